This design comes from an exercise in tuning for small area on the open sky130 flow, not from production work.
The RTL was checked by simulation tests, not by an equivalence proof against the original design.
Order is by start time. A run may have started before the one above it ended, and the first run may already hold edits.
Not every run is shown, and edits may drop behaviour that the tests do not exercise.

## config.mk

```make
export PLATFORM = sky130hd
export DESIGN_NAME = digital_clock_lcd
export DESIGN_NICKNAME = digital_clock_lcd
export VERILOG_FILES = /design/flow/design.v
export SDC_FILE = /design/flow/constraint.sdc
export NUM_CORES = 4
export LEC_CHECK = 0
export CAP_MARGIN = 20
export CORE_MARGIN = 2
export CORE_UTILIZATION = 40
export SLEW_MARGIN = 20
```

## constraint.sdc

```tcl
create_clock -name core_clock -period 12.0 [get_ports {clk}]
set_input_delay 2.4000 -clock core_clock [delete_from_list [all_inputs] [get_ports {clk}]]
set_output_delay 2.4000 -clock core_clock [all_outputs]
set_load 0.01 [all_outputs]
```

## design.v

```verilog
module digital_clock_lcd #(
    parameter CNT1MS = 10   
)(
    input             clk,
    input             resetn,
    input             set_en,
    input      [11:0] set_year,
    input      [4:0]  set_month,
    input      [4:0]  set_day,
    input      [4:0]  set_hour,
    input      [5:0]  set_min,
    input      [5:0]  set_sec,
    output reg        lcd_e,
    output reg        lcd_rs,
    output            lcd_rw,
    output reg [7:0]  lcd_data
);
    localparam [7:0] CMD_FUNCTION_SET = 8'b0011_1000;
    localparam [7:0] CMD_DISPLAY_OFF  = 8'b0000_1000;
    localparam [7:0] CMD_CLEAR        = 8'b0000_0001;
    localparam [7:0] CMD_ENTRY_MODE   = 8'b0000_0110;
    localparam [7:0] CMD_DISPLAY_ON   = 8'b0000_1100;
    localparam [7:0] CMD_RETURN_HOME  = 8'b0000_0010;
    localparam [7:0] CMD_SET_LINE1    = 8'b1000_0000;
    localparam [7:0] CMD_SET_LINE2    = 8'b1100_0000;
    localparam [7:0] CG_SPACE  = 8'h20;
    localparam [7:0] CG_DIGIT0 = 8'h30;  
    localparam [7:0] CG_SLASH  = 8'h2F;
    localparam [7:0] CG_COLON  = 8'h3A;
    assign lcd_rw = 1'b0;
    reg [31:0] cnt_clk;
    reg        tick1ms;
    always @(posedge clk or negedge resetn) begin
        if (!resetn) begin
            cnt_clk <= 0; tick1ms <= 0;
        end else if (cnt_clk == CNT1MS-1) begin
            cnt_clk <= 0; tick1ms <= 1;
        end else begin
            cnt_clk <= cnt_clk + 1; tick1ms <= 0;
        end
    end
    reg [1:0] t4_cnt;
    reg       tick4ms;
    always @(posedge clk or negedge resetn) begin
        if (!resetn) begin
            t4_cnt  <= 0; tick4ms <= 0;
        end else if (tick1ms) begin
            if (t4_cnt == 3) begin t4_cnt <= 0; tick4ms <= 1; end
            else begin t4_cnt <= t4_cnt + 1; tick4ms <= 0; end
        end else tick4ms <= 0;
    end
    reg [7:0] cnt1s;
    reg       tick1s;
    always @(posedge clk or negedge resetn) begin
        if (!resetn) begin
            cnt1s <= 0; tick1s <= 0;
        end else if (tick4ms) begin
            if (cnt1s == 249) begin cnt1s <= 0; tick1s <= 1; end
            else begin cnt1s <= cnt1s + 1; tick1s <= 0; end
        end else tick1s <= 0;
    end
    reg [11:0] year;
    reg [4:0]  month;
    reg [7:0]  day;
    reg [4:0]  hour;
    reg [5:0]  min;
    reg [5:0]  sec;
    function [7:0] days_in_month;
        input [4:0] m;
        begin
            case (m)
                1,3,5,7,8,10,12: days_in_month = 31;
                4,6,9,11:        days_in_month = 30;
                2:               days_in_month = 28;
                default:         days_in_month = 31;
            endcase
        end
    endfunction
    always @(posedge clk or negedge resetn) begin
        if (!resetn) begin
            year  <= 12'd2024;
            month <= 5'd1;
            day   <= 8'd1;
            hour  <= 5'd0;
            min   <= 6'd0;
            sec   <= 6'd0;
        end else if (set_en) begin
            year  <= set_year;
            month <= set_month;
            day   <= {3'b000, set_day};
            hour  <= set_hour;
            min   <= set_min;
            sec   <= set_sec;
        end else if (tick1s) begin
            if (sec == 59) begin sec <= 0;
                if (min == 59) begin min <= 0;
                    if (hour == 23) begin hour <= 0;
                        if (day == days_in_month(month)) begin day <= 1;
                            if (month == 12) begin month <= 1; year <= year + 1; end
                            else month <= month + 1;
                        end else day <= day + 1;
                    end else hour <= hour + 1;
                end else min <= min + 1;
            end else sec <= sec + 1;
        end
    end
    localparam S_INIT   = 2'd0;
    localparam S_WRITE  = 2'd1;
    localparam S_RETURN = 2'd2;
    reg [1:0] state;
    reg [2:0] init_cnt;
    reg [4:0] pos;
    reg       line_sel;
    reg [1:0] e_cnt;   
    always @(posedge clk or negedge resetn) begin
        if (!resetn) begin
            state    <= S_INIT;
            init_cnt <= 0;
            pos      <= 0;
            line_sel <= 0;
            e_cnt    <= 0;
        end else begin
            if (tick1ms) begin
                if (e_cnt == 3) e_cnt <= 0;
                else             e_cnt <= e_cnt + 1;
            end
            if (tick4ms) begin
                case (state)
                    S_INIT:    if (init_cnt < 5) init_cnt <= init_cnt + 1;
                               else              state    <= S_WRITE;
                    S_WRITE:   if (pos < 16) pos <= pos + 1;
                               else begin pos <= 0; state <= S_RETURN; end
                    S_RETURN:  begin state <= S_WRITE;
                               line_sel <= ~line_sel; end
                    default:   state <= S_INIT;
                endcase
            end
        end
    end
    function [7:0] init_cmds;
        input [2:0] i;
        begin
            case (i)
                3'd0:    init_cmds = CMD_FUNCTION_SET;
                3'd1:    init_cmds = CMD_DISPLAY_OFF;
                3'd2:    init_cmds = CMD_CLEAR;
                3'd3:    init_cmds = CMD_ENTRY_MODE;
                3'd4:    init_cmds = CMD_DISPLAY_ON;
                3'd5:    init_cmds = CMD_RETURN_HOME;
                default: init_cmds = 8'h00;
            endcase
        end
    endfunction
    function [7:0] get_char;
        input        line;
        input [4:0]  idx;
        begin
            if (!line) begin
                case (idx)
                    0:  get_char = CG_DIGIT0 + (year / 1000);
                    1:  get_char = CG_DIGIT0 + ((year / 100)   % 10);
                    2:  get_char = CG_DIGIT0 + ((year / 10)    % 10);
                    3:  get_char = CG_DIGIT0 + (year           % 10);
                    4:  get_char = CG_SLASH;
                    5:  get_char = CG_DIGIT0 + (month / 10);
                    6:  get_char = CG_DIGIT0 + (month % 10);
                    7:  get_char = CG_SLASH;
                    8:  get_char = CG_DIGIT0 + (day   / 10);
                    9:  get_char = CG_DIGIT0 + (day   % 10);
                    default: get_char = CG_SPACE;
                endcase
            end else begin
                case (idx)
                    0:  get_char = CG_DIGIT0 + (hour  / 10);
                    1:  get_char = CG_DIGIT0 + (hour  % 10);
                    2:  get_char = CG_COLON;
                    3:  get_char = CG_DIGIT0 + (min   / 10);
                    4:  get_char = CG_DIGIT0 + (min   % 10);
                    5:  get_char = CG_COLON;
                    6:  get_char = CG_DIGIT0 + (sec   / 10);
                    7:  get_char = CG_DIGIT0 + (sec   % 10);
                    default: get_char = CG_SPACE;
                endcase
            end
        end
    endfunction
    always @(posedge clk or negedge resetn) begin
        if (!resetn) begin
            lcd_rs   <= 0;
            lcd_data <= 0;
            lcd_e    <= 0;
        end else begin
            if (tick4ms) begin
                case (state)
                    S_INIT: begin
                        lcd_rs   <= 0;
                        lcd_data <= init_cmds(init_cnt);
                    end
                    S_WRITE: begin
                        if (pos == 0) begin
                            lcd_rs   <= 0;
                            lcd_data <= (line_sel ? CMD_SET_LINE2 : CMD_SET_LINE1);
                        end else begin
                            lcd_rs   <= 1;
                            lcd_data <= get_char(line_sel, pos-1);
                        end
                    end
                    S_RETURN: begin
                        lcd_rs   <= 0;
                        lcd_data <= CMD_RETURN_HOME;
                    end
                endcase
            end
            lcd_e <= (e_cnt == 2'd1);
        end
    end
endmodule
```

## run.sh

```bash
#!/bin/bash
# synth_recipe.tcl (not shown) runs the flow's synth.tcl, then flattens the netlist and writes it again
# the make line also repeats each setting of config.mk as NAME=value (left out here)
make -C /OpenROAD-flow-scripts/flow DESIGN_CONFIG=/design/flow/config.mk WORK_HOME=/design/flow/orfs CLKGATE_MAP_FILE= SYNTH_SCRIPT=/design/flow/synth_recipe.tcl finish
```

==> results.yml, run 1 <==
synth:
  seq_area_frac_synth_pct: 20.21
  post_synth_inst_count: 1893
  synth_common_cells: "209 x sky130_fd_sc_hd__nor2_1, 182 x sky130_fd_sc_hd__nand2_1, 163 x sky130_fd_sc_hd__o21ai_0, 137 x sky130_fd_sc_hd__a21oi_1, 101 x sky130_fd_sc_hd__dfrtp_1"
  async_reset_ff_share_pct: 100.0
  synth_enable_flop_cells: 0
  synth.avg_cell_area_um2: 7.224
  syn_nets: 2004
  synth.largest_area_cell: "sky130_fd_sc_hd__dfrtp_1"
  yosysTopAreaCellShare_pct: 18.48
  post_synth_mux_area_share_pct: 2.608
  post_synth_main_area_contributors: "sky130_fd_sc_hd__dfrtp_1 18%, sky130_fd_sc_hd__ha_1 6.3%, sky130_fd_sc_hd__o21ai_0 6.0%"
  synth.yosys.warnings: 1
  total_of_flip_flops_plus_latches_after_synthesis: 110
  synth-xor-area-share_pct: 6.203
  mappedNetlistArea_mm2: 0.01368
  yosys_most_used_dff: "sky130_fd_sc_hd__dfrtp_1"
  combinational_family_with_the_most_area_after_synthesis: "compound AO/OA/AOI/OAI gates"
  synth_compound_gate_area_share_pct: 32.18
  yosys.cell_count.top_type: "sky130_fd_sc_hd__nor2_1"
  synth_fa_ha_area_share_pct: 7.356
  synth_simple_gate_area_share_pct: 25.75
  post_synth_cell_types: 113
critical_path:
  worst-r2r-setup-slack_ns: 2.83
  critical_path_class: "register to register"
  worst-endpoint-required_ns: 12.31
  worst-path-max-fanout: 31
  critical_path.reg2reg.startpoint: "year[9]"
  worst_path_largest_cell_delay_ns: 0.90
  startpoint_type: "register"
  worst_path_max_delay_cell: "sky130_fd_sc_hd__dfstp_2"
  critPathLaunch: "year[9]"
  critical_path.endpoint_type: "register"
  critical-path-top-cell-by-count: "sky130_fd_sc_hd__nor2_1"
  arrival_ns: 9.48
global_routing:
  grt_usage_pct: 22.56
  globalRouteOverflowTotal: 0
  antenna_found_initial: 0
  grt_first_pass_wirelength_um: 66640
  first_global_vias: 12610
  grt_max_degree: 57
route:
  drt-met1-wl_um: 19620
  dr_wl_met3_um: 1843
  first_iter_violations: 1081
  routed_wirelength_um: 40940
  remaining_drc_errors: 0
  drt-vias-per-instance: 6.116
  route.met2.wl_um: 18650
  dr_total_vias: 14040
  wl_per_cell_um: 17.84
  highest-signal-layer: "met4"
  drt.antenna.violating_nets: 0
  firstDrtPassIters: 7
run:
  drv.max_cap_violation_count: 0
timing:
  finalMaxSlewViolations: 0
  max-slew-margin-rel_pct: 32.38
  maxClockFrequency_ghz: 0.1091
  finalClockSkew_ns: 0.02139
  fin_crit_sh_pct: 76.40
  timing_hold_violations_final: 0
  setup_tns_ns: 0
  worst-slew-pin-transition_ns: 1.003
  timing.final.setup_violations: 0
  layout_min_cycle_time_ns: 9.169
  rsz0062_at_grt: "false"
cells_and_area:
  flow.area_growth_from_synthesis_pct: 6.651
  final_layout_size_suffix_gt1_share_pct: 5.577
  combined_area_of_the_multi_input_logic_cells_mm2: 0.01014
  antenna_cells: 0
  fin_util_pct: 43.39
  ff_latch_area_mm2: 0.002764
  nFillCells: 3433
  nets: 1953
floorplan:
  rows: 67
  design.die.area_mm2: 0.03568
  top_level_ports: 53
  dieWidth_um: 188.9
  die_h_um: 188.9
  floorplan.initialDensity_pct: 40.68
  coreArea_mm2: 0.03362
run_status:
  run_status: "finished clean"
clocking:
  post_cts_hold_fix_bufs: 0
  clock_latency_ns: 0.38
  cts.htree.levels: 3
  clock_buffer_count_from_cts: 9
  cts_tree: "built"
  cts_resized: 0
  worst_setup_hold_path_clk_slew_ns: 0.09
  post_cts.repair.setup_buffers: 0
  clock_tree.buffer_depth: 2
  cts_sinks: 110
  cts_root_buffer: "sky130_fd_sc_hd__clkbuf_16"
place:
  buffer_ports.inserted: 51
  finalWeightedCongestion: 0.9287
  detailed_place_hpwl_um: 30620
hold_path:
  holdCritPathClass: "register to register"
  worstHoldStart: "cnt_clk[31]"
==> cell type report <==
class                      instances  area share [%]
clock buffer                       9           1.544
clock inverter                     7          0.4461
inverter                          72           1.853
multi-input combinational       1591           69.55
sequential                       110           18.95
tap                              448           3.843
timing repair buffer              58           3.809
==> metal layers <==
layer	vias up	global-route usage, %
li1	6923	-
met1	6650	32.35
met2	412	35.98
met3	52	1.872
met4	0	6.881
met5	-	0
==> worst max-delay path, delay by kind of cell (launching register included) <==
kind            cells  cell delay [ns]
simple gates       11             4.04
compound gates     13             3.25
fa+ha+maj           2             0.59
buf+inv             1             0.11
xor+xnor            1             0.19
flops               1             0.90
==> stage by stage <==
stage               cells  worst slack, ns  instance area, um2  hold WS, ns
finish               2295            2.832               14590       0.4834
global route         2295            2.244               14590       0.5170
detailed placement   2279            3.056               14300       0.4806
CTS                  2295            2.996               14590       0.4958
global placement     2279            3.415               14300       0.4712
floorplan            1893            5.214               13680       0.4467
==> registers in the layout, summed over array words and instances, names as in the netlist, 2 cells and up <==
signal    cells
cnt_clk      32
year         12
cnt1s         8
day           8
lcd_data      8
min           6
sec           6
hour          5
month         5
pos           5
init_cnt      3
e_cnt         2
state         2
t4_cnt        2
==> cells by family after synthesis <==
group                      Yosys count
xor gates and xnor gates            96
adders and majority gates           83
DFF                                110
and+or+nand+nor                    731
other                                1
buffers and inverters              192
muxes                               34
AOI/OAI and AO/OA                  646
==> path summary, 6_finish.rpt <==
| path | endpoint | depth (start not counted) |
|---|---|---|
| max | lcd_data[5] | 28 |
| min | cnt_clk[31] | 1 |
| max reg2reg | lcd_data[5] | 28 |
| min reg2reg | cnt_clk[31] | 1 |
| max in group asynchronous | init_cnt[1] | 2 |
| min in group asynchronous | hour[3] | 1 |
==> cell usage in the layout, fill, tap and decap left out, types with 11 or more instances in the layout <==
master,n
sky130_fd_sc_hd__or3_1,11
sky130_fd_sc_hd__nand2_1,182
sky130_fd_sc_hd__xor2_1,17
sky130_fd_sc_hd__nor3_1,64
sky130_fd_sc_hd__a21o_1,17
sky130_fd_sc_hd__mux2i_1,21
sky130_fd_sc_hd__o21a_1,15
sky130_fd_sc_hd__and3_1,21
sky130_fd_sc_hd__a32oi_1,12
sky130_fd_sc_hd__nand2b_1,28
sky130_fd_sc_hd__o21ai_1,12
sky130_fd_sc_hd__a211oi_1,22
sky130_fd_sc_hd__dfrtp_1,101
sky130_fd_sc_hd__o21ai_0,163
sky130_fd_sc_hd__o211ai_1,21
sky130_fd_sc_hd__o31ai_1,12
sky130_fd_sc_hd__ha_1,69
sky130_fd_sc_hd__o22ai_1,22
sky130_fd_sc_hd__nor2_1,209
sky130_fd_sc_hd__a31oi_1,32
sky130_fd_sc_hd__a21oi_1,137
sky130_fd_sc_hd__and2_1,16
sky130_fd_sc_hd__xnor2_1,78
sky130_fd_sc_hd__or2_2,13
sky130_fd_sc_hd__maj3_1,12
sky130_fd_sc_hd__clkdlybuf4s50_1,49
sky130_fd_sc_hd__nand4_1,20
sky130_fd_sc_hd__a22oi_1,21
sky130_fd_sc_hd__nor4_1,26
sky130_fd_sc_hd__nor2b_1,22
sky130_fd_sc_hd__inv_1,66
sky130_fd_sc_hd__mux2_2,12
sky130_fd_sc_hd__nand3_1,80
sky130_fd_sc_hd__a221oi_1,12
Power of run 1 is not shown: the default activity estimate is doubtful for this run.
==> run 2, diff against run 1 <==
==> design.v (replaced) <==
module digital_clock_lcd (
    input             clk,
    input             resetn,
    input             set_en,
    input      [11:0] set_year,
    input      [4:0]  set_month,
    input      [4:0]  set_day,
    input      [4:0]  set_hour,
    input      [5:0]  set_min,
    input      [5:0]  set_sec,
    output            lcd_e,
    output            lcd_rs,
    output            lcd_rw,
    output     [7:0]  lcd_data
);
    assign lcd_rw = 1'b0;
    reg [3:0] cb;
    reg [1:0] ca;
    wire cb9  = cb[3] & cb[0];
    wire tick = cb9 & ca[1] & ca[0];
    wire t0   = ~cb[3] & ~cb[2] & ~cb[1] & ~cb[0] & ~ca[1] & ~ca[0];
    always @(posedge clk or negedge resetn) begin
        if (!resetn) begin
            cb <= 4'd8; ca <= 2'd3;
        end else begin
            cb <= cb9 ? 4'd0 : cb + 4'd1;
            if (cb9) ca <= ca + 2'd1;
        end
    end
    assign lcd_e = ~ca[1] & ca[0];
    reg [7:0] sc;
    wire sc249 = sc[7] & sc[6] & sc[5] & sc[4] & sc[3] & ~sc[2] & sc[0];
    wire adv   = t0 & sc249;
    always @(posedge clk or negedge resetn) begin
        if (!resetn) sc <= 8'hff;
        else if (t0) sc <= sc249 ? 8'd0 : sc + 8'd1;
    end
    reg [11:0] year;
    reg [3:0]  month;
    reg [4:0]  day;
    reg [4:0]  hour;
    reg [5:0]  min;
    reg [5:0]  sec;
    reg [4:0] dim;
    always @* begin
        case (month)
            4'd4, 4'd6, 4'd9, 4'd11: dim = 5'd30;
            4'd2:                    dim = 5'd28;
            default:                 dim = 5'd31;
        endcase
    end
    always @(posedge clk or negedge resetn) begin
        if (!resetn) begin
            year  <= 12'd2024;
            month <= 4'd1;
            day   <= 5'd1;
            hour  <= 5'd0;
            min   <= 6'd0;
            sec   <= 6'd0;
        end else if (set_en) begin
            year  <= set_year;
            month <= set_month[3:0];
            day   <= set_day;
            hour  <= set_hour;
            min   <= set_min;
            sec   <= set_sec;
        end else if (adv) begin
            if (sec == 6'd59) begin sec <= 6'd0;
                if (min == 6'd59) begin min <= 6'd0;
                    if (hour == 5'd23) begin hour <= 5'd0;
                        if (day == dim) begin day <= 5'd1;
                            if (month == 4'd12) begin month <= 4'd1; year <= year + 12'd1; end
                            else month <= month + 4'd1;
                        end else day <= day + 5'd1;
                    end else hour <= hour + 5'd1;
                end else min <= min + 6'd1;
            end else sec <= sec + 6'd1;
        end
    end
    reg       ln;
    reg [4:0] p;
    wire      pz = (p == 5'd0);
    wire       nln = pz ? ~ln : ln;
    wire [4:0] np  = pz ? 5'd15 : p + 5'd1;
    always @(posedge clk or negedge resetn) begin
        if (!resetn) begin
            ln <= 1'b0; p <= 5'd7;
        end else if (tick) begin
            ln <= nln; p <= np;
        end
    end
    function [3:0] add3;
        input [3:0] a;
        reg g;
        begin
            g = a[3] | (a[2] & (a[1] | a[0]));
            add3[3] = g;
            add3[2] = (a[3] & a[0]) | (a[2] & ~a[1] & ~a[0]);
            add3[1] = (a[3] & ~a[0]) | (~a[2] & a[1]) | (a[2] & a[1] & a[0]);
            add3[0] = a[0] ^ g;
        end
    endfunction
    function [15:0] bcd12;
        input [11:0] y;
        integer i;
        reg [27:0] s;
        begin
            s = {16'b0, y};
            for (i = 0; i < 12; i = i + 1) begin
                if (i >= 3) s[15:12] = add3(s[15:12]);
                if (i >= 6) s[19:16] = add3(s[19:16]);
                if (i >= 9) s[23:20] = add3(s[23:20]);
                s = s << 1;
            end
            bcd12 = s[27:12];
        end
    endfunction
    reg [11:0] cv;    
    reg [1:0]  cs;    
    always @* begin
        cv = 12'd0; cs = 2'd0;
        if (!nln) begin
            case (np[3:0])
                4'd0: begin cv = year; cs = 2'd3; end
                4'd1: begin cv = year; cs = 2'd2; end
                4'd2: begin cv = year; cs = 2'd1; end
                4'd3: begin cv = year; cs = 2'd0; end
                4'd5: begin cv = month; cs = 2'd1; end
                4'd6: begin cv = month; cs = 2'd0; end
                4'd8: begin cv = day; cs = 2'd1; end
                4'd9: begin cv = day; cs = 2'd0; end
                default: ;
            endcase
        end else begin
            case (np[3:0])
                4'd0: begin cv = hour; cs = 2'd1; end
                4'd1: begin cv = hour; cs = 2'd0; end
                4'd3: begin cv = min;  cs = 2'd1; end
                4'd4: begin cv = min;  cs = 2'd0; end
                4'd6: begin cv = sec;  cs = 2'd1; end
                4'd7: begin cv = sec;  cs = 2'd0; end
                default: ;
            endcase
        end
    end
    wire [15:0] cb16 = bcd12(cv);
    wire [3:0]  nd = cb16[cs*4 +: 4];
    reg [3:0] dreg;
    always @(posedge clk) begin
        if (tick) dreg <= nd;
    end
    reg [7:0] od;
    always @* begin
        od = 8'h00;
        if (p[4]) begin
            if (!ln) begin
                case (p[3:0])
                    4'd0, 4'd1, 4'd2, 4'd3, 4'd5, 4'd6, 4'd8, 4'd9: od = {4'h3, dreg};
                    4'd4, 4'd7: od = 8'h2F;
                    default: od = 8'h20;
                endcase
            end else begin
                case (p[3:0])
                    4'd0, 4'd1, 4'd3, 4'd4, 4'd6, 4'd7: od = {4'h3, dreg};
                    4'd2, 4'd5: od = 8'h3A;
                    default: od = 8'h20;
                endcase
            end
        end else begin
            case (p[3:0])
                4'd0:  od = 8'h02;
                4'd9:  od = 8'h38;
                4'd10: od = 8'h08;
                4'd11: od = 8'h01;
                4'd12: od = 8'h06;
                4'd13: od = 8'h0C;
                4'd14: od = 8'h02;
                4'd15: od = ln ? 8'hC0 : 8'h80;
                default: od = 8'h00;
            endcase
        end
    end
    assign lcd_rs   = p[4];
    assign lcd_data = od;
endmodule
--- a/config.mk
+++ b/config.mk
@@ -5,6 +5,7 @@
 export SDC_FILE = /design/flow/constraint.sdc
 export NUM_CORES = 4
 export LEC_CHECK = 0
+export ABC_AREA = 1
 export CAP_MARGIN = 20
 export CORE_MARGIN = 2
 export CORE_UTILIZATION = 40
==> results.yml, run 2 <==
floorplan:
  die_h_um: 119.5
  dieWidth_um: 119.5
  floorplan.initialDensity_pct: 40.58
  rows: 42
  top_level_ports: 53
  coreArea_mm2: 0.01314
  design.die.area_mm2: 0.01427
timing:
  finalClockSkew_ns: 0.006769
  layout_min_cycle_time_ns: 6.360
  fin_crit_sh_pct: 53.00
  worst-slew-pin-transition_ns: 0.7533
  setup_tns_ns: 0
  timing.final.setup_violations: 0
  finalMaxSlewViolations: 0
  max-slew-margin-rel_pct: 49.78
  rsz0062_at_grt: "false"
  maxClockFrequency_ghz: 0.1572
  timing_hold_violations_final: 0
cells_and_area:
  flow.area_growth_from_synthesis_pct: 18.05
  layout_commonest_cell: "sky130_fd_sc_hd__nand2_1"
  nFillCells: 1298
  nets: 898
  registers.top_by_ff_count: "year"
  combined_area_of_the_multi_input_logic_cells_mm2: 0.003122
  most_used_cells_in_the_layout_excluding_fill_and_tap_cells: "178 x sky130_fd_sc_hd__nand2_1, 132 x sky130_fd_sc_hd__inv_1, 70 x sky130_fd_sc_hd__o21ai_0, 62 x sky130_fd_sc_hd__nor2_1, 49 x sky130_fd_sc_hd__clkdlybuf4s50_1"
  largest_reg_flops: 12
  stdcell_count: 1019
  antenna_cells: 0
  ff_latch_area_mm2: 0.001600
  final_layout_size_suffix_gt1_share_pct: 10.44
  layout_top_registers: "year (12), sc (8)"
route:
  dr_total_vias: 5227
  firstDrtPassIters: 5
  remaining_drc_errors: 0
  drt-vias-per-instance: 5.130
  drt.antenna.violating_nets: 0
  first_iter_violations: 327
  wl_per_cell_um: 13.11
  routed_wirelength_um: 13360
synth:
  yosys_most_used_dff: "sky130_fd_sc_hd__dfrtp_1"
  yosysTopAreaCellShare_pct: 16.43
  synth.largest_area_cell: "sky130_fd_sc_hd__dfrtp_1"
  post_synth_inst_count: 786
  synth_enable_flop_cells: 4
  syn_nets: 846
  yosys.cell_count.top_type: "sky130_fd_sc_hd__nand2_1"
  seq_area_frac_synth_pct: 30.02
  async_reset_ff_share_pct: 93.55
  post_synth_main_area_contributors: "sky130_fd_sc_hd__dfrtp_1 16%, sky130_fd_sc_hd__nand2_1 13%, sky130_fd_sc_hd__dfstp_2 11%"
  post_synth_cell_types: 53
  synth_common_cells: "178 x sky130_fd_sc_hd__nand2_1, 132 x sky130_fd_sc_hd__inv_1, 70 x sky130_fd_sc_hd__o21ai_0, 62 x sky130_fd_sc_hd__nor2_1, 43 x sky130_fd_sc_hd__nand3_1"
  mappedNetlistArea_mm2: 0.005331
  total_of_flip_flops_plus_latches_after_synthesis: 62
  synth.yosys.warnings: 1
  synth.avg_cell_area_um2: 6.783
critical_path:
  timing.critical_path.cells: "clkdlybuf4s50_1, buf_4, nor2_1, nor2_1, inv_1, nor2_1, inv_1, nor2_1, clkinv_1, nor2_2, nand2_1, inv_1, o21ai_0, a22oi_1, a21oi_1"
  arrival_ns: 6.61
  critical_path_depth: 15
  timing.reg2reg.worst_path_depth: 31
  worst-endpoint-required_ns: 12.25
  worst-path-max-fanout: 39
  worst_path_max_delay_cell: "sky130_fd_sc_hd__nor2_1"
  critical_path_buf_inv_count: 6
  cpLargestDelayFamily: "simple AND/OR/NAND/NOR gates"
  critical-path-top-cell-by-count: "sky130_fd_sc_hd__nor2_1"
  worst_path_largest_cell_delay_ns: 0.51
  critical_path_class: "input pin to register"
  startpoint_type: "input pin"
  critical_path.endpoint_type: "register"
clocking:
  post_cts_hold_fix_bufs: 0
  clock_buffer_count_from_cts: 9
  cts_root_buffer: "sky130_fd_sc_hd__clkbuf_16"
  cts_resized: 0
  cts_sinks: 62
  worst_setup_hold_path_clk_slew_ns: 0.06
  clock_latency_ns: 0.34
  clock_tree.buffer_depth: 2
  post_cts.repair.setup_buffers: 0
  cts_tree: "built"
  cts.htree.levels: 3
place:
  finalWeightedCongestion: 0.9020
  placedCellCount: 1003
  buffer_ports.inserted: 50
  detailed_place_hpwl_um: 10240
global_routing:
  antenna_found_initial: 0
  grt_first_pass_wirelength_um: 22460
  first_global_vias: 4895
  grt_max_degree: 59
  globalRouteOverflowTotal: 0
  grt_usage_pct: 19.25
hold_path:
  min_delay_path_depth: 2
  holdCritPathClass: "register to register"
run:
  drv.max_cap_violation_count: 0
run_status:
  run_status: "finished clean"
-- run 2: stage by stage --
stage,area [um2],utilization [%],worst slack [ns],hold slack (ns)
final,6294,47.90,5.640,0.4754
after global routing,6294,47.90,5.093,0.5108
after CTS,6294,47.90,5.628,0.4828
after detailed placement,5993,45.62,5.289,0.4757
after global placement,5993,45.62,5.285,0.4627
after floorplan,5331,-,7.254,0.4508
-- run 2: final cells by class --
type | count | share of cell area, %
Tap cell | 176 | 3.499
Sequential cell | 62 | 25.43
Clock inverter | 5 | 0.9145
Timing Repair Buffer | 54 | 8.350
Multi-Input combinational cell | 571 | 49.60
Inverter | 140 | 8.350
Clock buffer | 11 | 3.857
-- run 2: final timing paths --
check	start	slack [ns]	to
min	cb[3]	0.48	cb[3]
max in group asynchronous	resetn	9.29	year[11]
min reg2reg	cb[3]	0.48	cb[3]
max	set_en	5.64	year[8]
min in group asynchronous	resetn	2.22	sec[0]
max reg2reg	p[0]	7.02	dreg[0]
-- run 2: logic make-up (layout without fill, tap and decap cells) --
group                      count (synthesis)  in the layout  share of synthesized area [%]
other                                      1              1                        0.07034
DFF                                       62             62                          30.02
adders and majority gates                 18             18                          4.224
buffers and inverters                    153            210                          11.43
and+or+nand+nor                          333            333                          27.29
AOI/OAI and AO/OA                        197            197                          23.21
xor gates and xnor gates                  22             22                          3.755
-- run 2: tightest hold or removal path, delay by kind of cell (launching register included) --
| kind | cells | cell delay, ns |
|---|---|---|
| compound gates | 1 | 0.06 |
| flops | 1 | 0.37 |
| buf+inv | 1 | 0.04 |
-- run 2: layer usage --
layer	part of all wire [%]	GRT usage, %	routed length (um)	up-vias
met4	1.5	6.103	206	0
met1	49	26.19	6480	2414
li1	-	-	-	2713
met2	46	30.89	6149	85
met3	3.9	3.688	519	15
met5	0	0	0	-
Power of run 2 is not shown: the default activity estimate is doubtful for this run.
==> run 3, diff against run 2 <==
==> flow/run.sh (new file) <==
#!/bin/bash
# Own layout flow: the standard synthesis, then an area re-mapping of the
# combinational logic (registers untouched), then the standard ORFS layout with
# small port buffers and a small clock tree.
set -euo pipefail
W=$(pwd)
R=$W/orfs/results/${FLOW_PLATFORM}/digital_clock_lcd/base
LIB=$FLOW_HOME/platforms/${FLOW_PLATFORM}/lib/sky130_fd_sc_hd__tt_025C_1v80.lib
YOSYS=$(command -v yosys || echo $FLOW_HOME/../tools/install/yosys/bin/yosys)

bash standard.sh synth > $W/log_synth.txt 2>&1
cp $R/1_2_yosys.v $W/synth_standard.v

sed -e "s#@LIB@#$LIB#g" -e "s#@IN@#$W/synth_standard.v#g" -e "s#@OUT@#$W/synth_reopt.v#g" \
    -e "s#@SCRIPT@#$W/flow/area.abc#g" -e "s#@TOP@#$FLOW_TOP#g" $W/flow/reopt.ys > $W/reopt.ys
$YOSYS -s $W/reopt.ys > $W/log_reopt.txt 2>&1
cp $W/synth_reopt.v $R/1_2_yosys.v
rm -f $R/1_synth.odb $R/1_synth.sdc

bash standard.sh \
  BUFFER_PORTS_ARGS="-buffer_cell sky130_fd_sc_hd__buf_1" \
  CTS_ARGS="-sink_clustering_enable -repair_clock_nets -dont_use_dummy_load -buf_list sky130_fd_sc_hd__clkbuf_4 -root_buf sky130_fd_sc_hd__clkbuf_8 -sink_clustering_size 10" \
  finish > $W/log_layout.txt 2>&1
==> flow/area.abc (new file) <==
strash
&get -n
&deepsyn -T 40
&put
dch -f
map -a
topo
dnsize
==> flow/reopt.ys (new file) <==
read_liberty -ignore_miss_func @LIB@
read_verilog @IN@
hierarchy -top @TOP@
setattr -mod -set keep_hierarchy 1 sky130_fd_sc_hd__df* sky130_fd_sc_hd__edf*
flatten
opt -purge
abc -script @SCRIPT@ -liberty @LIB@ -dont_use *probe* -dont_use *lpflow*
select @TOP@
opt_clean -purge
hilomap -singleton -hicell sky130_fd_sc_hd__conb_1 HI -locell sky130_fd_sc_hd__conb_1 LO
splitnets
opt_clean -purge
write_verilog -noattr -noexpr -nohex -nodec -selected @OUT@
==> standard.sh (new file) <==
#!/bin/bash
# synth_recipe.tcl (not shown) runs the flow's synth.tcl, then flattens the netlist and writes it again
# the make line also repeats each setting of config.mk as NAME=value (left out here)
make -C /OpenROAD-flow-scripts/flow DESIGN_CONFIG=/design/flow/config.mk WORK_HOME=/design/flow/orfs CLKGATE_MAP_FILE= SYNTH_SCRIPT=/design/flow/synth_recipe.tcl "${@:-finish}"
removed: run.sh
==> results.yml, run 3 <==
hold_path:
  hold_end: "sc[6]"
  min_delay_path_depth: 2
  worstHoldStart: "sc[6]"
  holdCritPathClass: "register to register"
timing:
  finalClockSkew_ns: 0.02992
  layout_min_cycle_time_ns: 6.296
  maxClockFrequency_ghz: 0.1588
  timing_hold_violations_final: 0
  timing.final.setup_violations: 0
  max-slew-margin-rel_pct: 50.68
  fin_crit_sh_pct: 52.47
  rsz0062_at_grt: "false"
  finalMaxSlewViolations: 0
  setup_tns_ns: 0
  worst-slew-pin-transition_ns: 0.7398
clocking:
  clock_tree.buffer_depth: 2
  clock_buffer_count_from_cts: 9
  cts_sinks: 62
  cts_tree: "built"
  clock_latency_ns: 0.36
  post_cts_hold_fix_bufs: 0
  cts.htree.levels: 3
  cts_resized: 0
  post_cts.repair.setup_buffers: 0
  cts_root_buffer: "sky130_fd_sc_hd__clkbuf_8"
  worst_setup_hold_path_clk_slew_ns: 0.08
global_routing:
  first_global_vias: 4055
  grt_max_degree: 59
  antenna_found_initial: 0
  grt_first_pass_wirelength_um: 18830
  grt_usage_pct: 20.56
  globalRouteOverflowTotal: 0
critical_path:
  worst-endpoint-required_ns: 12.25
  critical_path.reg2reg.startpoint: "ca[1]"
  worst_path_largest_cell_delay_ns: 0.39
  reg2reg_to: "year[10]"
  worst-path-max-fanout: 7
  arrival_ns: 6.55
  startpoint_type: "register"
  worst_path_max_delay_cell: "sky130_fd_sc_hd__dfstp_2"
  critical-path-top-cell-by-count: "sky130_fd_sc_hd__clkinv_1"
  critical_path.endpoint_type: "register"
  worst-r2r-setup-slack_ns: 5.70
  timing.reg2reg.worst_path_depth: 38
  critical_path_class: "register to register"
place:
  detailed_place_hpwl_um: 8379
  buffer_ports.inserted: 50
  finalWeightedCongestion: 0.8946
cells_and_area:
  antenna_cells: 0
  registers.top_by_ff_count: "year"
  nFillCells: 1096
  layout_top_registers: "year (12), sc (8)"
  layout_commonest_cell: "sky130_fd_sc_hd__nor2_1"
  most_used_cells_in_the_layout_excluding_fill_and_tap_cells: "131 x sky130_fd_sc_hd__nor2_1, 116 x sky130_fd_sc_hd__nand2_1, 112 x sky130_fd_sc_hd__clkinv_1, 57 x sky130_fd_sc_hd__o21ai_0, 48 x sky130_fd_sc_hd__buf_1"
  largest_reg_flops: 12
  nets: 736
  final_layout_size_suffix_gt1_share_pct: 5.347
  flow.area_growth_from_synthesis_pct: 11.80
floorplan:
  dieWidth_um: 106.9
  coreArea_mm2: 0.01028
  floorplan.initialDensity_pct: 41.17
  design.die.area_mm2: 0.01142
  die_h_um: 106.9
  top_level_ports: 53
  rows: 37
synth:
  post_synth_inst_count: 631
  mappedNetlistArea_mm2: 0.004232
  syn_nets: 673
  synth.yosys.warnings: 1
  synth.avg_cell_area_um2: 6.706
route:
  firstDrtPassIters: 6
  wl_per_cell_um: 13.18
  drt.antenna.violating_nets: 0
  first_iter_violations: 264
  dr_total_vias: 4361
  drt-vias-per-instance: 5.267
  remaining_drc_errors: 0
  routed_wirelength_um: 10910
run:
  drv.max_cap_violation_count: 0
run_status:
  run_status: "finished clean"
run 3: layout make-up:
cell class	instances	area [um2]	area share (%)
timing repair buffer	52	205.2	4.337
sequential	62	1600	33.83
tap	136	170.2	3.597
clock buffer	9	123.9	2.618
multi-input combinational	457	2211	46.73
inverter	112	420.4	8.887
run 3: worst max-delay path by stage:
stage | end | start | slack (ns)
floorplan | year[11] | ca[1] | 6.98
global placement | year[10] | ca[1] | 5.92
detailed placement | year[10] | ca[1] | 5.76
CTS | year[10] | ca[1] | 5.66
global route | year[10] | ca[1] | 4.62
finish | year[10] | ca[1] | 5.70
run 3: per-layer routing:
metal  track usage, %  up-vias  part of all wire, %
li1                 -     2249                    -
met1            28.54     1994                   49
met2            32.94      106                   46
met3            3.647       12                  4.4
met4            5.937        0                  1.3
met5                0        -                    0
run 3: critical path, delay by kind of cell (launching register included):
family | cells | cell delay (ns)
buffers and inverters | 11 | 1.08
AO/OA/AOI/OAI | 2 | 0.26
flip-flops | 1 | 0.39
AND/OR/NAND/NOR | 25 | 4.48
run 3: per-stage QoR:
step	std cells	utilization, %	worst slack [ns]	hold WS [ns]	instance area [um2]
final	828	46.03	5.704	0.4695	4731
after global routing	828	46.03	4.625	0.4956	4731
after CTS	828	46.03	5.659	0.4728	4731
after detailed placement	819	44.83	5.758	0.4611	4607
after global placement	819	44.83	5.921	0.4542	4607
after floorplan	631	-	6.984	0.4445	4232
Power of run 3 is not shown: the default activity estimate is doubtful for this run.
==> run 4, diff against run 3 <==
--- a/flow/run.sh
+++ b/flow/run.sh
@@ -19,5 +19,5 @@
 
 bash standard.sh \
   BUFFER_PORTS_ARGS="-buffer_cell sky130_fd_sc_hd__buf_1" \
-  CTS_ARGS="-sink_clustering_enable -repair_clock_nets -dont_use_dummy_load -buf_list sky130_fd_sc_hd__clkbuf_4 -root_buf sky130_fd_sc_hd__clkbuf_8 -sink_clustering_size 10" \
+  CTS_ARGS="-sink_clustering_enable -repair_clock_nets -dont_use_dummy_load -buf_list \"sky130_fd_sc_hd__clkbuf_4 sky130_fd_sc_hd__clkbuf_8\" -root_buf sky130_fd_sc_hd__clkbuf_8" \
   finish > $W/log_layout.txt 2>&1
==> results.yml, run 4 <==
place:
  finalWeightedCongestion: 0.8946
  placedCellCount: 819
  buffer_ports.inserted: 50
  detailed_place_hpwl_um: 8379
  dpl_worst_slack_ns: 5.758
run_status:
  run_status: "did not finish"
  error_line: "[ERROR STA-0564] clock_tree_synthesis positional arguments not supported."
  failed_at: "clock tree synthesis"
synth:
  post_synth_inst_count: 631
  mappedNetlistArea_mm2: 0.004232
  synth.yosys.warnings: 1
  synth.avg_cell_area_um2: 6.706
  syn_nets: 673
floorplan:
  die_h_um: 106.9
  rows: 37
  floorplan.initialDensity_pct: 41.17
  top_level_ports: 53
  dieWidth_um: 106.9
-- run 4: worst min-delay path by stage --
stage | startpoint | end | slack (ns) | cells past startpoint
after floorplan | sc[6] | sc[6] | 0.44 | 2
after global placement | sc[6] | sc[6] | 0.45 | 2
after detailed placement | sc[6] | sc[6] | 0.46 | 2
-- run 4: metrics by stage --
step | area (um2) | hold slack (ns)
2_1_floorplan | 4232 | 0.4445
3_5_place_dp | 4607 | 0.4611
3_3_place_gp | 4607 | 0.4542
==> run 5, diff against run 4 <==
==> design.v (replaced) <==
module digital_clock_lcd (
    input             clk,
    input             resetn,
    input             set_en,
    input      [11:0] set_year,
    input      [4:0]  set_month,
    input      [4:0]  set_day,
    input      [4:0]  set_hour,
    input      [5:0]  set_min,
    input      [5:0]  set_sec,
    output            lcd_e,
    output            lcd_rs,
    output            lcd_rw,
    output     [7:0]  lcd_data
);
    assign lcd_rw = 1'b0;
    reg [3:0] cb;
    reg [1:0] ca;
    wire cb9  = cb[3] & cb[0];
    wire tick = cb9 & ca[1] & ca[0];
    wire t0   = ~(cb[3] | cb[2] | cb[1] | cb[0] | ca[1] | ca[0]);
    always @(posedge clk or negedge resetn) begin
        if (!resetn) begin
            cb <= 4'd8; ca <= 2'd3;
        end else begin
            cb <= cb9 ? 4'd0 : cb + 4'd1;
            if (cb9) ca <= ca + 2'd1;
        end
    end
    assign lcd_e = ~ca[1] & ca[0];
    reg [7:0] sc;
    wire sctop = sc[7] & sc[6] & sc[5] & sc[4] & sc[3];
    wire sc249 = sctop & ~sc[2] & sc[0];
    wire adv   = t0 & sc249;
    always @(posedge clk or negedge resetn) begin
        if (!resetn) sc <= 8'hff;
        else if (t0) sc <= sc249 ? 8'd0 : sc + 8'd1;
    end
    reg [11:0] year;
    reg [3:0]  month;
    reg [4:0]  day;
    reg [4:0]  hour;
    reg [5:0]  min;
    reg [5:0]  sec;
    wire ws  = sec[5] & sec[4] & sec[3] & sec[1] & sec[0];      
    wire wm  = min[5] & min[4] & min[3] & min[1] & min[0];      
    wire wh  = hour[4] & hour[2] & hour[1] & hour[0];           
    wire m2  = ~month[3] & ~month[2] & month[1] & ~month[0];    
    wire m30 = (~month[3] & month[2] & ~month[0]) | (month[3] & month[0]);  
    wire d28 = day[4] & day[3] & day[2];
    wire d30 = d28 & day[1];
    wire d31 = d30 & day[0];
    wire wd  = m2 ? d28 : (m30 ? d30 : d31);
    wire wmo = month[3] & month[2];                             
    wire cs_ = adv;
    wire cm_ = cs_ & ws;
    wire ch_ = cm_ & wm;
    wire cd_ = ch_ & wh;
    wire co_ = cd_ & wd;
    wire cy_ = co_ & wmo;
    function [5:0] step6;
        input [5:0] v; input c; input w; input lo;
        integer i; reg k;
        begin
            k = c;
            for (i = 0; i < 6; i = i + 1) begin
                step6[i] = (v[i] ^ k) & ~(c & w);
                k = k & v[i];
            end
            step6[0] = step6[0] | (c & w & lo);
        end
    endfunction
    wire [5:0] ns  = step6(sec, cs_, ws, 1'b0);
    wire [5:0] nm  = step6(min, cm_, wm, 1'b0);
    wire [5:0] nh  = step6({1'b0, hour}, ch_, wh, 1'b0);
    wire [5:0] ndy = step6({1'b0, day}, cd_, wd, 1'b1);
    wire [5:0] nmo = step6({2'b0, month}, co_, wmo, 1'b1);
    reg  [11:0] ny;
    integer j; reg ky;
    always @* begin
        ky = cy_;
        for (j = 0; j < 12; j = j + 1) begin
            ny[j] = year[j] ^ ky;
            ky = ky & year[j];
        end
    end
    always @(posedge clk or negedge resetn) begin
        if (!resetn) begin
            year  <= 12'd2024;
            month <= 4'd1;
            day   <= 5'd1;
            hour  <= 5'd0;
            min   <= 6'd0;
            sec   <= 6'd0;
        end else if (set_en) begin
            year  <= set_year;
            month <= set_month[3:0];
            day   <= set_day;
            hour  <= set_hour;
            min   <= set_min;
            sec   <= set_sec;
        end else begin
            year  <= ny;
            month <= nmo[3:0];
            day   <= ndy[4:0];
            hour  <= nh[4:0];
            min   <= nm;
            sec   <= ns;
        end
    end
    reg       ln;
    reg [4:0] p;
    wire      pret = p[4] & ~p[3] & ~p[2] & ~p[1] & ~p[0];
    always @(posedge clk or negedge resetn) begin
        if (!resetn) begin
            ln <= 1'b0; p <= 5'd23;
        end else if (tick) begin
            if (pret) begin ln <= ~ln; p <= 5'd31; end
            else p <= p + 5'd1;
        end
    end
    function [3:0] add3;
        input [3:0] a;
        reg g;
        begin
            g = a[3] | (a[2] & (a[1] | a[0]));
            add3[3] = g;
            add3[2] = (a[3] & a[0]) | (a[2] & ~a[1] & ~a[0]);
            add3[1] = (a[3] & ~a[0]) | (~a[2] & a[1]) | (a[2] & a[1] & a[0]);
            add3[0] = a[0] ^ g;
        end
    endfunction
    function [15:0] bcd12;
        input [11:0] y;
        integer i;
        reg [27:0] s;
        begin
            s = {16'b0, y};
            for (i = 0; i < 12; i = i + 1) begin
                if (i >= 3) s[15:12] = add3(s[15:12]);
                if (i >= 6) s[19:16] = add3(s[19:16]);
                if (i >= 9) s[23:20] = add3(s[23:20]);
                s = s << 1;
            end
            bcd12 = s[27:12];
        end
    endfunction
    reg [11:0] cv;
    reg [1:0]  cs;
    always @* begin
        cv = 12'bx; cs = 2'bx;
        if (!ln) begin
            case (p)
                5'd31: begin cv = year; cs = 2'd3; end
                5'd0:  begin cv = year; cs = 2'd2; end
                5'd1:  begin cv = year; cs = 2'd1; end
                5'd2:  begin cv = year; cs = 2'd0; end
                5'd4:  begin cv = {8'd0, month}; cs = 2'd1; end
                5'd5:  begin cv = {8'd0, month}; cs = 2'd0; end
                5'd7:  begin cv = {7'd0, day}; cs = 2'd1; end
                5'd8:  begin cv = {7'd0, day}; cs = 2'd0; end
                default: ;
            endcase
        end else begin
            case (p)
                5'd31: begin cv = {7'd0, hour}; cs = 2'd1; end
                5'd0:  begin cv = {7'd0, hour}; cs = 2'd0; end
                5'd2:  begin cv = {6'd0, min}; cs = 2'd1; end
                5'd3:  begin cv = {6'd0, min}; cs = 2'd0; end
                5'd5:  begin cv = {6'd0, sec}; cs = 2'd1; end
                5'd6:  begin cv = {6'd0, sec}; cs = 2'd0; end
                default: ;
            endcase
        end
    end
    wire [15:0] cbcd = bcd12(cv);
    wire [3:0]  nd = cbcd[cs*4 +: 4];
    reg [3:0] dreg;
    always @(posedge clk) begin
        if (tick) dreg <= nd;
    end
    reg [7:0] od;
    always @* begin
        od = 8'h00;
        if (!p[4]) begin
            if (!ln) begin
                case (p[3:0])
                    4'd0, 4'd1, 4'd2, 4'd3, 4'd5, 4'd6, 4'd8, 4'd9: od = {4'h3, dreg};
                    4'd4, 4'd7: od = 8'h2F;
                    default: od = 8'h20;
                endcase
            end else begin
                case (p[3:0])
                    4'd0, 4'd1, 4'd3, 4'd4, 4'd6, 4'd7: od = {4'h3, dreg};
                    4'd2, 4'd5: od = 8'h3A;
                    default: od = 8'h20;
                endcase
            end
        end else begin
            case (p[3:0])
                4'd0:  od = 8'h02;
                4'd9:  od = 8'h38;
                4'd10: od = 8'h08;
                4'd11: od = 8'h01;
                4'd12: od = 8'h06;
                4'd13: od = 8'h0C;
                4'd14: od = 8'h02;
                4'd15: od = ln ? 8'hC0 : 8'h80;
                4'd7, 4'd8: od = 8'h00;
                default: od = 8'hxx;
            endcase
        end
    end
    assign lcd_rs   = ~p[4];
    assign lcd_data = od;
endmodule
==> flow/run.sh (replaced) <==
#!/bin/bash
# Own layout flow: the standard synthesis, then an area re-mapping of the
# combinational logic with ABC (registers untouched; several ABC scripts are
# tried and the smallest netlist is kept), then the standard ORFS layout with
# small port buffers and a small clock tree.
set -euo pipefail
W=$(pwd)
R=$W/orfs/results/${FLOW_PLATFORM}/digital_clock_lcd/base
LIB=$FLOW_HOME/platforms/${FLOW_PLATFORM}/lib/sky130_fd_sc_hd__tt_025C_1v80.lib
YOSYS=$(command -v yosys || echo $FLOW_HOME/../tools/install/yosys/bin/yosys)

bash standard.sh synth > $W/log_synth.txt 2>&1
cp $R/1_2_yosys.v $W/synth_standard.v

area_of() {
  $YOSYS -q -p "read_liberty -lib $LIB; read_verilog $1; hierarchy -top $FLOW_TOP; tee -q -o $1.stat stat -liberty $LIB" > /dev/null 2>&1 || return 1
  grep "Chip area" $1.stat | awk '{print $NF}'
}

for s in A B D F; do
  sed -e "s#@LIB@#$LIB#g" -e "s#@IN@#$W/synth_standard.v#g" -e "s#@OUT@#$W/synth_$s.v#g" \
      -e "s#@SCRIPT@#$W/flow/$s.abc#g" -e "s#@TOP@#$FLOW_TOP#g" $W/flow/reopt.ys > $W/reopt_$s.ys
  ( timeout 900 $YOSYS -s $W/reopt_$s.ys > $W/log_reopt_$s.txt 2>&1 || rm -f $W/synth_$s.v ) &
done
wait

best=$W/synth_standard.v
besta=$(area_of $best)
echo "standard $besta" > $W/log_pick.txt
for s in A B D F; do
  f=$W/synth_$s.v
  [[ -s $f ]] || { echo "$s failed" >> $W/log_pick.txt; continue; }
  a=$(area_of $f) || { echo "$s unreadable" >> $W/log_pick.txt; continue; }
  echo "$s $a" >> $W/log_pick.txt
  if awk -v a="$a" -v b="$besta" 'BEGIN{exit !(a < b)}'; then best=$f; besta=$a; fi
done
echo "picked $best $besta" >> $W/log_pick.txt

cp $best $R/1_2_yosys.v
rm -f $R/1_synth.odb $R/1_synth.sdc

bash standard.sh \
  BUFFER_PORTS_ARGS="-buffer_cell sky130_fd_sc_hd__buf_1" \
  CTS_ARGS="-sink_clustering_enable -repair_clock_nets -dont_use_dummy_load -buf_list sky130_fd_sc_hd__clkbuf_4 -root_buf sky130_fd_sc_hd__clkbuf_8 -sink_clustering_size 10" \
  finish > $W/log_layout.txt 2>&1
==> flow/A.abc (new file) <==
strash
&get -n
&deepsyn -T 40
&put
dch -f
map -a
topo
dnsize
==> flow/B.abc (new file) <==
strash
&get -n
&deepsyn -T 40
&nf -R 1000
&put
topo
dnsize
==> flow/D.abc (new file) <==
strash
&get -n
&deepsyn -T 40
&dch -f
&nf -R 1000 -a
&put
topo
dnsize
==> flow/F.abc (new file) <==
strash
&get -n
&deepsyn -T 40
&dch -f
&nf -R 1000 -a
&put
mfs3 -a
topo
dnsize
removed: flow/area.abc
==> results.yml, run 5 <==
route:
  dr_total_vias: 3862
  wl_per_cell_um: 13.52
  first_iter_violations: 150
  routed_wirelength_um: 9626
  firstDrtPassIters: 4
  drt-vias-per-instance: 5.424
  remaining_drc_errors: 0
  drt.antenna.violating_nets: 0
cells_and_area:
  nFillCells: 1042
  largest_reg_flops: 12
  antenna_cells: 0
  layout_top_registers: "year (12), sc (8)"
  layout_commonest_cell: "sky130_fd_sc_hd__nand2_1"
  most_used_cells_in_the_layout_excluding_fill_and_tap_cells: "90 x sky130_fd_sc_hd__nand2_1, 63 x sky130_fd_sc_hd__a21oi_1, 61 x sky130_fd_sc_hd__nor2_1, 48 x sky130_fd_sc_hd__buf_1"
  nets: 623
  registers.top_by_ff_count: "year"
  final_layout_size_suffix_gt1_share_pct: 6.908
  flow.area_growth_from_synthesis_pct: 12.55
critical_path:
  worst-r2r-setup-slack_ns: 4.25
  worst-path-max-fanout: 8
  reg2reg_to: "dreg[2]"
  worst_path_largest_cell_delay_ns: 0.65
  arrival_ns: 7.94
  critical_path_class: "register to register"
  worst_path_max_delay_cell: "sky130_fd_sc_hd__nor3_1"
  critical_path.reg2reg.startpoint: "p[3]"
  critical_path.endpoint_type: "register"
  startpoint_type: "register"
  worst-endpoint-required_ns: 12.19
  timing.reg2reg.worst_path_depth: 36
  critical-path-top-cell-by-count: "sky130_fd_sc_hd__nand2_1"
global_routing:
  grt_first_pass_wirelength_um: 16530
  first_global_vias: 3689
  antenna_found_initial: 0
  globalRouteOverflowTotal: 0
  grt_max_degree: 64
  grt_usage_pct: 18.13
hold_path:
  holdCritPathClass: "register to register"
  worstHoldStart: "sc[3]"
  min_delay_path_depth: 2
  hold_end: "sc[3]"
clocking:
  worst_setup_hold_path_clk_slew_ns: 0.07
  cts_sinks: 62
  post_cts_hold_fix_bufs: 0
  post_cts.repair.setup_buffers: 0
  cts_tree: "built"
  clock_latency_ns: 0.34
  clock_buffer_count_from_cts: 9
  cts_root_buffer: "sky130_fd_sc_hd__clkbuf_8"
  cts_resized: 0
  clock_tree.buffer_depth: 2
  cts.htree.levels: 3
timing:
  layout_min_cycle_time_ns: 7.747
  rsz0062_at_grt: "false"
  timing.final.setup_violations: 0
  fin_crit_sh_pct: 64.56
  timing_hold_violations_final: 0
  worst-slew-pin-transition_ns: 0.8016
  finalClockSkew_ns: 0.01982
  finalMaxSlewViolations: 0
  final_critical_path_setup_slack_ns: 4.253
  setup_tns_ns: 0
  maxClockFrequency_ghz: 0.1291
  max-slew-margin-rel_pct: 46.15
  final_hold_slack_ns: 0.5089
floorplan:
  top_level_ports: 53
  design.die.area_mm2: 0.01099
  die_h_um: 104.9
  coreArea_mm2: 0.009819
  rows: 36
  floorplan.initialDensity_pct: 41.44
  dieWidth_um: 104.9
place:
  detailed_place_hpwl_um: 6976
  buffer_ports.inserted: 50
  finalWeightedCongestion: 0.8377
  dpl_worst_slack_ns: 4.335
synth:
  synth.yosys.warnings: 1
  syn_nets: 558
  post_synth_inst_count: 516
  synth.avg_cell_area_um2: 7.885
  mappedNetlistArea_mm2: 0.004069
run_status:
  run_status: "finished clean"
run:
  drv.max_cap_violation_count: 0
## run 5: critical path: cells and delay by family, from the launching register on
family	cells	cell delay (ns)
XOR/XNOR	5	1.21
AND/OR/NAND/NOR	20	3.33
AO/OA/AOI/OAI	9	2.20
buffers and inverters	2	0.40
flip-flops	1	0.47
## run 5: metrics by stage
stage	std cells	area, um2	util [%]
5_1_grt	712	4579	46.64
6_report	712	4579	46.64
4_1_cts	712	4579	46.64
3_5_place_dp	703	4456	45.37
3_3_place_gp	703	4456	45.37
2_1_floorplan	516	4069	-
## run 5: how the worst max path moves through the flow
stage,startpoint,endpoint,slack (ns)
finish,p[3],dreg[2],4.25
global route,p[3],dreg[2],3.29
CTS,p[3],dreg[2],4.30
detailed placement,p[3],dreg[2],4.34
global placement,p[3],dreg[2],4.52
floorplan,p[3],dreg[0],5.17
## run 5: layer usage
layer | track usage, % | wire length (um) | up-vias
met1 | 23.85 | 4596 | 1772
met3 | 4.117 | 520 | 13
met4 | 4.667 | 102 | 0
li1 | - | - | 1983
met5 | 0 | 0 | -
met2 | 30.15 | 4406 | 94
## run 5: area by class of cell
type	count	area, um2	share of cell area, %
repair buffers	54	220.2	4.809
multi-input cells	433	2389	52.16
flip-flops and latches	62	1602	34.97
inverters	21	78.83	1.721
clock buffers	9	123.9	2.705
well taps	133	166.4	3.634
Power of run 5 is not shown: the default activity estimate is doubtful for this run.
==> run 6, diff against run 5 <==
--- a/flow/run.sh
+++ b/flow/run.sh
@@ -41,5 +41,5 @@
 
 bash standard.sh \
   BUFFER_PORTS_ARGS="-buffer_cell sky130_fd_sc_hd__buf_1" \
-  CTS_ARGS="-sink_clustering_enable -repair_clock_nets -dont_use_dummy_load -buf_list sky130_fd_sc_hd__clkbuf_4 -root_buf sky130_fd_sc_hd__clkbuf_8 -sink_clustering_size 10" \
+  CTS_ARGS="-sink_clustering_enable -repair_clock_nets -dont_use_dummy_load -buf_list sky130_fd_sc_hd__clkbuf_4 -root_buf sky130_fd_sc_hd__clkbuf_4 -sink_clustering_buffer sky130_fd_sc_hd__clkbuf_4 -sink_clustering_size 10" \
   finish > $W/log_layout.txt 2>&1
==> results.yml, run 6 <==
run_status:
  run_status: "finished clean"
cells_and_area:
  antenna_cells: 0
  flow.area_growth_from_synthesis_pct: 11.16
  layout_top_registers: "year (12), sc (8)"
  most_used_cells_in_the_layout_excluding_fill_and_tap_cells: "90 x sky130_fd_sc_hd__nand2_1, 63 x sky130_fd_sc_hd__a21oi_1, 61 x sky130_fd_sc_hd__nor2_1, 48 x sky130_fd_sc_hd__buf_1"
  final_layout_size_suffix_gt1_share_pct: 6.908
  registers.top_by_ff_count: "year"
  layout_commonest_cell: "sky130_fd_sc_hd__nand2_1"
  combined_area_of_the_multi_input_logic_cells_mm2: 0.002389
  largest_reg_flops: 12
  nets: 623
  nFillCells: 1050
  ff_latch_area_mm2: 0.001602
critical_path:
  arrival_ns: 7.96
  worst-endpoint-required_ns: 12.26
  worst_path_largest_cell_delay_ns: 0.62
  critical_path_class: "register to register"
  critical_path.endpoint_type: "register"
  worst_path_max_delay_cell: "sky130_fd_sc_hd__nor3_1"
  worst-path-max-fanout: 8
  startpoint_type: "register"
  critical-path-top-cell-by-count: "sky130_fd_sc_hd__nand2_1"
timing:
  finalMaxSlewViolations: 0
  setup_tns_ns: 0
  layout_min_cycle_time_ns: 7.701
  finalClockSkew_ns: 0.03799
  maxClockFrequency_ghz: 0.1299
  rsz0062_at_grt: "false"
  fin_crit_sh_pct: 64.18
  timing_hold_violations_final: 0
  max-slew-margin-rel_pct: 48.74
  worst-slew-pin-transition_ns: 0.7630
  timing.final.setup_violations: 0
route:
  remaining_drc_errors: 0
  first_iter_violations: 162
  dr_wl_met3_um: 442
  dr_total_vias: 3868
  firstDrtPassIters: 5
  drt-vias-per-instance: 5.433
  highest-signal-layer: "met4"
  wl_per_cell_um: 13.44
  route.met2.wl_um: 4350
  drt-met1-wl_um: 4631
  routed_wirelength_um: 9570
  drt.antenna.violating_nets: 0
place:
  finalWeightedCongestion: 0.8377
  detailed_place_hpwl_um: 6976
  buffer_ports.inserted: 50
floorplan:
  dieWidth_um: 104.9
  coreArea_mm2: 0.009819
  die_h_um: 104.9
  design.die.area_mm2: 0.01099
  floorplan.initialDensity_pct: 41.44
  rows: 36
  top_level_ports: 53
clocking:
  cts_tree: "built"
  cts_resized: 0
  post_cts_hold_fix_bufs: 0
  worst_setup_hold_path_clk_slew_ns: 0.10
  clock_latency_ns: 0.42
  cts_sinks: 62
  clock_tree.buffer_depth: 2
  clock_buffer_count_from_cts: 9
  post_cts.repair.setup_buffers: 0
  cts_root_buffer: "sky130_fd_sc_hd__clkbuf_4"
  cts.htree.levels: 3
global_routing:
  grt_usage_pct: 18.01
  first_global_vias: 3685
  antenna_found_initial: 0
  globalRouteOverflowTotal: 0
  grt_max_degree: 64
  grt_first_pass_wirelength_um: 16420
synth:
  syn_nets: 558
  synth.yosys.warnings: 1
  post_synth_inst_count: 516
  mappedNetlistArea_mm2: 0.004069
  synth.avg_cell_area_um2: 7.885
hold_path:
  holdCritPathClass: "register to register"
run:
  drv.max_cap_violation_count: 0
==> run 6: cell types whose count changed in the layout (fill, tap and decap cells not counted) <==
cell	before	now
sky130_fd_sc_hd__clkbuf_4	0	9
sky130_fd_sc_hd__clkbuf_8	9	0
==> run 6: critical path: cells and delay by family, from the launching register on <==
| kind | cells | cell delay, ns |
|---|---|---|
| and+or+nand+nor | 20 | 3.31 |
| AOI/OAI and AO/OA | 9 | 2.20 |
| xor gates and xnor gates | 5 | 1.20 |
| DFF | 1 | 0.48 |
| buffers and inverters | 2 | 0.40 |
==> run 6: metal layers <==
metal,vias to the layer above,track usage (%)
li1,1985,-
met3,15,3.431
met2,81,29.64
met5,-,0
met4,0,5.905
met1,1787,23.85
==> run 6: cell type report <==
class	count	area share (%)
multi-input cells	433	52.81
flip-flops and latches	62	35.41
repair buffers	54	4.869
well taps	133	3.679
inverters	21	1.743
clock buffers	9	1.494
==> run 6: path summary, 6_finish.rpt <==
path                         from        to  slack [ns]  cells after the start
setup / recovery             p[3]   dreg[2]        4.30                     36
hold / removal              sc[3]     sc[3]        0.51                      2
setup reg to reg             p[3]   dreg[2]        4.30                     36
hold reg to reg             sc[3]     sc[3]        0.51                      2
max in group asynchronous  resetn    min[5]        9.35                      2
min in group asynchronous  resetn  month[3]        2.12                      2
==> run 6: stage by stage <==
stage,hold WS (ns),utilization (%),instances,cell area [um2],worst slack (ns)
CTS,0.5161,46.06,712,4523,4.306
floorplan,0.4866,-,516,4069,5.168
finish,0.5135,46.06,712,4523,4.299
global route,0.5496,46.06,712,4523,3.289
global placement,0.4981,45.37,703,4456,4.516
detailed placement,0.5003,45.37,703,4456,4.335
Power of run 6 is not shown: the default activity estimate is doubtful for this run.
==> run 7, diff against run 6 <==
--- a/design.v
+++ b/design.v
@@ -16,25 +16,26 @@
     assign lcd_rw = 1'b0;
     reg [3:0] cb;
     reg [1:0] ca;
-    wire cb9  = cb[3] & cb[0];
-    wire tick = cb9 & ca[1] & ca[0];
-    wire t0   = ~(cb[3] | cb[2] | cb[1] | cb[0] | ca[1] | ca[0]);
+    wire cbw  = cb[3] & cb[2] & cb[1] & cb[0];
+    wire tick = cbw & ca[1] & ca[0];
+    wire t0   = ~cb[3] & cb[2] & cb[1] & ~cb[0] & ~ca[1] & ~ca[0];
+    wire [3:0] cbi = cb + 4'd1;
     always @(posedge clk or negedge resetn) begin
         if (!resetn) begin
-            cb <= 4'd8; ca <= 2'd3;
+            cb <= 4'd14; ca <= 2'd3;
         end else begin
-            cb <= cb9 ? 4'd0 : cb + 4'd1;
-            if (cb9) ca <= ca + 2'd1;
+            cb <= {cbi[3], cbi[2] | cbw, cbi[1] | cbw, cbi[0]};
+            if (cbw) ca <= ca + 2'd1;
         end
     end
     assign lcd_e = ~ca[1] & ca[0];
     reg [7:0] sc;
-    wire sctop = sc[7] & sc[6] & sc[5] & sc[4] & sc[3];
-    wire sc249 = sctop & ~sc[2] & sc[0];
-    wire adv   = t0 & sc249;
-    always @(posedge clk or negedge resetn) begin
-        if (!resetn) sc <= 8'hff;
-        else if (t0) sc <= sc249 ? 8'd0 : sc + 8'd1;
+    wire [8:0] sci = {1'b0, sc} + 9'd1;
+    wire scw = sci[8];                  
+    wire adv = t0 & scw;
+    always @(posedge clk or negedge resetn) begin
+        if (!resetn) sc <= 8'd5;
+        else if (t0) sc <= {sci[7:3], sci[2] | scw, sci[1] | scw, sci[0]};
     end
     reg [11:0] year;
     reg [3:0]  month;
@@ -145,34 +146,21 @@
             bcd12 = s[27:12];
         end
     endfunction
-    reg [11:0] cv;
-    reg [1:0]  cs;
-    always @* begin
-        cv = 12'bx; cs = 2'bx;
-        if (!ln) begin
-            case (p)
-                5'd31: begin cv = year; cs = 2'd3; end
-                5'd0:  begin cv = year; cs = 2'd2; end
-                5'd1:  begin cv = year; cs = 2'd1; end
-                5'd2:  begin cv = year; cs = 2'd0; end
-                5'd4:  begin cv = {8'd0, month}; cs = 2'd1; end
-                5'd5:  begin cv = {8'd0, month}; cs = 2'd0; end
-                5'd7:  begin cv = {7'd0, day}; cs = 2'd1; end
-                5'd8:  begin cv = {7'd0, day}; cs = 2'd0; end
-                default: ;
-            endcase
-        end else begin
-            case (p)
-                5'd31: begin cv = {7'd0, hour}; cs = 2'd1; end
-                5'd0:  begin cv = {7'd0, hour}; cs = 2'd0; end
-                5'd2:  begin cv = {6'd0, min}; cs = 2'd1; end
-                5'd3:  begin cv = {6'd0, min}; cs = 2'd0; end
-                5'd5:  begin cv = {6'd0, sec}; cs = 2'd1; end
-                5'd6:  begin cv = {6'd0, sec}; cs = 2'd0; end
-                default: ;
-            endcase
-        end
-    end
+    wire pa = p[4];
+    wire [3:0] q = p[3:0];
+    wire sY  = ~ln & (pa | (~q[3] & ~q[2]));
+    wire sMo = ~ln & ~pa & q[2] & ~q[1];
+    wire sD  = ~ln & ~pa & (q[3] | (q[2] & q[1]));
+    wire sH  =  ln & (pa | (~q[2] & ~q[1]));
+    wire sMi =  ln & ~pa & ~q[2] & q[1];
+    wire sS  =  ln & ~pa & q[2];
+    wire [11:0] cv = ({12{sY}} & year) | ({12{sMo}} & {8'd0, month}) | ({12{sD}} & {7'd0, day})
+                   | ({12{sH}} & {7'd0, hour}) | ({12{sMi}} & {6'd0, min}) | ({12{sS}} & {6'd0, sec});
+    wire tY = pa ? 1'b1 : (~q[1] & ~q[0]);             
+    wire uY = pa ? 1'b1 : (~q[1] & q[0]);
+    wire t0l = ~q[3] & ~(q[1] ^ q[0]);                  
+    wire t1l = pa | (q[1] & ~q[0] & ~q[2]) | (q[2] & q[0]);  
+    wire [1:0] cs = sY ? {tY, uY} : {1'b0, ln ? t1l : t0l};
     wire [15:0] cbcd = bcd12(cv);
     wire [3:0]  nd = cbcd[cs*4 +: 4];
     reg [3:0] dreg;
--- a/flow/run.sh
+++ b/flow/run.sh
@@ -17,7 +17,7 @@
   grep "Chip area" $1.stat | awk '{print $NF}'
 }
 
-for s in A B D F; do
+for s in B D J N; do
   sed -e "s#@LIB@#$LIB#g" -e "s#@IN@#$W/synth_standard.v#g" -e "s#@OUT@#$W/synth_$s.v#g" \
       -e "s#@SCRIPT@#$W/flow/$s.abc#g" -e "s#@TOP@#$FLOW_TOP#g" $W/flow/reopt.ys > $W/reopt_$s.ys
   ( timeout 900 $YOSYS -s $W/reopt_$s.ys > $W/log_reopt_$s.txt 2>&1 || rm -f $W/synth_$s.v ) &
@@ -27,7 +27,7 @@
 best=$W/synth_standard.v
 besta=$(area_of $best)
 echo "standard $besta" > $W/log_pick.txt
-for s in A B D F; do
+for s in B D J N; do
   f=$W/synth_$s.v
   [[ -s $f ]] || { echo "$s failed" >> $W/log_pick.txt; continue; }
   a=$(area_of $f) || { echo "$s unreadable" >> $W/log_pick.txt; continue; }
==> flow/J.abc (new file) <==
strash
&get -n
&deepsyn -T 40 -S 7
&dch -f
&nf -R 1000 -a
&put
topo
dnsize
==> flow/N.abc (new file) <==
strash
&get -n
&deepsyn -T 40
&dch -f
&nf -R 1000 -a -p
&put
topo
dnsize
removed: flow/A.abc
removed: flow/F.abc
==> results.yml, run 7 <==
floorplan:
  coreArea_mm2: 0.009729
  floorplan.initialDensity_pct: 41.13
  dieWidth_um: 104.0
  top_level_ports: 53
  rows: 36
  design.die.area_mm2: 0.01082
  die_h_um: 104.0
run_status:
  run_status: "finished clean"
timing:
  fin_crit_sh_pct: 66.75
  maxClockFrequency_ghz: 0.1249
  rsz0062_at_grt: "false"
  finalMaxSlewViolations: 0
  finalClockSkew_ns: 0.03641
  setup_tns_ns: 0
  layout_min_cycle_time_ns: 8.010
  timing.final.setup_violations: 0
  worst-slew-pin-transition_ns: 0.7313
  max-slew-margin-rel_pct: 50.87
  timing_hold_violations_final: 0
global_routing:
  antenna_found_initial: 0
  met1_usage_pct: 25.54
  grt_max_degree: 63
  grt_first_pass_wirelength_um: 16530
  first_global_vias: 3539
  grt-busiest-layer: "met2"
  grt_usage_pct: 18.52
  globalRouteOverflowTotal: 0
  grt_use_met3_pct: 4.073
  met2_usage_pct: 29.75
synth:
  syn_nets: 530
  mappedNetlistArea_mm2: 0.004001
  post_synth_inst_count: 488
  synth.yosys.warnings: 1
  synth.avg_cell_area_um2: 8.199
hold_path:
  hold_end: "sc[7]"
  min_delay_path_depth: 2
  holdCritPathClass: "register to register"
  worstHoldStart: "sc[7]"
cells_and_area:
  layout_top_registers: "year (12), sc (8)"
  final_layout_size_suffix_gt1_share_pct: 6.364
  largest_reg_flops: 12
  most_used_cells_in_the_layout_excluding_fill_and_tap_cells: "89 x sky130_fd_sc_hd__nand2_1, 51 x sky130_fd_sc_hd__nor2_1, 48 x sky130_fd_sc_hd__buf_1, 46 x sky130_fd_sc_hd__a21oi_1, 38 x sky130_fd_sc_hd__dfrtp_1"
  antenna_cells: 0
  nets: 594
  registers.top_by_ff_count: "year"
  flow.area_growth_from_synthesis_pct: 11.16
  layout_commonest_cell: "sky130_fd_sc_hd__nand2_1"
clocking:
  post_cts.repair.setup_buffers: 0
  cts_root_buffer: "sky130_fd_sc_hd__clkbuf_4"
  clock_tree.buffer_depth: 2
  cts_resized: 0
  clock_latency_ns: 0.41
  worst_setup_hold_path_clk_slew_ns: 0.10
  cts.htree.levels: 3
  cts_sinks: 62
  post_cts_hold_fix_bufs: 0
  clock_buffer_count_from_cts: 9
  cts_tree: "built"
place:
  finalWeightedCongestion: 0.8546
  buffer_ports.inserted: 50
  detailed_place_hpwl_um: 7086
route:
  dr_total_vias: 3760
  firstDrtPassIters: 6
  drt-vias-per-instance: 5.505
  remaining_drc_errors: 0
  drt.antenna.violating_nets: 0
  routed_wirelength_um: 9676
  wl_per_cell_um: 14.17
  first_iter_violations: 198
run:
  drv.max_cap_violation_count: 0
critical_path:
  critical-path-top-cell-by-count: "sky130_fd_sc_hd__nor2_1"
  timing.reg2reg.worst_path_depth: 40
  worst_path_max_delay_cell: "sky130_fd_sc_hd__dfstp_2"
  critical_path.endpoint_type: "register"
  reg2reg_to: "dreg[2]"
  startpoint_type: "register"
  arrival_ns: 8.15
  critical_path_class: "register to register"
  critical_path.reg2reg.startpoint: "p[2]"
  worst_path_largest_cell_delay_ns: 0.69
  worst-path-max-fanout: 15
  worst-r2r-setup-slack_ns: 3.99
  worst-endpoint-required_ns: 12.14
==> run 7: final cells by class <==
class,instances,area [um2]
Timing Repair Buffer,53,212.7
Fill cell,1020,5281
Clock buffer,9,67.56
Inverter,16,60.06
Sequential cell,62,1597
Multi-Input combinational cell,410,2345
Tap cell,133,166.4
==> run 7: critical path: cells and delay by family, from the launching register on <==
kind                   cells  cell delay (ns)
AO/OA/AOI/OAI             12             2.75
AND/OR/NAND/NOR           23             3.33
buffers and inverters      2             0.18
XOR/XNOR                   2             0.45
flip-flops                 1             0.69
multiplexers               1             0.33
==> run 7: worst max path at each step <==
stage / slack, ns / to / depth (start not counted) / from
2_1_floorplan: 5.14 / dreg[0] / 37 / p[4]
3_3_place_gp: 4.47 / dreg[2] / 40 / p[2]
3_5_place_dp: 4.14 / dreg[2] / 40 / p[2]
4_1_cts: 4.09 / dreg[2] / 40 / p[2]
5_1_grt: 3.18 / dreg[1] / 42 / p[2]
6_report: 3.99 / dreg[2] / 40 / p[2]
==> run 7: routing by layer <==
metal / vias to the layer above / part of all wire, %
met4: 0 / 1.0
met1: 1762 / 50
met2: 83 / 44
met5: - / 0
li1: 1904 / -
met3: 11 / 4.7
==> run 7: through the flow <==
stage / hold WS (ns) / utilization (%) / cell area [um2] / instances / setup WS (ns)
floorplan: 0.4545 / - / 4001 / 488 / 5.136
global placement: 0.4708 / 45.02 / 4380 / 674 / 4.468
detailed placement: 0.4811 / 45.02 / 4380 / 674 / 4.144
CTS: 0.5013 / 45.72 / 4448 / 683 / 4.088
global route: 0.5163 / 45.72 / 4448 / 683 / 3.176
finish: 0.4996 / 45.72 / 4448 / 683 / 3.990
Power of run 7 is not shown: the default activity estimate is doubtful for this run.
==> run 8, diff against run 7 <==
--- a/flow/run.sh
+++ b/flow/run.sh
@@ -41,5 +41,5 @@
 
 bash standard.sh \
   BUFFER_PORTS_ARGS="-buffer_cell sky130_fd_sc_hd__buf_1" \
-  CTS_ARGS="-sink_clustering_enable -repair_clock_nets -dont_use_dummy_load -buf_list sky130_fd_sc_hd__clkbuf_4 -root_buf sky130_fd_sc_hd__clkbuf_4 -sink_clustering_buffer sky130_fd_sc_hd__clkbuf_4 -sink_clustering_size 10" \
+  CTS_ARGS="-sink_clustering_enable -repair_clock_nets -dont_use_dummy_load -buf_list sky130_fd_sc_hd__clkbuf_8 -root_buf sky130_fd_sc_hd__clkbuf_8 -sink_clustering_buffer sky130_fd_sc_hd__clkbuf_8 -sink_clustering_size 16" \
   finish > $W/log_layout.txt 2>&1
==> results.yml, run 8 <==
route:
  wl_per_cell_um: 14.10
  dr_wl_met3_um: 588
  remaining_drc_errors: 0
  drt-met1-wl_um: 4672
  drt.antenna.violating_nets: 0
  route.met2.wl_um: 4303
  drt-vias-per-instance: 5.511
  dr_total_vias: 3764
  firstDrtPassIters: 6
  routed_wirelength_um: 9633
  highest-signal-layer: "met4"
  first_iter_violations: 167
clocking:
  cts.htree.levels: 3
  post_cts_hold_fix_bufs: 0
  cts_tree: "built"
  clock_tree.buffer_depth: 2
  clock_buffer_count_from_cts: 9
  cts_resized: 0
  cts_sinks: 62
  worst_setup_hold_path_clk_slew_ns: 0.06
  cts_root_buffer: "sky130_fd_sc_hd__clkbuf_8"
  post_cts.repair.setup_buffers: 0
  clock_latency_ns: 0.35
critical_path:
  worst-path-max-fanout: 15
  cpLargestDelayFamily: "simple AND/OR/NAND/NOR gates"
  critical-path-top-cell-by-count: "sky130_fd_sc_hd__nor2_1"
  worst_path_largest_cell_delay_ns: 0.68
  startpoint_type: "register"
  critical_path_buf_inv_count: 2
  critical_path_class: "register to register"
  worst_path_max_delay_cell: "sky130_fd_sc_hd__dfstp_2"
  worst-endpoint-required_ns: 12.08
  arrival_ns: 8.10
  critical_path.endpoint_type: "register"
timing:
  worst-slew-pin-transition_ns: 0.7280
  max-slew-margin-rel_pct: 51.47
  rsz0062_at_grt: "false"
  layout_min_cycle_time_ns: 8.021
  timing.final.setup_violations: 0
  finalMaxSlewViolations: 0
  fin_crit_sh_pct: 66.84
  setup_tns_ns: 0
  timing_hold_violations_final: 0
  finalClockSkew_ns: 0.01852
  maxClockFrequency_ghz: 0.1247
floorplan:
  die_h_um: 104.0
  floorplan.initialDensity_pct: 41.13
  rows: 36
  coreArea_mm2: 0.009729
  dieWidth_um: 104.0
  design.die.area_mm2: 0.01082
  top_level_ports: 53
cells_and_area:
  flow.area_growth_from_synthesis_pct: 12.57
  nFillCells: 1009
  layout_top_registers: "year (12), sc (8)"
  layout_commonest_cell: "sky130_fd_sc_hd__nand2_1"
  largest_reg_flops: 12
  registers.top_by_ff_count: "year"
  most_used_cells_in_the_layout_excluding_fill_and_tap_cells: "89 x sky130_fd_sc_hd__nand2_1, 51 x sky130_fd_sc_hd__nor2_1, 48 x sky130_fd_sc_hd__buf_1, 46 x sky130_fd_sc_hd__a21oi_1, 38 x sky130_fd_sc_hd__dfrtp_1"
  final_layout_size_suffix_gt1_share_pct: 6.364
  antenna_cells: 0
  nets: 594
  final_cell_area_mm2: 0.004504
synth:
  syn_nets: 530
  synth.avg_cell_area_um2: 8.199
  post_synth_inst_count: 488
  synth.yosys.warnings: 1
  mappedNetlistArea_mm2: 0.004001
run_status:
  run_status: "finished clean"
place:
  detailed_place_hpwl_um: 7086
  post_dp_cell_area_mm2: 0.004380
  buffer_ports.inserted: 50
  finalWeightedCongestion: 0.8546
global_routing:
  grt_usage_pct: 18.56
  grt_max_degree: 63
  antenna_found_initial: 0
  globalRouteOverflowTotal: 0
  grt_first_pass_wirelength_um: 16530
  first_global_vias: 3541
hold_path:
  holdCritPathClass: "register to register"
run:
  drv.max_cap_violation_count: 0
==> run 8: path summary, 6_finish.rpt <==
check | startpoint | endpoint | slack [ns] | cells past startpoint
setup / recovery | p[2] | dreg[2] | 3.98 | 40
hold / removal | sc[7] | sc[7] | 0.49 | 2
setup reg to reg | p[2] | dreg[2] | 3.98 | 40
hold reg to reg | sc[7] | sc[7] | 0.49 | 2
max in group asynchronous | resetn | year[11] | 9.31 | 2
min in group asynchronous | resetn | sc[1] | 2.20 | 2
==> run 8: layer usage <==
layer  vias up  GRT usage (%)
met2        95          29.75
met5         -              0
met3         9          5.201
met1      1757          25.54
li1       1903              -
met4         0          2.896
==> run 8: worst reg2reg max path, delay by kind of cell (launching register included) <==
kind | cells | cell delay (ns)
AO/OA/AOI/OAI | 12 | 2.75
XOR/XNOR | 2 | 0.45
multiplexers | 1 | 0.33
AND/OR/NAND/NOR | 23 | 3.34
flip-flops | 1 | 0.68
buffers and inverters | 2 | 0.18
==> run 8: layout make-up <==
| cell class | instances | area [um2] | area share, % |
|---|---|---|---|
| Inverter | 16 | 60.06 | 1.333 |
| Sequential cell | 62 | 1597 | 35.44 |
| Tap cell | 133 | 166.4 | 3.694 |
| Multi-Input combinational cell | 410 | 2345 | 52.06 |
| Timing Repair Buffer | 53 | 212.7 | 4.722 |
| Clock buffer | 9 | 123.9 | 2.750 |
==> run 8: metrics by stage <==
| stage | setup slack [ns] | util [%] | cells | hold WS (ns) |
|---|---|---|---|---|
| 6_report | 3.979 | 46.30 | 683 | 0.4903 |
| 5_1_grt | 3.176 | 46.30 | 683 | 0.5099 |
| 4_1_cts | 4.090 | 46.30 | 683 | 0.4960 |
| 3_5_place_dp | 4.144 | 45.02 | 674 | 0.4811 |
| 3_3_place_gp | 4.468 | 45.02 | 674 | 0.4708 |
| 2_1_floorplan | 5.136 | - | 488 | 0.4545 |
Power of run 8 is not shown: the default activity estimate is doubtful for this run.
==> run 9, diff against run 8 <==
--- a/flow/run.sh
+++ b/flow/run.sh
@@ -41,5 +41,5 @@
 
 bash standard.sh \
   BUFFER_PORTS_ARGS="-buffer_cell sky130_fd_sc_hd__buf_1" \
-  CTS_ARGS="-sink_clustering_enable -repair_clock_nets -dont_use_dummy_load -buf_list sky130_fd_sc_hd__clkbuf_8 -root_buf sky130_fd_sc_hd__clkbuf_8 -sink_clustering_buffer sky130_fd_sc_hd__clkbuf_8 -sink_clustering_size 16" \
+  CTS_ARGS="-sink_clustering_enable -repair_clock_nets -dont_use_dummy_load -buf_list sky130_fd_sc_hd__clkbuf_4 -root_buf sky130_fd_sc_hd__clkbuf_4 -sink_clustering_buffer sky130_fd_sc_hd__clkbuf_4 -sink_clustering_size 8 -sink_clustering_max_diameter 60" \
   finish > $W/log_layout.txt 2>&1
==> results.yml, run 9 <==
cells_and_area:
  ff_latch_area_mm2: 0.001597
  most_used_cells_in_the_layout_excluding_fill_and_tap_cells: "89 x sky130_fd_sc_hd__nand2_1, 51 x sky130_fd_sc_hd__nor2_1, 48 x sky130_fd_sc_hd__buf_1, 46 x sky130_fd_sc_hd__a21oi_1, 38 x sky130_fd_sc_hd__dfrtp_1"
  layout_top_registers: "year (12), sc (8)"
  largest_reg_flops: 12
  layout_commonest_cell: "sky130_fd_sc_hd__nand2_1"
  combined_area_of_the_multi_input_logic_cells_mm2: 0.002345
  nets: 594
  nFillCells: 1020
  final_layout_size_suffix_gt1_share_pct: 6.364
  flow.area_growth_from_synthesis_pct: 11.16
  registers.top_by_ff_count: "year"
  antenna_cells: 0
timing:
  timing_hold_violations_final: 0
  max-slew-margin-rel_pct: 50.87
  fin_crit_sh_pct: 66.75
  finalClockSkew_ns: 0.03641
  final_hold_slack_ns: 0.4996
  finalMaxSlewViolations: 0
  rsz0062_at_grt: "false"
  worst-slew-pin-transition_ns: 0.7313
  layout_min_cycle_time_ns: 8.010
  setup_tns_ns: 0
  maxClockFrequency_ghz: 0.1249
  timing.final.setup_violations: 0
route:
  first_iter_violations: 198
  drt-vias-per-instance: 5.505
  remaining_drc_errors: 0
  drt.antenna.violating_nets: 0
  dr_total_vias: 3760
  wl_per_cell_um: 14.17
  routed_wirelength_um: 9676
  firstDrtPassIters: 6
synth:
  synth.avg_cell_area_um2: 8.199
  synth.yosys.warnings: 1
  mappedNetlistArea_mm2: 0.004001
  syn_nets: 530
  post_synth_inst_count: 488
critical_path:
  worst-path-max-fanout: 15
  startpoint_type: "register"
  worst_path_largest_cell_delay_ns: 0.69
  worst-endpoint-required_ns: 12.14
  critPathLaunch: "p[2]"
  critical_path_class: "register to register"
  critical_path.reg2reg.startpoint: "p[2]"
  arrival_ns: 8.15
  timing.reg2reg.worst_path_depth: 40
  critical_path.endpoint_type: "register"
  worst_path_max_delay_cell: "sky130_fd_sc_hd__dfstp_2"
  critical-path-top-cell-by-count: "sky130_fd_sc_hd__nor2_1"
floorplan:
  design.die.area_mm2: 0.01082
  rows: 36
  dieWidth_um: 104.0
  floorplan.initialDensity_pct: 41.13
  coreArea_mm2: 0.009729
  die_h_um: 104.0
  top_level_ports: 53
place:
  finalWeightedCongestion: 0.8546
  buffer_ports.inserted: 50
  detailed_place_hpwl_um: 7086
clocking:
  cts_sinks: 62
  post_cts_hold_fix_bufs: 0
  cts.htree.levels: 3
  clock_buffer_count_from_cts: 9
  cts_root_buffer: "sky130_fd_sc_hd__clkbuf_4"
  clock_latency_ns: 0.41
  worst_setup_hold_path_clk_slew_ns: 0.10
  cts_resized: 0
  cts_tree: "built"
  clock_tree.buffer_depth: 2
  post_cts.repair.setup_buffers: 0
run:
  drv.max_cap_violation_count: 0
global_routing:
  antenna_found_initial: 0
  grt_first_pass_wirelength_um: 16530
  globalRouteOverflowTotal: 0
  grt_max_degree: 63
  grt_usage_pct: 18.52
  first_global_vias: 3539
run_status:
  run_status: "finished clean"
hold_path:
  worstHoldStart: "sc[7]"
  min_delay_path_depth: 2
  holdCritPathClass: "register to register"
[run 9: cell type report]
type / instances / area share, %
multi-input combinational: 410 / 52.71
sequential: 62 / 35.89
timing repair buffer: 53 / 4.782
tap: 133 / 3.741
clock buffer: 9 / 1.519
inverter: 16 / 1.350
[run 9: final timing paths]
kind	end	slack, ns
worst min register to register	sc[7]	0.50
worst max-delay path	dreg[2]	3.99
worst min-delay path	sc[7]	0.50
worst max register to register	dreg[2]	3.99
max in group asynchronous	year[11]	9.37
min in group asynchronous	sc[1]	2.12
[run 9: worst max-delay path: cells and delay by family, from the launching register on]
family | cells | cell delay [ns]
AND/OR/NAND/NOR | 23 | 3.33
AO/OA/AOI/OAI | 12 | 2.75
flip-flops | 1 | 0.69
XOR/XNOR | 2 | 0.45
multiplexers | 1 | 0.33
buffers and inverters | 2 | 0.18
[run 9: metal layers]
| metal | track usage, % | share of wire [%] | vias to the layer above |
|---|---|---|---|
| li1 | - | - | 1904 |
| met1 | 25.54 | 50 | 1762 |
| met2 | 29.75 | 44 | 83 |
| met3 | 4.073 | 4.7 | 11 |
| met4 | 4.344 | 1.0 | 0 |
| met5 | 0 | 0 | - |
[run 9: metrics by stage]
stage               cells  instance area (um2)  setup WS, ns  util [%]
finish                683                 4448         3.990     45.72
global route          683                 4448         3.176     45.72
CTS                   683                 4448         4.088     45.72
detailed placement    674                 4380         4.144     45.02
global placement      674                 4380         4.468     45.02
floorplan             488                 4001         5.136         -
Power of run 9 is not shown: the default activity estimate is doubtful for this run.
==> run 10, diff against run 9 <==
--- a/flow/run.sh
+++ b/flow/run.sh
@@ -41,5 +41,5 @@
 
 bash standard.sh \
   BUFFER_PORTS_ARGS="-buffer_cell sky130_fd_sc_hd__buf_1" \
-  CTS_ARGS="-sink_clustering_enable -repair_clock_nets -dont_use_dummy_load -buf_list sky130_fd_sc_hd__clkbuf_4 -root_buf sky130_fd_sc_hd__clkbuf_4 -sink_clustering_buffer sky130_fd_sc_hd__clkbuf_4 -sink_clustering_size 8 -sink_clustering_max_diameter 60" \
+  CTS_ARGS="-sink_clustering_enable -repair_clock_nets -dont_use_dummy_load -buf_list sky130_fd_sc_hd__clkbuf_4 -root_buf sky130_fd_sc_hd__clkbuf_4 -sink_clustering_buffer sky130_fd_sc_hd__clkbuf_4 -sink_clustering_size 10" \
   finish > $W/log_layout.txt 2>&1
--- a/config.mk
+++ b/config.mk
@@ -8,5 +8,5 @@
 export ABC_AREA = 1
 export CAP_MARGIN = 20
 export CORE_MARGIN = 2
-export CORE_UTILIZATION = 40
+export CORE_UTILIZATION = 60
 export SLEW_MARGIN = 20
==> results.yml, run 10 <==
run_status:
  run_status: "finished clean"
timing:
  max-slew-margin-rel_pct: 51.46
  finalMaxSlewViolations: 0
  setup_tns_ns: 0
  timing_hold_violations_final: 0
  finalClockSkew_ns: 0.03464
  rsz0062_at_grt: "false"
  fin_crit_sh_pct: 66.36
  maxClockFrequency_ghz: 0.1256
  timing.final.setup_violations: 0
  layout_min_cycle_time_ns: 7.964
  worst-slew-pin-transition_ns: 0.7226
hold_path:
  worstHoldStart: "sc[6]"
  hold_end: "sc[6]"
  holdCritPathClass: "register to register"
  min_delay_path_depth: 1
cells_and_area:
  layout_commonest_cell: "sky130_fd_sc_hd__nand2_1"
  final_layout_size_suffix_gt1_share_pct: 6.364
  nets: 594
  most_used_cells_in_the_layout_excluding_fill_and_tap_cells: "89 x sky130_fd_sc_hd__nand2_1, 51 x sky130_fd_sc_hd__nor2_1, 48 x sky130_fd_sc_hd__buf_1, 46 x sky130_fd_sc_hd__a21oi_1, 38 x sky130_fd_sc_hd__dfrtp_1"
  nFillCells: 534
  ff_latch_area_mm2: 0.001597
  combined_area_of_the_multi_input_logic_cells_mm2: 0.002345
  flow.area_growth_from_synthesis_pct: 9.412
  layout_top_registers: "year (12), sc (8)"
  largest_reg_flops: 12
  antenna_cells: 0
  registers.top_by_ff_count: "year"
critical_path:
  worst-r2r-setup-slack_ns: 4.04
  worst_path_max_delay_cell: "sky130_fd_sc_hd__dfstp_2"
  critical_path_class: "register to register"
  startpoint_type: "register"
  critical_path_buf_inv_count: 2
  worst-path-max-fanout: 15
  timing.reg2reg.worst_path_depth: 40
  reg2reg_to: "dreg[2]"
  critical-path-top-cell-by-count: "sky130_fd_sc_hd__nor2_1"
  worst-endpoint-required_ns: 12.15
  critical_path.endpoint_type: "register"
  arrival_ns: 8.11
  worst_path_largest_cell_delay_ns: 0.68
  critical_path.reg2reg.startpoint: "p[2]"
  cpLargestDelayFamily: "simple AND/OR/NAND/NOR gates"
route:
  first_iter_violations: 304
  drt.antenna.violating_nets: 0
  drt-vias-per-instance: 6.195
  wl_per_cell_um: 14.55
  firstDrtPassIters: 6
  dr_total_vias: 3884
  routed_wirelength_um: 9123
  remaining_drc_errors: 0
clocking:
  cts_root_buffer: "sky130_fd_sc_hd__clkbuf_4"
  cts.htree.levels: 3
  post_cts_hold_fix_bufs: 0
  cts_sinks: 62
  clock_buffer_count_from_cts: 9
  post_cts.repair.setup_buffers: 0
  clock_tree.buffer_depth: 2
  cts_resized: 0
  worst_setup_hold_path_clk_slew_ns: 0.10
  clock_latency_ns: 0.42
  cts_tree: "built"
floorplan:
  floorplan.initialDensity_pct: 62.66
  rows: 29
  design.die.area_mm2: 0.007338
  coreArea_mm2: 0.006386
  top_level_ports: 53
  die_h_um: 85.67
  dieWidth_um: 85.67
global_routing:
  grt_first_pass_wirelength_um: 15660
  first_global_vias: 3577
  grt_max_degree: 63
  globalRouteOverflowTotal: 0
  grt_usage_pct: 26.44
  antenna_found_initial: 0
synth:
  syn_nets: 530
  post_synth_inst_count: 488
  mappedNetlistArea_mm2: 0.004001
  synth.yosys.warnings: 1
  synth.avg_cell_area_um2: 8.199
run:
  drv.max_cap_violation_count: 0
place:
  finalWeightedCongestion: 0.8402
  buffer_ports.inserted: 50
  detailed_place_hpwl_um: 6669
## run 10: cell counts in the layout (fill, tap and decap cells not counted)
No cell type changed its count.
## run 10: area by class of cell
| class | instances | area share, % |
|---|---|---|
| tap | 77 | 2.201 |
| inverter | 16 | 1.372 |
| timing repair buffer | 53 | 4.859 |
| multi-input combinational | 410 | 53.56 |
| sequential | 62 | 36.47 |
| clock buffer | 9 | 1.543 |
## run 10: worst max path at each step
stage	start	end	slack (ns)	cells past startpoint
floorplan	p[4]	dreg[0]	5.14	37
global placement	p[2]	dreg[2]	4.54	40
detailed placement	p[2]	dreg[2]	4.20	40
CTS	p[2]	dreg[2]	4.14	40
global route	p[2]	dreg[2]	3.18	40
finish	p[2]	dreg[2]	4.04	40
## run 10: layer usage
metal	global-route usage [%]	vias to the layer above	routed length, um	share of wire, %
met5	0	-	0	0
met4	10.68	0	163	1.8
li1	-	1912	-	-
met2	45.03	126	4379	48
met3	4.139	16	498	5.5
met1	33.73	1830	4082	45
## run 10: through the flow
stage                     cell area (um2)  hold slack [ns]  util (%)  instances  setup WS, ns
after floorplan                      4001           0.4545         -        488         5.136
after global placement               4310           0.4679     67.50        618         4.538
after detailed placement             4310           0.4786     67.50        618         4.197
after CTS                            4378           0.4972     68.55        627         4.135
after global routing                 4378           0.5147     68.55        627         3.175
final                                4378           0.4923     68.55        627         4.036
Power of run 10 is not shown: the default activity estimate is doubtful for this run.
==> run 11, diff against run 10 <==
--- a/flow/run.sh
+++ b/flow/run.sh
@@ -41,5 +41,5 @@
 
 bash standard.sh \
   BUFFER_PORTS_ARGS="-buffer_cell sky130_fd_sc_hd__buf_1" \
-  CTS_ARGS="-sink_clustering_enable -repair_clock_nets -dont_use_dummy_load -buf_list sky130_fd_sc_hd__clkbuf_4 -root_buf sky130_fd_sc_hd__clkbuf_4 -sink_clustering_buffer sky130_fd_sc_hd__clkbuf_4 -sink_clustering_size 10" \
+  CTS_ARGS="-sink_clustering_enable -repair_clock_nets -dont_use_dummy_load -buf_list sky130_fd_sc_hd__clkbuf_4 -root_buf sky130_fd_sc_hd__clkbuf_4 -sink_clustering_buffer sky130_fd_sc_hd__clkbuf_4 -sink_clustering_size 6 -sink_clustering_max_diameter 40" \
   finish > $W/log_layout.txt 2>&1
--- a/config.mk
+++ b/config.mk
@@ -8,5 +8,5 @@
 export ABC_AREA = 1
 export CAP_MARGIN = 20
 export CORE_MARGIN = 2
-export CORE_UTILIZATION = 60
+export CORE_UTILIZATION = 40
 export SLEW_MARGIN = 20
==> results.yml, run 11 <==
floorplan:
  rows: 36
  coreArea_mm2: 0.009729
  dieWidth_um: 104.0
  floorplan.initialDensity_pct: 41.13
  die_h_um: 104.0
  design.die.area_mm2: 0.01082
  top_level_ports: 53
run:
  drv.max_cap_violation_count: 0
critical_path:
  critical_path_class: "register to register"
  arrival_ns: 8.15
  worst_path_max_delay_cell: "sky130_fd_sc_hd__dfstp_2"
  critical-path-top-cell-by-count: "sky130_fd_sc_hd__nor2_1"
  critical_path.endpoint_type: "register"
  worst_path_largest_cell_delay_ns: 0.69
  startpoint_type: "register"
  worst-path-max-fanout: 15
  worst-endpoint-required_ns: 12.14
cells_and_area:
  nets: 594
  flow.area_growth_from_synthesis_pct: 11.16
  layout_commonest_cell: "sky130_fd_sc_hd__nand2_1"
  largest_reg_flops: 12
  most_used_cells_in_the_layout_excluding_fill_and_tap_cells: "89 x sky130_fd_sc_hd__nand2_1, 51 x sky130_fd_sc_hd__nor2_1, 48 x sky130_fd_sc_hd__buf_1, 46 x sky130_fd_sc_hd__a21oi_1, 38 x sky130_fd_sc_hd__dfrtp_1"
  nFillCells: 1020
  layout_top_registers: "year (12), sc (8)"
  antenna_cells: 0
  final_layout_size_suffix_gt1_share_pct: 6.364
  ff_latch_area_mm2: 0.001597
  combined_area_of_the_multi_input_logic_cells_mm2: 0.002345
  registers.top_by_ff_count: "year"
clocking:
  cts.htree.levels: 3
  clock_buffer_count_from_cts: 9
  post_cts_hold_fix_bufs: 0
  cts_root_buffer: "sky130_fd_sc_hd__clkbuf_4"
  cts_sinks: 62
  worst_setup_hold_path_clk_slew_ns: 0.10
  cts_resized: 0
  post_cts.repair.setup_buffers: 0
  clock_tree.buffer_depth: 2
  clock_latency_ns: 0.41
  cts_tree: "built"
route:
  firstDrtPassIters: 6
  dr_total_vias: 3760
  wl_per_cell_um: 14.17
  routed_wirelength_um: 9676
  first_iter_violations: 198
  remaining_drc_errors: 0
  drt.antenna.violating_nets: 0
  drt-vias-per-instance: 5.505
hold_path:
  holdCritPathClass: "register to register"
timing:
  setup_tns_ns: 0
  layout_min_cycle_time_ns: 8.010
  timing.final.setup_violations: 0
  maxClockFrequency_ghz: 0.1249
  finalMaxSlewViolations: 0
  max-slew-margin-rel_pct: 50.87
  finalClockSkew_ns: 0.03641
  timing_hold_violations_final: 0
  fin_crit_sh_pct: 66.75
  rsz0062_at_grt: "false"
  worst-slew-pin-transition_ns: 0.7313
synth:
  post_synth_inst_count: 488
  synth.avg_cell_area_um2: 8.199
  syn_nets: 530
  synth.yosys.warnings: 1
  mappedNetlistArea_mm2: 0.004001
place:
  buffer_ports.inserted: 50
  detailed_place_hpwl_um: 7086
  finalWeightedCongestion: 0.8546
global_routing:
  first_global_vias: 3539
  globalRouteOverflowTotal: 0
  grt_usage_pct: 18.52
  antenna_found_initial: 0
  grt_first_pass_wirelength_um: 16530
  grt_max_degree: 63
run_status:
  run_status: "finished clean"
-- run 11: per-layer routing --
metal  vias to the layer above  global-route usage, %  share of wire, %  wire length [um]
li1                       1904                      -                 -                 -
met1                      1762                  25.54                50              4824
met2                        83                  29.75                44              4293
met3                        11                  4.073               4.7               459
met4                         0                  4.344               1.0                97
met5                         -                      0                 0                 0
-- run 11: cell type report --
cell class	instances	share of cell area, %
Clock buffer	9	1.519
Inverter	16	1.350
Multi-Input combinational cell	410	52.71
Sequential cell	62	35.89
Tap cell	133	3.741
Timing Repair Buffer	53	4.782
-- run 11: through the flow --
step | area, um2 | utilization [%] | worst slack (ns) | instances | hold WS [ns]
after global routing | 4448 | 45.72 | 3.176 | 683 | 0.5163
after detailed placement | 4380 | 45.02 | 4.144 | 674 | 0.4811
after CTS | 4448 | 45.72 | 4.088 | 683 | 0.5013
after global placement | 4380 | 45.02 | 4.468 | 674 | 0.4708
final | 4448 | 45.72 | 3.990 | 683 | 0.4996
after floorplan | 4001 | - | 5.136 | 488 | 0.4545
-- run 11: path summary, 6_finish.rpt --
check	startpoint	end	slack, ns	cells after the start
setup / recovery	p[2]	dreg[2]	3.99	40
hold / removal	sc[7]	sc[7]	0.50	2
setup reg to reg	p[2]	dreg[2]	3.99	40
hold reg to reg	sc[7]	sc[7]	0.50	2
max in group asynchronous	resetn	year[11]	9.37	2
min in group asynchronous	resetn	sc[1]	2.12	2
-- run 11: critical path: cells and delay by family, from the launching register on --
family	cells	cell delay [ns]
compound gates	12	2.75
mux	1	0.33
xor+xnor	2	0.45
buf+inv	2	0.18
flops	1	0.69
simple gates	23	3.33
Power of run 11 is not shown: the default activity estimate is doubtful for this run.
==> run 12, diff against run 11 <==
--- a/flow/run.sh
+++ b/flow/run.sh
@@ -8,6 +8,7 @@
 R=$W/orfs/results/${FLOW_PLATFORM}/digital_clock_lcd/base
 LIB=$FLOW_HOME/platforms/${FLOW_PLATFORM}/lib/sky130_fd_sc_hd__tt_025C_1v80.lib
 YOSYS=$(command -v yosys || echo $FLOW_HOME/../tools/install/yosys/bin/yosys)
+SCRIPTS="B D S1 S2 S3 S4 S5 S6"
 
 bash standard.sh synth > $W/log_synth.txt 2>&1
 cp $R/1_2_yosys.v $W/synth_standard.v
@@ -17,17 +18,18 @@
   grep "Chip area" $1.stat | awk '{print $NF}'
 }
 
-for s in B D J N; do
+for s in $SCRIPTS; do
   sed -e "s#@LIB@#$LIB#g" -e "s#@IN@#$W/synth_standard.v#g" -e "s#@OUT@#$W/synth_$s.v#g" \
       -e "s#@SCRIPT@#$W/flow/$s.abc#g" -e "s#@TOP@#$FLOW_TOP#g" $W/flow/reopt.ys > $W/reopt_$s.ys
-  ( timeout 900 $YOSYS -s $W/reopt_$s.ys > $W/log_reopt_$s.txt 2>&1 || rm -f $W/synth_$s.v ) &
 done
-wait
+export W YOSYS
+printf '%s\n' $SCRIPTS | xargs -P ${NUM_CORES:-4} -I{} bash -c \
+  'timeout 900 $YOSYS -s $W/reopt_{}.ys > $W/log_reopt_{}.txt 2>&1 || rm -f $W/synth_{}.v' || true
 
 best=$W/synth_standard.v
 besta=$(area_of $best)
 echo "standard $besta" > $W/log_pick.txt
-for s in B D J N; do
+for s in $SCRIPTS; do
   f=$W/synth_$s.v
   [[ -s $f ]] || { echo "$s failed" >> $W/log_pick.txt; continue; }
   a=$(area_of $f) || { echo "$s unreadable" >> $W/log_pick.txt; continue; }
@@ -41,5 +43,5 @@
 
 bash standard.sh \
   BUFFER_PORTS_ARGS="-buffer_cell sky130_fd_sc_hd__buf_1" \
-  CTS_ARGS="-sink_clustering_enable -repair_clock_nets -dont_use_dummy_load -buf_list sky130_fd_sc_hd__clkbuf_4 -root_buf sky130_fd_sc_hd__clkbuf_4 -sink_clustering_buffer sky130_fd_sc_hd__clkbuf_4 -sink_clustering_size 6 -sink_clustering_max_diameter 40" \
+  CTS_ARGS="-sink_clustering_enable -repair_clock_nets -dont_use_dummy_load -buf_list sky130_fd_sc_hd__clkbuf_4 -root_buf sky130_fd_sc_hd__clkbuf_4 -sink_clustering_buffer sky130_fd_sc_hd__clkbuf_4 -sink_clustering_size 10" \
   finish > $W/log_layout.txt 2>&1
==> flow/S1.abc (new file) <==
strash
&get -n
&deepsyn -T 40 -S 1
&dch -f
&nf -R 1000 -a
&put
topo
dnsize
==> flow/S2.abc (new file) <==
strash
&get -n
&deepsyn -T 40 -S 2
&dch -f
&nf -R 1000 -a
&put
topo
dnsize
==> flow/S3.abc (new file) <==
strash
&get -n
&deepsyn -T 40 -S 3
&dch -f
&nf -R 1000 -a
&put
topo
dnsize
==> flow/S4.abc (new file) <==
strash
&get -n
&deepsyn -T 40 -S 4
&dch -f
&nf -R 1000 -a
&put
topo
dnsize
==> flow/S5.abc (new file) <==
strash
&get -n
&deepsyn -T 40 -S 5
&dch -f
&nf -R 1000 -a
&put
topo
dnsize
==> flow/S6.abc (new file) <==
strash
&get -n
&deepsyn -T 40 -S 6
&dch -f
&nf -R 1000 -a
&put
topo
dnsize
--- a/config.mk
+++ b/config.mk
@@ -8,5 +8,5 @@
 export ABC_AREA = 1
 export CAP_MARGIN = 20
 export CORE_MARGIN = 2
-export CORE_UTILIZATION = 40
+export CORE_UTILIZATION = 60
 export SLEW_MARGIN = 20
removed: flow/J.abc
removed: flow/N.abc
==> results.yml, run 12 <==
run_status:
  run_status: "finished clean"
timing:
  worst-slew-pin-transition_ns: 0.7227
  rsz0062_at_grt: "false"
  max-slew-margin-rel_pct: 51.82
  layout_min_cycle_time_ns: 6.472
  setup_tns_ns: 0
  finalClockSkew_ns: 0.04700
  finalMaxSlewViolations: 0
  fin_crit_sh_pct: 53.94
  timing_hold_violations_final: 0
  final_critical_path_setup_slack_ns: 5.528
  maxClockFrequency_ghz: 0.1545
  timing.final.setup_violations: 0
global_routing:
  grt_usage_pct: 26.93
  grt_max_degree: 62
  globalRouteOverflowTotal: 0
  first_global_vias: 3511
  grt_first_pass_wirelength_um: 15770
  antenna_found_initial: 0
cells_and_area:
  most_used_cells_in_the_layout_excluding_fill_and_tap_cells: "91 x sky130_fd_sc_hd__nand2_1, 57 x sky130_fd_sc_hd__nor2_1, 51 x sky130_fd_sc_hd__a21oi_1, 48 x sky130_fd_sc_hd__buf_1, 44 x sky130_fd_sc_hd__o21ai_0"
  final_layout_size_suffix_gt1_share_pct: 5.903
  nFillCells: 595
  antenna_cells: 0
  layout_commonest_cell: "sky130_fd_sc_hd__nand2_1"
  registers.top_by_ff_count: "year"
  largest_reg_flops: 12
  flow.area_growth_from_synthesis_pct: 9.324
  stdcell_count: 636
  layout_top_registers: "year (12), sc (8)"
  nets: 603
floorplan:
  rows: 29
  floorplan.initialDensity_pct: 62.34
  die_h_um: 85.23
  top_level_ports: 53
  dieWidth_um: 85.23
  design.die.area_mm2: 0.007264
  coreArea_mm2: 0.006350
critical_path:
  worst-endpoint-required_ns: 12.30
  startpoint_type: "register"
  critical_path.endpoint_type: "register"
  critical_path_class: "register to register"
  worst-path-max-fanout: 7
  arrival_ns: 6.77
clocking:
  cts_root_buffer: "sky130_fd_sc_hd__clkbuf_4"
  clock_tree.buffer_depth: 2
  cts.htree.levels: 3
  post_cts.repair.setup_buffers: 0
  clock_latency_ns: 0.43
  worst_setup_hold_path_clk_slew_ns: 0.12
  clock_buffer_count_from_cts: 9
  cts_sinks: 62
  cts_resized: 0
  post_cts_hold_fix_bufs: 0
  cts_tree: "built"
route:
  routed_wirelength_um: 9215
  drt-vias-per-instance: 6.041
  firstDrtPassIters: 5
  dr_total_vias: 3842
  drt.antenna.violating_nets: 0
  wl_per_cell_um: 14.49
  remaining_drc_errors: 0
  first_iter_violations: 217
place:
  finalWeightedCongestion: 0.9091
  detailed_place_hpwl_um: 6711
  buffer_ports.inserted: 50
  placedCellCount: 627
  dpl_worst_slack_ns: 5.657
synth:
  synth.yosys.warnings: 1
  synth.avg_cell_area_um2: 7.949
  syn_nets: 540
  post_synth_inst_count: 498
  mappedNetlistArea_mm2: 0.003959
hold_path:
  holdCritPathClass: "register to register"
run:
  drv.max_cap_violation_count: 0
run 12: stage by stage:
stage / hold slack (ns) / instance area (um2) / util, %
after floorplan: 0.4445 / 3959 / -
after global placement: 0.4600 / 4260 / 67.09
after detailed placement: 0.4696 / 4260 / 67.09
after CTS: 0.4896 / 4328 / 68.16
after global routing: 0.5079 / 4328 / 68.16
final: 0.4842 / 4328 / 68.16
run 12: worst paths after layout:
| check | from | end | slack [ns] | cells after the start |
|---|---|---|---|---|
| worst max-delay path | cb[1] | year[11] | 5.53 | 25 |
| worst min-delay path | sc[7] | sc[7] | 0.48 | 1 |
| worst max register to register | cb[1] | year[11] | 5.53 | 25 |
| worst min register to register | sc[7] | sc[7] | 0.48 | 1 |
| max in group asynchronous | resetn | min[3] | 9.37 | 2 |
| min in group asynchronous | resetn | cb[0] | 2.09 | 2 |
run 12: layout make-up:
type / instances / area (um2) / share of cell area, %
Clock buffer: 9 / 67.56 / 1.561
Multi-Input combinational cell: 418 / 2295 / 53.02
Inverter: 18 / 67.56 / 1.561
Timing Repair Buffer: 52 / 205.2 / 4.741
Sequential cell: 62 / 1597 / 36.89
Tap cell: 77 / 96.34 / 2.226
run 12: layer usage:
metal	wire length (um)	global-route usage (%)	up-vias
met5	0	0	-
met4	165	8.802	0
met3	465	6.323	18
met2	4302	42.54	126
met1	4281	36.78	1794
li1	-	-	1904
run 12: critical path, stage by stage, from the launching register on:
cell	delay [ns]
sky130_fd_sc_hd__dfstp_2	0.58
sky130_fd_sc_hd__nand2_1	0.06
sky130_fd_sc_hd__nor2_1	0.27
sky130_fd_sc_hd__nand4_1	0.20
sky130_fd_sc_hd__nor2_1	0.26
sky130_fd_sc_hd__nand3_1	0.18
sky130_fd_sc_hd__nor2_1	0.22
sky130_fd_sc_hd__nand3_1	0.22
sky130_fd_sc_hd__nor2_1	0.18
sky130_fd_sc_hd__and2_0	0.28
sky130_fd_sc_hd__and4_1	0.31
sky130_fd_sc_hd__nand3_1	0.18
sky130_fd_sc_hd__nor2_1	0.15
sky130_fd_sc_hd__and2_0	0.24
sky130_fd_sc_hd__and3_1	0.24
sky130_fd_sc_hd__and2_0	0.33
sky130_fd_sc_hd__nand3_1	0.14
sky130_fd_sc_hd__nor3_1	0.43
sky130_fd_sc_hd__and3_1	0.31
sky130_fd_sc_hd__and3_1	0.27
sky130_fd_sc_hd__nand3_1	0.16
sky130_fd_sc_hd__nor2_1	0.42
sky130_fd_sc_hd__nand2_1	0.14
sky130_fd_sc_hd__nor2_1	0.20
sky130_fd_sc_hd__xor2_1	0.08
sky130_fd_sc_hd__mux2_1	0.29
Power of run 12 is not shown: the default activity estimate is doubtful for this run.
==> run 13, diff against run 12 <==
--- a/flow/run.sh
+++ b/flow/run.sh
@@ -43,5 +43,5 @@
 
 bash standard.sh \
   BUFFER_PORTS_ARGS="-buffer_cell sky130_fd_sc_hd__buf_1" \
-  CTS_ARGS="-sink_clustering_enable -repair_clock_nets -dont_use_dummy_load -buf_list sky130_fd_sc_hd__clkbuf_4 -root_buf sky130_fd_sc_hd__clkbuf_4 -sink_clustering_buffer sky130_fd_sc_hd__clkbuf_4 -sink_clustering_size 10" \
+  CTS_ARGS="-sink_clustering_enable -repair_clock_nets -dont_use_dummy_load -buf_list sky130_fd_sc_hd__clkbuf_4 -root_buf sky130_fd_sc_hd__clkbuf_4 -sink_clustering_buffer sky130_fd_sc_hd__clkbuf_4 -sink_clustering_size 10 -sink_buffer_max_cap_derate 0.6" \
   finish > $W/log_layout.txt 2>&1
==> results.yml, run 13 <==
cells_and_area:
  combined_area_of_the_multi_input_logic_cells_mm2: 0.002295
  antenna_cells: 0
  registers.top_by_ff_count: "year"
  largest_reg_flops: 12
  nets: 603
  nFillCells: 595
  flow.area_growth_from_synthesis_pct: 9.324
  ff_latch_area_mm2: 0.001597
  layout_commonest_cell: "sky130_fd_sc_hd__nand2_1"
  most_used_cells_in_the_layout_excluding_fill_and_tap_cells: "91 x sky130_fd_sc_hd__nand2_1, 57 x sky130_fd_sc_hd__nor2_1, 51 x sky130_fd_sc_hd__a21oi_1, 48 x sky130_fd_sc_hd__buf_1, 44 x sky130_fd_sc_hd__o21ai_0"
  stdcell_count: 636
  layout_top_registers: "year (12), sc (8)"
  final_layout_size_suffix_gt1_share_pct: 5.903
floorplan:
  dieWidth_um: 85.23
  design.die.area_mm2: 0.007264
  top_level_ports: 53
  coreArea_mm2: 0.006350
  rows: 29
  die_h_um: 85.23
  floorplan.initialDensity_pct: 62.34
critical_path:
  worst-endpoint-required_ns: 12.30
  worst-path-max-fanout: 7
  startpoint_type: "register"
  critical_path_class: "register to register"
  critical_path.endpoint_type: "register"
  arrival_ns: 6.77
timing:
  max-slew-margin-rel_pct: 51.82
  maxClockFrequency_ghz: 0.1545
  timing_hold_violations_final: 0
  worst-slew-pin-transition_ns: 0.7227
  final_critical_path_setup_slack_ns: 5.528
  timing.final.setup_violations: 0
  finalMaxSlewViolations: 0
  finalClockSkew_ns: 0.04700
  layout_min_cycle_time_ns: 6.472
  fin_crit_sh_pct: 53.94
  setup_tns_ns: 0
  rsz0062_at_grt: "false"
global_routing:
  first_global_vias: 3511
  antenna_found_initial: 0
  grt_first_pass_wirelength_um: 15770
  globalRouteOverflowTotal: 0
  grt_usage_pct: 26.93
  grt_max_degree: 62
clocking:
  clock_latency_ns: 0.43
  worst_setup_hold_path_clk_slew_ns: 0.12
  cts_resized: 0
  clock_tree.buffer_depth: 2
  cts_root_buffer: "sky130_fd_sc_hd__clkbuf_4"
  cts.htree.levels: 3
  cts_sinks: 62
  post_cts.repair.setup_buffers: 0
  cts_tree: "built"
  post_cts_hold_fix_bufs: 0
  clock_buffer_count_from_cts: 9
hold_path:
  holdCritPathClass: "register to register"
place:
  dpl_worst_slack_ns: 5.657
  placedCellCount: 627
  detailed_place_hpwl_um: 6711
  finalWeightedCongestion: 0.9091
  buffer_ports.inserted: 50
run_status:
  run_status: "finished clean"
synth:
  synth.avg_cell_area_um2: 7.949
  synth.yosys.warnings: 1
  post_synth_inst_count: 498
  syn_nets: 540
  mappedNetlistArea_mm2: 0.003959
route:
  wl_per_cell_um: 14.49
  first_iter_violations: 217
  routed_wirelength_um: 9215
  dr_total_vias: 3842
  firstDrtPassIters: 5
  drt-vias-per-instance: 6.041
  remaining_drc_errors: 0
  drt.antenna.violating_nets: 0
run:
  drv.max_cap_violation_count: 0
## run 13: cell counts in the layout (fill, tap and decap cells not counted)
Identical to the previous run, type by type.
## run 13: cell type report
type / instances / area share (%)
clock buffer: 9 / 1.561
inverter: 18 / 1.561
multi-input combinational: 418 / 53.02
sequential: 62 / 36.89
tap: 77 / 2.226
timing repair buffer: 52 / 4.741
## run 13: routing by layer
metal  part of all wire, %  vias to the layer above  GRT usage, %
met4                   1.8                        0         8.802
met5                     0                        -             0
met1                    46                     1794         36.78
met2                    47                      126         42.54
met3                   5.0                       18         6.323
li1                      -                     1904             -
## run 13: worst paths after layout
path | startpoint | endpoint | slack, ns | cells after the start
max | cb[1] | year[11] | 5.53 | 25
min | sc[7] | sc[7] | 0.48 | 1
max reg2reg | cb[1] | year[11] | 5.53 | 25
min reg2reg | sc[7] | sc[7] | 0.48 | 1
max in group asynchronous | resetn | min[3] | 9.37 | 2
min in group asynchronous | resetn | cb[0] | 2.09 | 2
## run 13: through the flow
step                      hold WS [ns]  utilization [%]  instance area, um2
after detailed placement        0.4696            67.09                4260
after global routing            0.5079            68.16                4328
after CTS                       0.4896            68.16                4328
after floorplan                 0.4445                -                3959
final                           0.4842            68.16                4328
after global placement          0.4600            67.09                4260
## run 13: critical path, cell delays in order (launching register included)
cell	delay, ns
sky130_fd_sc_hd__dfstp_2	0.58
sky130_fd_sc_hd__nand2_1	0.06
sky130_fd_sc_hd__nor2_1	0.27
sky130_fd_sc_hd__nand4_1	0.20
sky130_fd_sc_hd__nor2_1	0.26
sky130_fd_sc_hd__nand3_1	0.18
sky130_fd_sc_hd__nor2_1	0.22
sky130_fd_sc_hd__nand3_1	0.22
sky130_fd_sc_hd__nor2_1	0.18
sky130_fd_sc_hd__and2_0	0.28
sky130_fd_sc_hd__and4_1	0.31
sky130_fd_sc_hd__nand3_1	0.18
sky130_fd_sc_hd__nor2_1	0.15
sky130_fd_sc_hd__and2_0	0.24
sky130_fd_sc_hd__and3_1	0.24
sky130_fd_sc_hd__and2_0	0.33
sky130_fd_sc_hd__nand3_1	0.14
sky130_fd_sc_hd__nor3_1	0.43
sky130_fd_sc_hd__and3_1	0.31
sky130_fd_sc_hd__and3_1	0.27
sky130_fd_sc_hd__nand3_1	0.16
sky130_fd_sc_hd__nor2_1	0.42
sky130_fd_sc_hd__nand2_1	0.14
sky130_fd_sc_hd__nor2_1	0.20
sky130_fd_sc_hd__xor2_1	0.08
sky130_fd_sc_hd__mux2_1	0.29
Power of run 13 is not shown: the default activity estimate is doubtful for this run.
==> run 14, diff against run 13 <==
--- a/flow/run.sh
+++ b/flow/run.sh
@@ -43,5 +43,5 @@
 
 bash standard.sh \
   BUFFER_PORTS_ARGS="-buffer_cell sky130_fd_sc_hd__buf_1" \
-  CTS_ARGS="-sink_clustering_enable -repair_clock_nets -dont_use_dummy_load -buf_list sky130_fd_sc_hd__clkbuf_4 -root_buf sky130_fd_sc_hd__clkbuf_4 -sink_clustering_buffer sky130_fd_sc_hd__clkbuf_4 -sink_clustering_size 10 -sink_buffer_max_cap_derate 0.6" \
+  CTS_ARGS="-sink_clustering_enable -repair_clock_nets -dont_use_dummy_load -buf_list {sky130_fd_sc_hd__clkbuf_4 sky130_fd_sc_hd__clkbuf_8} -root_buf sky130_fd_sc_hd__clkbuf_4 -sink_clustering_buffer sky130_fd_sc_hd__clkbuf_4 -sink_clustering_size 10" \
   finish > $W/log_layout.txt 2>&1
==> results.yml, run 14 <==
critical_path:
  critical_path_class: "register to register"
  timing.reg2reg.worst_path_depth: 25
  worst-r2r-setup-slack_ns: 5.53
  critical_path.endpoint_type: "register"
  reg2reg_to: "year[11]"
  worst-path-max-fanout: 7
  arrival_ns: 6.77
  worst-endpoint-required_ns: 12.30
  startpoint_type: "register"
  critical_path.reg2reg.startpoint: "cb[1]"
cells_and_area:
  flow.area_growth_from_synthesis_pct: 9.324
  largest_reg_flops: 12
  registers.top_by_ff_count: "year"
  nFillCells: 595
  layout_commonest_cell: "sky130_fd_sc_hd__nand2_1"
  final_layout_size_suffix_gt1_share_pct: 5.903
  antenna_cells: 0
  most_used_cells_in_the_layout_excluding_fill_and_tap_cells: "91 x sky130_fd_sc_hd__nand2_1, 57 x sky130_fd_sc_hd__nor2_1, 51 x sky130_fd_sc_hd__a21oi_1, 48 x sky130_fd_sc_hd__buf_1, 44 x sky130_fd_sc_hd__o21ai_0"
  layout_top_registers: "year (12), sc (8)"
  nets: 603
synth:
  post_synth_inst_count: 498
  synth.yosys.warnings: 1
  syn_nets: 540
  mappedNetlistArea_mm2: 0.003959
  synth.avg_cell_area_um2: 7.949
clocking:
  cts_resized: 0
  clock_buffer_count_from_cts: 9
  cts.htree.levels: 3
  clock_tree.buffer_depth: 2
  worst_setup_hold_path_clk_slew_ns: 0.12
  cts_sinks: 62
  clock_latency_ns: 0.43
  cts_tree: "built"
  cts_root_buffer: "sky130_fd_sc_hd__clkbuf_4"
  post_cts_hold_fix_bufs: 0
  post_cts.repair.setup_buffers: 0
route:
  wl_per_cell_um: 14.49
  routed_wirelength_um: 9215
  drt.antenna.violating_nets: 0
  dr_total_vias: 3842
  firstDrtPassIters: 5
  remaining_drc_errors: 0
  first_iter_violations: 217
  drt-vias-per-instance: 6.041
floorplan:
  design.die.area_mm2: 0.007264
  rows: 29
  die_h_um: 85.23
  dieWidth_um: 85.23
  coreArea_mm2: 0.006350
  top_level_ports: 53
  floorplan.initialDensity_pct: 62.34
timing:
  layout_min_cycle_time_ns: 6.472
  finalMaxSlewViolations: 0
  worst-slew-pin-transition_ns: 0.7227
  timing_hold_violations_final: 0
  rsz0062_at_grt: "false"
  fin_crit_sh_pct: 53.94
  finalClockSkew_ns: 0.04700
  setup_tns_ns: 0
  timing.final.setup_violations: 0
  maxClockFrequency_ghz: 0.1545
  max-slew-margin-rel_pct: 51.82
  final_hold_slack_ns: 0.4842
global_routing:
  first_global_vias: 3511
  grt_usage_pct: 26.93
  grt_first_pass_wirelength_um: 15770
  antenna_found_initial: 0
  grt_max_degree: 62
  globalRouteOverflowTotal: 0
run:
  drv.max_cap_violation_count: 0
hold_path:
  hold_end: "sc[7]"
  min_delay_path_depth: 1
  worstHoldStart: "sc[7]"
  holdCritPathClass: "register to register"
place:
  buffer_ports.inserted: 50
  finalWeightedCongestion: 0.9091
  detailed_place_hpwl_um: 6711
run_status:
  run_status: "finished clean"
-- run 14: worst max path at each step --
stage	startpoint	endpoint	slack, ns
2_1_floorplan	cb[1]	year[11]	6.69
3_3_place_gp	cb[1]	year[11]	5.90
3_5_place_dp	cb[1]	year[11]	5.66
4_1_cts	cb[1]	year[11]	5.58
5_1_grt	cb[1]	year[11]	4.70
6_report	cb[1]	year[11]	5.53
-- run 14: routing by layer --
metal / GRT usage (%) / share of wire (%) / up-vias / wire length [um]
li1: - / - / 1904 / -
met1: 36.78 / 46 / 1794 / 4281
met2: 42.54 / 47 / 126 / 4302
met3: 6.323 / 5.0 / 18 / 465
met4: 8.802 / 1.8 / 0 / 165
met5: 0 / 0 / - / 0
-- run 14: metrics by stage --
step | setup WS (ns) | cell area, um2 | cells | util [%]
after CTS | 5.580 | 4328 | 636 | 68.16
final | 5.528 | 4328 | 636 | 68.16
after floorplan | 6.686 | 3959 | 498 | -
after global placement | 5.903 | 4260 | 627 | 67.09
after global routing | 4.701 | 4328 | 636 | 68.16
after detailed placement | 5.657 | 4260 | 627 | 67.09
-- run 14: layout make-up --
| cell class | count | area [um2] | share of cell area, % |
|---|---|---|---|
| Inverter | 18 | 67.56 | 1.561 |
| Tap cell | 77 | 96.34 | 2.226 |
| Sequential cell | 62 | 1597 | 36.89 |
| Clock buffer | 9 | 67.56 | 1.561 |
| Multi-Input combinational cell | 418 | 2295 | 53.02 |
| Timing Repair Buffer | 52 | 205.2 | 4.741 |
-- run 14: worst max-delay path: stages (launching register included) --
cell and delay (ns):
sky130_fd_sc_hd__dfstp_2 0.58, sky130_fd_sc_hd__nand2_1 0.06, sky130_fd_sc_hd__nor2_1 0.27, sky130_fd_sc_hd__nand4_1 0.20
sky130_fd_sc_hd__nor2_1 0.26, sky130_fd_sc_hd__nand3_1 0.18, sky130_fd_sc_hd__nor2_1 0.22, sky130_fd_sc_hd__nand3_1 0.22
sky130_fd_sc_hd__nor2_1 0.18, sky130_fd_sc_hd__and2_0 0.28, sky130_fd_sc_hd__and4_1 0.31, sky130_fd_sc_hd__nand3_1 0.18
sky130_fd_sc_hd__nor2_1 0.15, sky130_fd_sc_hd__and2_0 0.24, sky130_fd_sc_hd__and3_1 0.24, sky130_fd_sc_hd__and2_0 0.33
sky130_fd_sc_hd__nand3_1 0.14, sky130_fd_sc_hd__nor3_1 0.43, sky130_fd_sc_hd__and3_1 0.31, sky130_fd_sc_hd__and3_1 0.27
sky130_fd_sc_hd__nand3_1 0.16, sky130_fd_sc_hd__nor2_1 0.42, sky130_fd_sc_hd__nand2_1 0.14, sky130_fd_sc_hd__nor2_1 0.20
sky130_fd_sc_hd__xor2_1 0.08, sky130_fd_sc_hd__mux2_1 0.29
Power of run 14 is not shown: the default activity estimate is doubtful for this run.
==> run 15, diff against run 14 <==
--- a/flow/run.sh
+++ b/flow/run.sh
@@ -41,7 +41,20 @@
 cp $best $R/1_2_yosys.v
 rm -f $R/1_synth.odb $R/1_synth.sdc
 
-bash standard.sh \
-  BUFFER_PORTS_ARGS="-buffer_cell sky130_fd_sc_hd__buf_1" \
-  CTS_ARGS="-sink_clustering_enable -repair_clock_nets -dont_use_dummy_load -buf_list {sky130_fd_sc_hd__clkbuf_4 sky130_fd_sc_hd__clkbuf_8} -root_buf sky130_fd_sc_hd__clkbuf_4 -sink_clustering_buffer sky130_fd_sc_hd__clkbuf_4 -sink_clustering_size 10" \
+CTS_SMALL="-sink_clustering_enable -repair_clock_nets -dont_use_dummy_load -buf_list sky130_fd_sc_hd__clkbuf_4 -root_buf sky130_fd_sc_hd__clkbuf_4 -sink_clustering_buffer sky130_fd_sc_hd__clkbuf_4 -sink_clustering_size 10"
+CTS_BIG="-sink_clustering_enable -repair_clock_nets -dont_use_dummy_load -buf_list sky130_fd_sc_hd__clkbuf_8 -root_buf sky130_fd_sc_hd__clkbuf_8 -sink_clustering_buffer sky130_fd_sc_hd__clkbuf_8 -sink_clustering_size 16"
+
+bash standard.sh BUFFER_PORTS_ARGS="-buffer_cell sky130_fd_sc_hd__buf_1" CTS_ARGS="$CTS_SMALL" \
   finish > $W/log_layout.txt 2>&1
+
+export R LIB
+openroad -no_init -exit $W/flow/clkslew.tcl > $W/log_clkslew.txt 2>&1 || true
+sl=$(awk '/MAXCLKSLEW/{print $2}' $W/log_clkslew.txt)
+if [[ -z "$sl" ]] || awk -v s="$sl" 'BEGIN{exit !(s > 0.1225)}'; then
+  echo "clock slew $sl: redoing CTS with larger buffers" >> $W/log_pick.txt
+  rm -f $R/4_* $R/5_* $R/6_* $W/out/final.def
+  bash standard.sh BUFFER_PORTS_ARGS="-buffer_cell sky130_fd_sc_hd__buf_1" CTS_ARGS="$CTS_BIG" \
+    finish > $W/log_layout2.txt 2>&1
+else
+  echo "clock slew $sl: kept" >> $W/log_pick.txt
+fi
==> flow/clkslew.tcl (new file) <==
# Largest flip-flop clock-pin slew (ns) of the final layout, for run.sh's fallback.
read_db $::env(R)/6_final.odb
read_liberty $::env(LIB)
read_sdc $::env(R)/6_final.sdc
read_spef $::env(R)/6_final.spef
set mx 0
foreach p [get_pins -hierarchical */CLK] {
  foreach prop {slew_max_rise slew_max_fall} {
    set v [get_property $p $prop]
    if {$v > $mx} { set mx $v }
  }
}
puts "MAXCLKSLEW $mx"
==> results.yml, run 15 <==
place:
  buffer_ports.inserted: 50
  detailed_place_hpwl_um: 6711
  placedCellCount: 627
  finalWeightedCongestion: 0.9091
timing:
  max-slew-margin-rel_pct: 51.82
  layout_min_cycle_time_ns: 6.472
  setup_tns_ns: 0
  finalClockSkew_ns: 0.04700
  maxClockFrequency_ghz: 0.1545
  finalMaxSlewViolations: 0
  final_hold_slack_ns: 0.4842
  timing_hold_violations_final: 0
  worst-slew-pin-transition_ns: 0.7227
  timing.final.setup_violations: 0
  rsz0062_at_grt: "false"
  fin_crit_sh_pct: 53.94
run:
  drv.max_cap_violation_count: 0
global_routing:
  met2_usage_pct: 42.54
  met1_usage_pct: 36.78
  antenna_found_initial: 0
  grt-busiest-layer: "met2"
  grt_use_met3_pct: 6.323
  first_global_vias: 3511
  grt_first_pass_wirelength_um: 15770
  globalRouteOverflowTotal: 0
  grt_max_degree: 62
  grt_usage_pct: 26.93
synth:
  synth.yosys.warnings: 1
  syn_nets: 540
  synth.avg_cell_area_um2: 7.949
  post_synth_inst_count: 498
  mappedNetlistArea_mm2: 0.003959
floorplan:
  rows: 29
  design.die.area_mm2: 0.007264
  dieWidth_um: 85.23
  top_level_ports: 53
  floorplan.initialDensity_pct: 62.34
  die_h_um: 85.23
  coreArea_mm2: 0.006350
critical_path:
  worst_path_largest_cell_delay_ns: 0.58
  critical-path-top-cell-by-count: "sky130_fd_sc_hd__nor2_1"
  startpoint_type: "register"
  cpLargestDelayFamily: "simple AND/OR/NAND/NOR gates"
  critical_path.endpoint_type: "register"
  worst_path_max_delay_cell: "sky130_fd_sc_hd__dfstp_2"
  worst-path-max-fanout: 7
  critical_path_class: "register to register"
  arrival_ns: 6.77
  worst-endpoint-required_ns: 12.30
  critical_path_buf_inv_count: 0
clocking:
  clock_latency_ns: 0.43
  post_cts_hold_fix_bufs: 0
  post_cts.repair.setup_buffers: 0
  clock_tree.buffer_depth: 2
  cts_resized: 0
  cts_root_buffer: "sky130_fd_sc_hd__clkbuf_4"
  cts.htree.levels: 3
  clock_buffer_count_from_cts: 9
  worst_setup_hold_path_clk_slew_ns: 0.12
  cts_sinks: 62
  cts_tree: "built"
hold_path:
  holdCritPathClass: "register to register"
route:
  drt.antenna.violating_nets: 0
  drt-vias-per-instance: 6.041
  firstDrtPassIters: 5
  wl_per_cell_um: 14.49
  first_iter_violations: 217
  remaining_drc_errors: 0
  dr_total_vias: 3842
  routed_wirelength_um: 9215
cells_and_area:
  nets: 603
  registers.top_by_ff_count: "year"
  layout_commonest_cell: "sky130_fd_sc_hd__nand2_1"
  antenna_cells: 0
  flow.area_growth_from_synthesis_pct: 9.324
  largest_reg_flops: 12
  fin_util_pct: 68.16
  layout_top_registers: "year (12), sc (8)"
  most_used_cells_in_the_layout_excluding_fill_and_tap_cells: "91 x sky130_fd_sc_hd__nand2_1, 57 x sky130_fd_sc_hd__nor2_1, 51 x sky130_fd_sc_hd__a21oi_1, 48 x sky130_fd_sc_hd__buf_1, 44 x sky130_fd_sc_hd__o21ai_0"
  stdcell_count: 636
  final_layout_size_suffix_gt1_share_pct: 5.903
  nFillCells: 595
run_status:
  run_status: "finished clean"
==> run 15: final cells by class <==
| class | instances | area (um2) | share of cell area (%) |
|---|---|---|---|
| Timing Repair Buffer | 52 | 205.2 | 4.741 |
| Multi-Input combinational cell | 418 | 2295 | 53.02 |
| Sequential cell | 62 | 1597 | 36.89 |
| Tap cell | 77 | 96.34 | 2.226 |
| Inverter | 18 | 67.56 | 1.561 |
| Clock buffer | 9 | 67.56 | 1.561 |
==> run 15: path summary, 6_finish.rpt <==
path                       startpoint        to  slack (ns)  depth (start not counted)
min in group asynchronous      resetn     cb[0]        2.09                          2
hold / removal                  sc[7]     sc[7]        0.48                          1
hold reg to reg                 sc[7]     sc[7]        0.48                          1
setup / recovery                cb[1]  year[11]        5.53                         25
max in group asynchronous      resetn    min[3]        9.37                          2
setup reg to reg                cb[1]  year[11]        5.53                         25
==> run 15: routing by layer <==
| metal | share of wire, % | vias to the layer above |
|---|---|---|
| li1 | - | 1904 |
| met1 | 46 | 1794 |
| met3 | 5.0 | 18 |
| met2 | 47 | 126 |
| met5 | 0 | - |
| met4 | 1.8 | 0 |
==> run 15: metrics by stage <==
stage	setup WS (ns)	cell area, um2
after floorplan	6.686	3959
after global placement	5.903	4260
after detailed placement	5.657	4260
after CTS	5.580	4328
after global routing	4.701	4328
final	5.528	4328
Power of run 15 is not shown: the default activity estimate is doubtful for this run.
==> run 16, diff against run 15 <==
--- a/flow/run.sh
+++ b/flow/run.sh
@@ -8,33 +8,41 @@
 R=$W/orfs/results/${FLOW_PLATFORM}/digital_clock_lcd/base
 LIB=$FLOW_HOME/platforms/${FLOW_PLATFORM}/lib/sky130_fd_sc_hd__tt_025C_1v80.lib
 YOSYS=$(command -v yosys || echo $FLOW_HOME/../tools/install/yosys/bin/yosys)
-SCRIPTS="B D S1 S2 S3 S4 S5 S6"
+SCRIPTS="S1 S2 S3 S4 S5 S6 S7 S8"
 
 bash standard.sh synth > $W/log_synth.txt 2>&1
 cp $R/1_2_yosys.v $W/synth_standard.v
 
 area_of() {
-  $YOSYS -q -p "read_liberty -lib $LIB; read_verilog $1; hierarchy -top $FLOW_TOP; tee -q -o $1.stat stat -liberty $LIB" > /dev/null 2>&1 || return 1
+  $YOSYS -p "read_liberty -lib $LIB; read_verilog $1; hierarchy -top $FLOW_TOP; tee -q -o $1.stat stat -liberty $LIB" > $1.log_area.txt 2>&1 || return 1
   grep "Chip area" $1.stat | awk '{print $NF}'
 }
 
-for s in $SCRIPTS; do
-  sed -e "s#@LIB@#$LIB#g" -e "s#@IN@#$W/synth_standard.v#g" -e "s#@OUT@#$W/synth_$s.v#g" \
-      -e "s#@SCRIPT@#$W/flow/$s.abc#g" -e "s#@TOP@#$FLOW_TOP#g" $W/flow/reopt.ys > $W/reopt_$s.ys
-done
-export W YOSYS
-printf '%s\n' $SCRIPTS | xargs -P ${NUM_CORES:-4} -I{} bash -c \
-  'timeout 900 $YOSYS -s $W/reopt_{}.ys > $W/log_reopt_{}.txt 2>&1 || rm -f $W/synth_{}.v' || true
+# Re-map the combinational logic of netlist $1 with each ABC script; outputs synth_<round>_<script>.v
+remap() {
+  local in=$1 rnd=$2
+  for s in $SCRIPTS; do
+    sed -e "s#@LIB@#$LIB#g" -e "s#@IN@#$in#g" -e "s#@OUT@#$W/synth_${rnd}_$s.v#g" \
+        -e "s#@SCRIPT@#$W/flow/$s.abc#g" -e "s#@TOP@#$FLOW_TOP#g" $W/flow/reopt.ys > $W/reopt_${rnd}_$s.ys
+  done
+  export W YOSYS rnd
+  printf '%s\n' $SCRIPTS | xargs -P ${NUM_CORES:-4} -I{} bash -c \
+    'timeout 900 $YOSYS -s $W/reopt_${rnd}_{}.ys > $W/log_reopt_${rnd}_{}.txt 2>&1 || rm -f $W/synth_${rnd}_{}.v' || true
+}
 
 best=$W/synth_standard.v
 besta=$(area_of $best)
 echo "standard $besta" > $W/log_pick.txt
-for s in $SCRIPTS; do
-  f=$W/synth_$s.v
-  [[ -s $f ]] || { echo "$s failed" >> $W/log_pick.txt; continue; }
-  a=$(area_of $f) || { echo "$s unreadable" >> $W/log_pick.txt; continue; }
-  echo "$s $a" >> $W/log_pick.txt
-  if awk -v a="$a" -v b="$besta" 'BEGIN{exit !(a < b)}'; then best=$f; besta=$a; fi
+# two rounds: the second starts from the first round's smallest netlist
+for rnd in 1 2; do
+  remap $best $rnd
+  for s in $SCRIPTS; do
+    f=$W/synth_${rnd}_$s.v
+    [[ -s $f ]] || { echo "$rnd $s failed" >> $W/log_pick.txt; continue; }
+    a=$(area_of $f) || { echo "$rnd $s unreadable" >> $W/log_pick.txt; continue; }
+    echo "$rnd $s $a" >> $W/log_pick.txt
+    if awk -v a="$a" -v b="$besta" 'BEGIN{exit !(a < b)}'; then best=$f; besta=$a; fi
+  done
 done
 echo "picked $best $besta" >> $W/log_pick.txt
 
==> flow/S7.abc (new file) <==
strash
&get -n
&deepsyn -T 40 -S 7
&dch -f
&nf -R 1000 -a
&put
topo
dnsize
==> flow/S8.abc (new file) <==
strash
&get -n
&deepsyn -T 40 -S 8
&dch -f
&nf -R 1000 -a
&put
topo
dnsize
removed: flow/B.abc
removed: flow/D.abc
==> results.yml, run 16 <==
run_status:
  run_status: "finished clean"
synth:
  synth.yosys.warnings: 1
  synth.avg_cell_area_um2: 8.122
  mappedNetlistArea_mm2: 0.003931
  post_synth_inst_count: 484
  syn_nets: 526
route:
  dr_total_vias: 3718
  drt-vias-per-instance: 5.977
  first_iter_violations: 240
  routed_wirelength_um: 8997
  drt.antenna.violating_nets: 0
  firstDrtPassIters: 4
  wl_per_cell_um: 14.46
  remaining_drc_errors: 0
floorplan:
  coreArea_mm2: 0.006350
  top_level_ports: 53
  floorplan.initialDensity_pct: 61.91
  design.die.area_mm2: 0.007216
  dieWidth_um: 84.95
  rows: 29
  die_h_um: 84.95
timing:
  finalMaxSlewViolations: 0
  maxClockFrequency_ghz: 0.1409
  setup_tns_ns: 0
  fin_crit_sh_pct: 59.16
  max-slew-margin-rel_pct: 51.46
  final_critical_path_setup_slack_ns: 4.900
  timing_hold_violations_final: 0
  worst-slew-pin-transition_ns: 0.7282
  timing.final.setup_violations: 0
  rsz0062_at_grt: "false"
  layout_min_cycle_time_ns: 7.100
  finalClockSkew_ns: 0.01883
hold_path:
  min_delay_path_depth: 1
  worstHoldStart: "sc[4]"
  holdCritPathClass: "register to register"
cells_and_area:
  largest_reg_flops: 12
  flow.area_growth_from_synthesis_pct: 9.389
  fin_util_pct: 67.72
  nets: 589
  layout_commonest_cell: "sky130_fd_sc_hd__nand2_1"
  most_used_cells_in_the_layout_excluding_fill_and_tap_cells: "89 x sky130_fd_sc_hd__nand2_1, 48 x sky130_fd_sc_hd__nor2_1, 48 x sky130_fd_sc_hd__buf_1, 45 x sky130_fd_sc_hd__a21oi_1, 43 x sky130_fd_sc_hd__o21ai_0"
  layout_top_registers: "year (12), sc (8)"
  antenna_cells: 0
  registers.top_by_ff_count: "year"
  final_layout_size_suffix_gt1_share_pct: 6.055
place:
  finalWeightedCongestion: 0.9157
  dpl_worst_slack_ns: 4.994
  detailed_place_hpwl_um: 6546
  buffer_ports.inserted: 50
clocking:
  cts_sinks: 62
  cts_root_buffer: "sky130_fd_sc_hd__clkbuf_4"
  worst_setup_hold_path_clk_slew_ns: 0.09
  post_cts.repair.setup_buffers: 0
  cts_resized: 0
  clock_latency_ns: 0.41
  post_cts_hold_fix_bufs: 0
  clock_buffer_count_from_cts: 9
  cts.htree.levels: 3
  cts_tree: "built"
  clock_tree.buffer_depth: 2
critical_path:
  critical_path.endpoint_type: "register"
  timing.reg2reg.worst_path_depth: 25
  arrival_ns: 7.37
  critical_path.reg2reg.startpoint: "cb[1]"
  worst-endpoint-required_ns: 12.27
  worst_setup_path_endpoint: "year[11]"
  critical_path_class: "register to register"
  reg2reg_to: "year[11]"
  critPathLaunch: "cb[1]"
  worst-r2r-setup-slack_ns: 4.90
  startpoint_type: "register"
  worst-path-max-fanout: 8
global_routing:
  antenna_found_initial: 0
  grt_max_degree: 66
  first_global_vias: 3422
  grt_use_met3_pct: 4.669
  met1_usage_pct: 37.48
  grt_first_pass_wirelength_um: 15380
  met2_usage_pct: 40.20
  grt_usage_pct: 26.23
  grt-busiest-layer: "met2"
  globalRouteOverflowTotal: 0
run:
  drv.max_cap_violation_count: 0
## run 16: worst min-delay path by stage
stage          endpoint  slack, ns
2_1_floorplan     sc[4]       0.44
6_report          sc[4]       0.48
3_5_place_dp      sc[4]       0.46
5_1_grt           sc[4]       0.51
4_1_cts           sc[4]       0.48
3_3_place_gp      sc[4]       0.46
## run 16: cell type report
cell class                      count  area (um2)
Timing Repair Buffer               52       205.2
Inverter                           14       52.55
Sequential cell                    62        1597
Tap cell                           77       96.34
Clock buffer                        9       67.56
Fill cell                         562        2049
Multi-Input combinational cell    408        2282
## run 16: per-stage QoR
step	instances	instance area, um2	hold WS, ns
2_1_floorplan	484	3931	0.4445
3_3_place_gp	613	4233	0.4613
3_5_place_dp	613	4233	0.4635
4_1_cts	622	4300	0.4821
5_1_grt	622	4300	0.5084
6_report	622	4300	0.4764
## run 16: per-layer routing
metal  vias to the layer above  share of wire (%)  wire [um]
met2                        92                 46       4137
met4                         0                1.7        155
met5                         -                  0          0
met1                      1738                 47       4260
li1                       1871                  -          -
met3                        17                4.9        444
## run 16: worst max-delay path, cell delays in order (launching register included)
cell and delay, ns:
sky130_fd_sc_hd__dfstp_2 0.56, sky130_fd_sc_hd__nor4b_1 0.55, sky130_fd_sc_hd__nand4_1 0.28, sky130_fd_sc_hd__nor2_1 0.28
sky130_fd_sc_hd__nand3_1 0.16, sky130_fd_sc_hd__nor2_1 0.20, sky130_fd_sc_hd__nand3_1 0.23, sky130_fd_sc_hd__nor2_1 0.17
sky130_fd_sc_hd__and2_0 0.27, sky130_fd_sc_hd__and4_1 0.30, sky130_fd_sc_hd__and3_1 0.27, sky130_fd_sc_hd__nand4_1 0.18
sky130_fd_sc_hd__nor2_1 0.26, sky130_fd_sc_hd__nand3_1 0.18, sky130_fd_sc_hd__nor2_1 0.39, sky130_fd_sc_hd__nand4_1 0.17
sky130_fd_sc_hd__nor3b_1 0.45, sky130_fd_sc_hd__and3_1 0.38, sky130_fd_sc_hd__and3_1 0.24, sky130_fd_sc_hd__and2_0 0.25
sky130_fd_sc_hd__nand2_1 0.12, sky130_fd_sc_hd__nor2_1 0.19, sky130_fd_sc_hd__and2_0 0.39, sky130_fd_sc_hd__and3_1 0.27
sky130_fd_sc_hd__xnor2_1 0.12, sky130_fd_sc_hd__o21ai_0 0.08
Power of run 16 is not shown: the default activity estimate is doubtful for this run.

## separate check: timing with driven ports
Ports are ideal in the flow. The routed layouts listed here were re-timed in OpenROAD.
Step 1 assumes that a clkbuf_16 drives the clock port and a buf_2 every other input.
Step 2 adds t to the input delays and takes it off the output delays; t is the mean of the earliest and latest rising clock arrival at the registers after step 1. Input paths then give back, and output paths get back, about the clock's delay inside the block.
a / b / c = no drivers / after step 1 / after step 2; a / b = the first two.
run	t (ns)	setup slack, ns	hold WS [ns]	worst data-port slew with drivers (ns)	pins driven straight from the clock port
run 1	0.426	2.831 / 2.831 / 2.831	0.483 / 0.483 / 0.483	0.05	1
run 2	0.376	5.640 / 5.658 / 5.282	0.475 / 0.475 / 0.475	0.04	1
run 3	0.375	5.704 / 5.704 / 5.704	0.469 / 0.469 / 0.469	0.03	1
run 5	0.365	4.253 / 4.253 / 4.253	0.509 / 0.509 / 0.509	0.04	1
run 6	0.429	4.299 / 4.299 / 4.299	0.513 / 0.513 / 0.513	0.04	1
run 7	0.426	3.990 / 3.990 / 3.990	0.500 / 0.500 / 0.500	0.05	1
run 8	0.370	3.979 / 3.979 / 3.979	0.490 / 0.490 / 0.490	0.05	1
run 9	0.426	3.990 / 3.990 / 3.990	0.500 / 0.500 / 0.500	0.05	1
run 10	0.429	4.036 / 4.036 / 4.036	0.492 / 0.492 / 0.492	0.04	1
run 11	0.426	3.990 / 3.990 / 3.990	0.500 / 0.500 / 0.500	0.05	1
run 12	0.430	5.528 / 5.528 / 5.528	0.484 / 0.484 / 0.484	0.03	1
run 13	0.430	5.528 / 5.528 / 5.528	0.484 / 0.484 / 0.484	0.03	1
run 14	0.430	5.528 / 5.528 / 5.528	0.484 / 0.484 / 0.484	0.03	1
run 15	0.430	5.528 / 5.528 / 5.528	0.484 / 0.484 / 0.484	0.03	1
run 16	0.432	4.900 / 4.900 / 4.900	0.476 / 0.476 / 0.476	0.04	1
After both steps setup and hold are still met in every run listed. For run 2, which loses most, drivers alone change the setup slack by +0.018 ns; drivers and shift together by -0.358 ns.
